What follows belongs to an exercise in optimizing a design on an open flow for small area; a production flow would make more cautious choices.
Where RTL was checked, it was by simulation tests only, not by an equivalence proof against the original.
Runs are listed by start time; runs that overlapped did not see each other's results, and the first one shown may already differ from the original design.
The series may have gaps, and a smaller design here may also do less where the tests do not look.
For runs 2 and 3, only the layout was checked, not whether the RTL still works.
Power is estimated from default activity; no workload was simulated.

==> flow/design.v <==
`timescale 1ns / 1ps
module Decoder(
    input wire[3:0] number,
    output wire [6:0] seg
    );
    assign seg = (number == 4'b0000) ? 7'b1000000 :
                 (number == 4'b0001) ? 7'b1111001 :
                 (number == 4'b0010) ? 7'b0100100 :
                 (number == 4'b0011) ? 7'b0110000 :
                 (number == 4'b0100) ? 7'b0011001 :
                 (number == 4'b0101) ? 7'b0010010 :
                 (number == 4'b0110) ? 7'b0000010 :
                 (number == 4'b0111) ? 7'b1111000 :
                 (number == 4'b1000) ? 7'b0000000 :
                 (number == 4'b1001) ? 7'b0010000 :
                 (number == 4'b1010) ? 7'b0001000 :
                 (number == 4'b1011) ? 7'b0000011 :
                 (number == 4'b1100) ? 7'b0100111 :
                 (number == 4'b1101) ? 7'b0100001 :
                 (number == 4'b1110) ? 7'b0000110 :
                 (number == 4'b1111) ? 7'b0001110 :
                 7'b1111111;
endmodule
`timescale 1ns / 1ps
module VGA_Decoder(
    input wire [9:0] vert_Cnt,
    input wire [9:0] horiz_Cnt,
    input wire [6:0] digit1,
    input wire [6:0] digit2, 
    input wire [6:0] digit3, 
    input wire [6:0] digit4, 
    input wire [6:0] digit5,
    input wire [6:0] digit6,
    output drive_enable
    );
    wire Digit1SegA;
    wire Digit1SegB;
    wire Digit1SegF;
    wire Digit1SegG;
    wire Digit1SegC;
    wire Digit1SegE;
    wire Digit1SegD;
    wire Digit1;
    wire Digit2SegA;
    wire Digit2SegB;
    wire Digit2SegF;
    wire Digit2SegG;
    wire Digit2SegC;
    wire Digit2SegE;
    wire Digit2SegD;
    wire Digit2;
    wire Digit3SegA;
    wire Digit3SegB;
    wire Digit3SegF;
    wire Digit3SegG;
    wire Digit3SegC;
    wire Digit3SegE;
    wire Digit3SegD;
    wire Digit3;
    wire Digit4SegA;
    wire Digit4SegB;
    wire Digit4SegF;
    wire Digit4SegG;
    wire Digit4SegC;
    wire Digit4SegE;
    wire Digit4SegD;
    wire Digit4;
    wire Digit5SegA;
    wire Digit5SegB;
    wire Digit5SegF;
    wire Digit5SegG;
    wire Digit5SegC;
    wire Digit5SegE;
    wire Digit5SegD;
    wire Digit5;
    wire Digit6SegA;
    wire Digit6SegB;
    wire Digit6SegF;
    wire Digit6SegG;
    wire Digit6SegC;
    wire Digit6SegE;
    wire Digit6SegD;
    wire Digit6;
    wire colon1;
    wire colon2;
    parameter Hbias = 10'd144;
    assign Digit1 = Digit1SegA || Digit1SegB || Digit1SegF || Digit1SegG|| Digit1SegC || Digit1SegE || Digit1SegD;
    assign Digit2 = Digit2SegA || Digit2SegB || Digit2SegF || Digit2SegG|| Digit2SegC || Digit2SegE || Digit2SegD;
    assign Digit3 = Digit3SegA || Digit3SegB || Digit3SegF || Digit3SegG|| Digit3SegC || Digit3SegE || Digit3SegD;
    assign Digit4 = Digit4SegA || Digit4SegB || Digit4SegF || Digit4SegG|| Digit4SegC || Digit4SegE || Digit4SegD;
    assign Digit5 = Digit5SegA || Digit5SegB || Digit5SegF || Digit5SegG|| Digit5SegC || Digit5SegE || Digit5SegD;
    assign Digit6 = Digit6SegA || Digit6SegB || Digit6SegF || Digit6SegG|| Digit6SegC || Digit6SegE || Digit6SegD;
    assign drive_enable = Digit1 || Digit2 || colon1 || Digit3 || Digit4 || colon2 || Digit5 || Digit6;
    parameter segHsize = 10'd65;
    parameter segVsize = 10'd15;
    parameter segVsize2 = 10'd70;
    parameter segHsize2 = 10'd10;
    parameter DDHSpace = 10'd20;
    parameter DCHSpace = DDHSpace;
    parameter ColonHSize = 10'd14;
    parameter ColonVSize = 10'd17;
    parameter ColonVoffset = 10'd200;
    parameter CCVoffset = 10'd60;
    parameter SegD1AV1 = 10'd150;   
    parameter SegD1AV2 = SegD1AV1 + segVsize;
    parameter SegD1AH1 = 10'd50+Hbias;   
    parameter SegD1AH2 = SegD1AH1 + segHsize; 
    assign Digit1SegA = ((~digit1[0])&&(vert_Cnt >= SegD1AV1)&&(vert_Cnt <= SegD1AV2)&&(horiz_Cnt >= SegD1AH1)&&(horiz_Cnt <= SegD1AH2));
    parameter D2SAH1 = SegD1AH2 + DDHSpace;
    parameter D2SAH2 = D2SAH1 + segHsize;
    assign Digit2SegA = ((~digit2[0])&&(vert_Cnt >= SegD1AV1)&&(vert_Cnt <= SegD1AV2)&&(horiz_Cnt >= D2SAH1)&&(horiz_Cnt <= D2SAH2));
    parameter Colon1TopV2 = ColonVoffset + ColonVSize;
    parameter Colon1BotV1 = Colon1TopV2 + CCVoffset;
    parameter Colon1BotV2 = Colon1BotV1 + ColonVSize;
    parameter Colon1H1 = D2SAH2 + DCHSpace;
    parameter Colon1H2 = Colon1H1 + ColonHSize;
    assign colon1 = (((vert_Cnt >= ColonVoffset)&&(vert_Cnt <= Colon1TopV2)||(vert_Cnt >= Colon1BotV1)&&(vert_Cnt <= Colon1BotV2))&&(horiz_Cnt >= Colon1H1)&&(horiz_Cnt <= Colon1H2));
    parameter D3SAH1 = Colon1H2 + DCHSpace;
    parameter D3SAH2 = D3SAH1 + segHsize;
    assign Digit3SegA = ((~digit3[0])&&(vert_Cnt >= SegD1AV1)&&(vert_Cnt <= SegD1AV2)&&(horiz_Cnt >= D3SAH1)&&(horiz_Cnt <= D3SAH2));
    parameter D4SAH1 = D3SAH2 + DDHSpace;
    parameter D4SAH2 = D4SAH1 + segHsize;
    assign Digit4SegA = ((~digit4[0])&&(vert_Cnt >= SegD1AV1)&&(vert_Cnt <= SegD1AV2)&&(horiz_Cnt >= D4SAH1)&&(horiz_Cnt <= D4SAH2));
    parameter Colon2H1 = D4SAH2 + DCHSpace;
    parameter Colon2H2 = Colon2H1 + ColonHSize;
    assign colon2 = (((vert_Cnt >= ColonVoffset)&&(vert_Cnt <= Colon1TopV2)||(vert_Cnt >= Colon1BotV1)&&(vert_Cnt <= Colon1BotV2))&&(horiz_Cnt >= Colon2H1)&&(horiz_Cnt <= Colon2H2));
    parameter D5SAH1 = Colon2H2 + DCHSpace;
    parameter D5SAH2 = D5SAH1 + segHsize;
    assign Digit5SegA = ((~digit5[0])&&(vert_Cnt >= SegD1AV1)&&(vert_Cnt <= SegD1AV2)&&(horiz_Cnt >= D5SAH1)&&(horiz_Cnt <= D5SAH2));
    parameter D6SAH1 = D5SAH2 + DDHSpace;
    parameter D6SAH2 = D6SAH1 + segHsize;
    assign Digit6SegA = ((~digit6[0])&&(vert_Cnt >= SegD1AV1)&&(vert_Cnt <= SegD1AV2)&&(horiz_Cnt >= D6SAH1)&&(horiz_Cnt <= D6SAH2));
    parameter SegD1BV = SegD1AV2 + segVsize2;
    parameter SegD1BH = SegD1AH2 - segHsize2;
    assign Digit1SegB = ((~digit1[1])&&(vert_Cnt >= SegD1AV2)&&(vert_Cnt <= SegD1BV)&&(horiz_Cnt >= SegD1BH)&&(horiz_Cnt <= SegD1AH2));
    parameter D2SBH1 = SegD1BH + DDHSpace + segHsize;
    parameter D2SBH2 = D2SBH1 + segHsize2;
    assign Digit2SegB = ((~digit2[1])&&(vert_Cnt >= SegD1AV2)&&(vert_Cnt <= SegD1BV)&&(horiz_Cnt >= D2SBH1)&&(horiz_Cnt <= D2SBH2));
    parameter D3SBH1 = Colon1H2 + DCHSpace + segHsize - segHsize2;
    parameter D3SBH2 = D3SBH1 + segHsize2;
    assign Digit3SegB = ((~digit3[1])&&(vert_Cnt >= SegD1AV2)&&(vert_Cnt <= SegD1BV)&&(horiz_Cnt >= D3SBH1)&&(horiz_Cnt <= D3SBH2));
    parameter D4SBH1 = D3SBH1 + DDHSpace + segHsize;
    parameter D4SBH2 = D4SBH1 + segHsize2;
    assign Digit4SegB = ((~digit4[1])&&(vert_Cnt >= SegD1AV2)&&(vert_Cnt <= SegD1BV)&&(horiz_Cnt >= D4SBH1)&&(horiz_Cnt <= D4SBH2));
    parameter D5SBH1 = Colon2H2 + DCHSpace + segHsize - segHsize2;
    parameter D5SBH2 = D5SBH1 + segHsize2;
    assign Digit5SegB = ((~digit5[1])&&(vert_Cnt >= SegD1AV2)&&(vert_Cnt <= SegD1BV)&&(horiz_Cnt >= D5SBH1)&&(horiz_Cnt <= D5SBH2));
    parameter D6SBH1 = D5SBH1 + DDHSpace + segHsize;
    parameter D6SBH2 = D6SBH1 + segHsize2;
    assign Digit6SegB = ((~digit6[1])&&(vert_Cnt >= SegD1AV2)&&(vert_Cnt <= SegD1BV)&&(horiz_Cnt >= D6SBH1)&&(horiz_Cnt <= D6SBH2));
    parameter SegD1FH = SegD1AH1 + segHsize2;
    assign Digit1SegF = ((~digit1[5])&&(vert_Cnt >= SegD1AV2)&&(vert_Cnt <= SegD1BV)&&(horiz_Cnt >= SegD1AH1)&&(horiz_Cnt <= SegD1FH));
    parameter D2SFH1 = SegD1AH1 + DDHSpace + segHsize;
    parameter D2SFH2 = D2SFH1 + segHsize2;
    assign Digit2SegF = ((~digit2[5])&&(vert_Cnt >= SegD1AV2)&&(vert_Cnt <= SegD1BV)&&(horiz_Cnt >= D2SFH1)&&(horiz_Cnt <= D2SFH2));
    parameter D3SFH1 = Colon1H2 + DCHSpace;
    parameter D3SFH2 = D3SFH1 + segHsize2;
    assign Digit3SegF = ((~digit3[5])&&(vert_Cnt >= SegD1AV2)&&(vert_Cnt <= SegD1BV)&&(horiz_Cnt >= D3SFH1)&&(horiz_Cnt <= D3SFH2));
    parameter D4SFH1 = D3SFH1 + DDHSpace + segHsize;
    parameter D4SFH2 = D4SFH1 + segHsize2;
    assign Digit4SegF = ((~digit4[5])&&(vert_Cnt >= SegD1AV2)&&(vert_Cnt <= SegD1BV)&&(horiz_Cnt >= D4SFH1)&&(horiz_Cnt <= D4SFH2));
    parameter D5SFH1 = Colon2H2 + DCHSpace;
    parameter D5SFH2 = D5SFH1 + segHsize2;
    assign Digit5SegF = ((~digit5[5])&&(vert_Cnt >= SegD1AV2)&&(vert_Cnt <= SegD1BV)&&(horiz_Cnt >= D5SFH1)&&(horiz_Cnt <= D5SFH2));
    parameter D6SFH1 = D5SFH1 + DDHSpace + segHsize;
    parameter D6SFH2 = D6SFH1 + segHsize2;
    assign Digit6SegF = ((~digit6[5])&&(vert_Cnt >= SegD1AV2)&&(vert_Cnt <= SegD1BV)&&(horiz_Cnt >= D6SFH1)&&(horiz_Cnt <= D6SFH2));
    parameter SegD1GV = SegD1BV + segVsize;
    assign Digit1SegG = ((~digit1[6])&&(vert_Cnt >= SegD1BV)&&(vert_Cnt <= SegD1GV)&&(horiz_Cnt >= SegD1AH1)&&(horiz_Cnt <= SegD1AH2));
    parameter D2SGH1 = SegD1AH2 + DDHSpace;
    parameter D2SGH2 = D2SGH1 + segHsize;
    assign Digit2SegG = ((~digit2[6])&&(vert_Cnt >= SegD1BV)&&(vert_Cnt <= SegD1GV)&&(horiz_Cnt >= D2SGH1)&&(horiz_Cnt <= D2SGH2));
    assign Digit3SegG = ((~digit3[6])&&(vert_Cnt >= SegD1BV)&&(vert_Cnt <= SegD1GV)&&(horiz_Cnt >= D3SAH1)&&(horiz_Cnt <= D3SAH2));
    assign Digit4SegG = ((~digit4[6])&&(vert_Cnt >= SegD1BV)&&(vert_Cnt <= SegD1GV)&&(horiz_Cnt >= D4SAH1)&&(horiz_Cnt <= D4SAH2));
    assign Digit5SegG = ((~digit5[6])&&(vert_Cnt >= SegD1BV)&&(vert_Cnt <= SegD1GV)&&(horiz_Cnt >= D5SAH1)&&(horiz_Cnt <= D5SAH2));
    assign Digit6SegG = ((~digit6[6])&&(vert_Cnt >= SegD1BV)&&(vert_Cnt <= SegD1GV)&&(horiz_Cnt >= D6SAH1)&&(horiz_Cnt <= D6SAH2));
    parameter SegD1CV = SegD1GV + segVsize2;
    assign Digit1SegC = ((~digit1[2])&&(vert_Cnt >= SegD1GV)&&(vert_Cnt <= SegD1CV)&&(horiz_Cnt >= SegD1BH)&&(horiz_Cnt <= SegD1AH2));
    assign Digit2SegC = ((~digit2[2])&&(vert_Cnt >= SegD1GV)&&(vert_Cnt <= SegD1CV)&&(horiz_Cnt >= D2SBH1)&&(horiz_Cnt <= D2SBH2));
    assign Digit3SegC = ((~digit3[2])&&(vert_Cnt >= SegD1GV)&&(vert_Cnt <= SegD1CV)&&(horiz_Cnt >= D3SBH1)&&(horiz_Cnt <= D3SBH2));
    assign Digit4SegC = ((~digit4[2])&&(vert_Cnt >= SegD1GV)&&(vert_Cnt <= SegD1CV)&&(horiz_Cnt >= D4SBH1)&&(horiz_Cnt <= D4SBH2));
    assign Digit5SegC = ((~digit5[2])&&(vert_Cnt >= SegD1GV)&&(vert_Cnt <= SegD1CV)&&(horiz_Cnt >= D5SBH1)&&(horiz_Cnt <= D5SBH2));
    assign Digit6SegC = ((~digit6[2])&&(vert_Cnt >= SegD1GV)&&(vert_Cnt <= SegD1CV)&&(horiz_Cnt >= D6SBH1)&&(horiz_Cnt <= D6SBH2));
    assign Digit1SegE = ((~digit1[4])&&(vert_Cnt >= SegD1GV)&&(vert_Cnt <= SegD1CV)&&(horiz_Cnt >= SegD1AH1)&&(horiz_Cnt <= SegD1FH));
    assign Digit2SegE = ((~digit2[4])&&(vert_Cnt >= SegD1GV)&&(vert_Cnt <= SegD1CV)&&(horiz_Cnt >= D2SFH1)&&(horiz_Cnt <= D2SFH2));
    assign Digit3SegE = ((~digit3[4])&&(vert_Cnt >= SegD1GV)&&(vert_Cnt <= SegD1CV)&&(horiz_Cnt >= D3SFH1)&&(horiz_Cnt <= D3SFH2));
    assign Digit4SegE = ((~digit4[4])&&(vert_Cnt >= SegD1GV)&&(vert_Cnt <= SegD1CV)&&(horiz_Cnt >= D4SFH1)&&(horiz_Cnt <= D4SFH2));
    assign Digit5SegE = ((~digit5[4])&&(vert_Cnt >= SegD1GV)&&(vert_Cnt <= SegD1CV)&&(horiz_Cnt >= D5SFH1)&&(horiz_Cnt <= D5SFH2));
    assign Digit6SegE = ((~digit6[4])&&(vert_Cnt >= SegD1GV)&&(vert_Cnt <= SegD1CV)&&(horiz_Cnt >= D6SFH1)&&(horiz_Cnt <= D6SFH2));
    parameter SegD1DV = SegD1CV + segVsize;
    assign Digit1SegD = ((~digit1[3])&&(vert_Cnt >= SegD1CV)&&(vert_Cnt <= SegD1DV)&&(horiz_Cnt >= SegD1AH1)&&(horiz_Cnt <= SegD1AH2));
    parameter D2SDH1 = SegD1AH2 + DDHSpace;
    parameter D2SDH2 = D2SDH1 + segHsize;
    assign Digit2SegD = ((~digit2[3])&&(vert_Cnt >= SegD1CV)&&(vert_Cnt <= SegD1DV)&&(horiz_Cnt >= D2SDH1)&&(horiz_Cnt <= D2SDH2));
    assign Digit3SegD = ((~digit3[3])&&(vert_Cnt >= SegD1CV)&&(vert_Cnt <= SegD1DV)&&(horiz_Cnt >= D3SAH1)&&(horiz_Cnt <= D3SAH2));
    assign Digit4SegD = ((~digit4[3])&&(vert_Cnt >= SegD1CV)&&(vert_Cnt <= SegD1DV)&&(horiz_Cnt >= D4SAH1)&&(horiz_Cnt <= D4SAH2));
    assign Digit5SegD = ((~digit5[3])&&(vert_Cnt >= SegD1CV)&&(vert_Cnt <= SegD1DV)&&(horiz_Cnt >= D5SAH1)&&(horiz_Cnt <= D5SAH2));
    assign Digit6SegD = ((~digit6[3])&&(vert_Cnt >= SegD1CV)&&(vert_Cnt <= SegD1DV)&&(horiz_Cnt >= D6SAH1)&&(horiz_Cnt <= D6SAH2));
endmodule
`timescale 1ns / 1ps
module Clock_Divider #(
    parameter [26:0] DIV = 27'd5000
    )(
    input clk_100MHZ,
    input rst,
    output clk_1Hz,
    output tick_1Hz
    );
    reg [26:0] counter;
    reg clock;
    assign clk_1Hz = clock;
    assign tick_1Hz = (counter == DIV) && !clock;
    always @(posedge clk_100MHZ) begin
        if (rst) begin
            counter <= 0;
            clock <= 0;
        end else if (counter == DIV) begin
            counter <= 0;
            clock <= ~clock;
        end else begin
            counter <= counter + 1;
        end
    end
endmodule
`timescale 1ns / 1ps
module Clock_Divider_VGA(
    input clk_100MHZ,
    input rst,
    output clk_25MHz,
    output tick_25MHz
    );
    reg counter;
    reg clock;
    assign clk_25MHz = clock;
    assign tick_25MHz = (counter == 1) && !clock;
    always @(posedge clk_100MHZ) begin
        if (rst) begin
            counter <= 0;
            clock <= 0;
        end else if (counter == 1) begin
            counter <= 0;
            clock <= ~clock;
        end else begin
            counter <= counter + 1;
        end
    end
endmodule
`timescale 1ns / 1ps
module Horiz_Counter(
    input clk_100MHZ,
    input rst,
    input pix_en,
    output wire [9:0] hcount,
    output vert_clock,
    output vert_tick
    );
    reg [9:0] Hcounter;
    reg clock;
    assign hcount = Hcounter;
    assign vert_clock = clock;
    assign vert_tick = pix_en && (Hcounter == 799) && !clock;
    always @(posedge clk_100MHZ) begin
        if (rst) begin
            Hcounter <= 0;
            clock <= 0;
        end else if (pix_en) begin
            if(Hcounter == 799) begin
                clock <= ~clock;
                Hcounter <= 0;
            end else begin
                Hcounter <= Hcounter + 1;
            end
        end
    end
endmodule
`timescale 1ns / 1ps
module Vert_Counter(
    input clk_100MHZ,
    input rst,
    input vert_en,
    output wire [9:0] vcount
    );
    reg  [9:0] Vcounter;
    assign vcount = Vcounter;
    always @(posedge clk_100MHZ) begin
        if (rst) begin
            Vcounter <= 0;
        end else if (vert_en) begin
            if(Vcounter == 524) begin
                Vcounter <= 0;
            end else begin
                Vcounter <= Vcounter + 1;
            end
        end
    end
endmodule
`timescale 1ns / 1ps
module Seven_Seg_Mux #(
    parameter [26:0] DIV = 27'd5 - 1
    )(
    input clock,
    input rst,
    input decimal_place_1,
    input decimal_place_2,
    input decimal_place_3,
    input decimal_place_4,
    input wire [6:0] dig1,
    input wire [6:0] dig2,
    input wire [6:0] dig3,
    input wire [6:0] dig4,
    output wire[7:0] dig_out,
    output wire [3:0] anode
    );
    reg clk_1kHz;
    reg [26:0] counter;
    reg [1:0] sequencer;
    wire scan_en;
    reg [7:0] digit;
    reg [3:0] anode_reg;
    assign dig_out = digit;
    assign anode = anode_reg;
    assign scan_en = (counter == DIV) && !clk_1kHz;
    always @(posedge clock) begin
        if (rst) begin
            counter <= 0;
            clk_1kHz <= 0;
        end else if (counter == DIV) begin
            counter <= 0;
            clk_1kHz <= ~clk_1kHz;
        end else begin
            counter <= counter + 1;
        end
    end
    always @(posedge clock) begin
        if (rst) begin
            digit <= 8'b11111111;
            anode_reg <= 4'b1111;
            sequencer <= 2'b00;
        end else if (scan_en) begin
            case(sequencer)
                2'b00: begin
                digit <= {~decimal_place_1,dig1};
                anode_reg <= 4'b0111;
                sequencer <= sequencer + 1;
                end
                2'b01: begin
                digit <= {~decimal_place_2,dig2};
                anode_reg <= 4'b1011;
                sequencer <= sequencer + 1;
                end
                2'b10: begin
                digit <= {~decimal_place_3,dig3};
                anode_reg <= 4'b1101;
                sequencer <= sequencer + 1;
                end
                2'b11: begin
                digit <= {~decimal_place_4,dig4};
                anode_reg <= 4'b1110;
                sequencer <= sequencer + 1;
                end
            endcase
        end
    end
endmodule
`timescale 1ns / 1ps
module VGA_Driver(
    input clock_100mhz,
    input rst,
    input wire [3:0] red_color,
    input wire [3:0] green_color,
    input wire [3:0] blue_color,
    input drive_enable,
    output vsync,
    output hsync,
    output wire [3:0] drive_Red,
    output wire [3:0] drive_Blue,
    output wire [3:0] drive_Green,
    output wire [9:0] Hcnt,
    output wire [9:0] Vcnt
    );
    wire clock_25mhz;
    wire pix_en;
    wire [9:0] horizcnt;
    wire [9:0] vertcnt;
    wire vert_clk;
    wire vert_en;
    Clock_Divider_VGA inst0(.clk_100MHZ(clock_100mhz), .rst(rst), .clk_25MHz(clock_25mhz), .tick_25MHz(pix_en));
    Horiz_Counter inst1 (.clk_100MHZ(clock_100mhz), .rst(rst), .pix_en(pix_en), .hcount(horizcnt), .vert_clock(vert_clk), .vert_tick(vert_en));
    Vert_Counter inst2 (.clk_100MHZ(clock_100mhz), .rst(rst), .vert_en(vert_en), .vcount(vertcnt));
    parameter Hsync_on = 10'd0;  
    parameter Hsync_off = 10'd96;
    parameter Hdisplay_on = 10'd144;  
    parameter Hdisplay_off = 10'd784; 
    parameter Vsync_on = 10'd0;  
    parameter Vsync_off = 10'd2;
    assign Hcnt = horizcnt;
    assign Vcnt = vertcnt;
    assign hsync = ~((horizcnt >= Hsync_on)&&(horizcnt <= Hsync_off));
    assign vsync = ~((vertcnt >= Vsync_on)&&(vertcnt <= Vsync_off));
    assign drive_Red = (drive_enable && (horizcnt >= Hdisplay_on)&&(horizcnt <= Hdisplay_off)) ? red_color : 4'b0000;
    assign drive_Blue = (drive_enable && (horizcnt >= Hdisplay_on)&&(horizcnt <= Hdisplay_off)) ? blue_color : 4'b0000;
    assign drive_Green = (drive_enable && (horizcnt >= Hdisplay_on)&&(horizcnt <= Hdisplay_off)) ? green_color : 4'b0000;
endmodule
`timescale 1ns / 1ps
module Clock_Counter(
    input clk_100MHZ,
    input rst,
    input wire [4:0] pb,
    input wire [15:0] switch,
    output wire [7:0] seg,
    output wire [15:0] leds,
    output wire [3:0] anode,
    output hsync,
    output vsync,
    output wire [3:0] VGA_Red,
    output wire [3:0] VGA_Green,
    output wire [3:0] VGA_Blue
    );
    wire clk_1Hz;
    wire tick_1Hz;
    wire [6:0] seg1;
    wire [6:0] seg2;
    wire [6:0] seg3;
    wire [6:0] seg4;
    wire [6:0] seg5;
    wire [6:0] seg6;
    wire [9:0] vertcnt;
    wire [9:0] horizcnt;
    wire drive_enable;
    reg [3:0] sec_ones;
    reg [3:0] sec_tens;
    reg [3:0] mins_ones;
    reg [3:0] mins_tens;
    reg [3:0] hours_ones;
    reg [3:0] hours_tens;
    assign leds[3:0] = sec_ones;
    assign leds[7:4] = sec_tens;
    assign leds[15:8] = 8'b00000000;
    Clock_Divider inst0(.clk_100MHZ(clk_100MHZ), .rst(rst), .clk_1Hz(clk_1Hz), .tick_1Hz(tick_1Hz));
    Seven_Seg_Mux inst1 (.clock(clk_100MHZ),.rst(rst),.decimal_place_1(1'b0),.decimal_place_2(clk_1Hz),.decimal_place_3(1'b0),.decimal_place_4(1'b0),.dig1(seg1),.dig2(seg2),.dig3(seg3),.dig4(seg4),.dig_out(seg),.anode(anode));
    Decoder inst2 (.number(hours_tens),.seg(seg1));
    Decoder inst3 (.number(hours_ones),.seg(seg2));
    Decoder inst4 (.number(mins_tens),.seg(seg3));
    Decoder inst5 (.number(mins_ones),.seg(seg4));
    Decoder inst6 (.number(sec_tens),.seg(seg5));
    Decoder inst7 (.number(sec_ones),.seg(seg6));
    VGA_Driver inst8(.clock_100mhz(clk_100MHZ),.rst(rst),.red_color(switch[15:12]),.green_color(switch[11:8]),.blue_color(switch[7:4]),.drive_enable(drive_enable),.vsync(vsync),.hsync(hsync),.drive_Red(VGA_Red),.drive_Green(VGA_Green),.drive_Blue(VGA_Blue),.Hcnt(horizcnt),.Vcnt(vertcnt));
    VGA_Decoder inst9(.vert_Cnt(vertcnt),.digit1(seg1),.digit2(seg2),.digit3(seg3),.digit4(seg4),.digit5(seg5),.digit6(seg6),.horiz_Cnt(horizcnt),.drive_enable(drive_enable));
    always @(posedge clk_100MHZ) begin
        if (rst) begin
            sec_ones <= 0;
            sec_tens <= 0;
            mins_ones <= 0;
            mins_tens <= 0;
            hours_ones <= 0;
            hours_tens <= 0;
        end else if (tick_1Hz) begin
        if(pb[2]) begin
            hours_ones <= hours_ones + 1;
            if ((hours_tens == 2) && (hours_ones == 3)) begin
                hours_ones <= 0;
                hours_tens <= 0;
           end else if(hours_ones == 9) begin
                hours_ones <= 0;
                hours_tens <= hours_tens + 1;
           end
        end else if(pb[1]) begin
            mins_ones <= mins_ones + 1;
            if ((mins_tens == 5) && (mins_ones == 9)) begin
                mins_ones <= 0;
                mins_tens <= 0;
            end else if(mins_ones == 9) begin
                mins_ones <= 0;
                mins_tens <= mins_tens + 1;
            end
        end else begin
            if ((sec_tens == 5) && (sec_ones == 9)) begin
                sec_ones <= 0;
                sec_tens <= 0;
                mins_ones <= mins_ones + 1;
                if ((mins_tens == 5) && (mins_ones == 9)) begin
                    mins_ones <= 0;
                    mins_tens <= 0;
                    hours_ones <= hours_ones + 1;
                    if ((hours_tens == 2) && (hours_ones == 3)) begin
                        hours_ones <= 0;
                        hours_tens <= 0;
                    end else if(hours_ones == 9) begin
                        hours_ones <= 0;
                        hours_tens <= hours_tens + 1;
                    end
                end else if(mins_ones == 9) begin
                    mins_ones <= 0;
                    mins_tens <= mins_tens + 1;
                end
            end else if(sec_ones == 9) begin
                sec_ones <= 0;
                sec_tens <= sec_tens + 1;
            end else begin
                sec_ones <= sec_ones + 1;
            end
        end
        end
    end
endmodule
==> flow/run.sh <==
#!/bin/bash
# synth_recipe.tcl (not shown) runs the flow's synth.tcl, then flattens the netlist and writes it again
# the make line also repeats each setting of config.mk as NAME=value (left out here)
make -C /OpenROAD-flow-scripts/flow DESIGN_CONFIG=/design/flow/config.mk WORK_HOME=/design/flow/orfs CLKGATE_MAP_FILE= SYNTH_SCRIPT=/design/flow/synth_recipe.tcl finish
==> flow/config.mk <==
export PLATFORM = sky130hd
export DESIGN_NAME = Clock_Counter
export DESIGN_NICKNAME = Clock_Counter
export VERILOG_FILES = /design/flow/design.v
export SDC_FILE = /design/flow/constraint.sdc
export NUM_CORES = 4
export LEC_CHECK = 0
export CAP_MARGIN = 20
export CORE_MARGIN = 2
export CORE_UTILIZATION = 35
export PLACE_DENSITY = 0.6
export SLEW_MARGIN = 20
==> flow/constraint.sdc <==
create_clock -name core_clock -period 10.0 [get_ports {clk_100MHZ}]
set_input_delay 2.0000 -clock core_clock [delete_from_list [all_inputs] [get_ports {clk_100MHZ}]]
set_output_delay 2.0000 -clock core_clock [all_outputs]
set_load 0.01 [all_outputs]
==> run summary, run 1 <==
clk buf depth 2; n_diodes 0; hpwl dp approximately 15000 um; Clock Pin Slew Worst Setup and Hold Paths 0.06 ns; drt wl/cell approximately 15 um; Yosys top cell area share 27.9%; CTS tree yes; die area roughly 0.025 sq mm; root buf cell clkbuf_16; PostCTS Resize Cnt 0; proportion of layout cells with a drive suffix above 1 5.75%; DR vias/cell around 5.4; status timing/DRC/antenna clean; power per standard cell area about 120 mW/mm^2; Min-Delay Path Depth 1; most common cell in the netlist nor2_1; post-route ant nets 0; post-synthesis cell area 0.00840 sq mm; period utilization a little under two thirds; Post-CTS Setup Repair Bufs 0; sequential share of the synthesized area 27.9%; Arrival @ worst endpoint 4.34 ns; YS warnings 6; number of buffers created by CTS 17; Rel. slew slack a little under a third; Final Hold Viols 0; skew final between 0.015 and 0.02 ns; Die Wd between 150 and 200 um; Post-CTS Hold Buffers 0; routability cong. about 0.9; HP Start inst8.inst0.counter; initial antenna violation count 0; #FFs+latches synth about 120; drt first pass iters 5; DRT Wirelength around 22000 um; HP Class reg -> reg; r2r setup slk 6.84 ns; cells on worst reg2reg path 8; H-tree levels 4; Least-Margin Pin Slew 1.02 ns; RSZ-0062 raised after global routing false; Core ar. between 0.02 and 0.025 sq mm; area leader, netlist dfxtp_1; NumNets Final about 1200; Final min period 6.34 ns; largest net degree at the start of global routing 38; number of global-route vias before repair around 7200; Area growth, synth to finish 13.9%; # clock sinks 117; Final Setup Violations 0; critical path required time roughly 8 ns; Clk Latency, worst-skew pair 0.43 ns; reg-to-reg endpoint hours_tens[2]; top cells by instance count after synthesis nor2_1 (168), dfxtp_1 (117), nand2_1 (91); drt drc 0; peak supply drop between 0.0001 and 0.00015 V; Post-synth ARST share 0%; cell leakage power 3.40 nW; port bufs 49; Hold Path End inst8.inst0.counter; Worst Setup End Kind output pin; max-slew violations 0; routed via count just under 8000; CP max stage delay ~0.78 ns; top flop regs inst0.counter: 27 flops, inst1.counter: 27 flops; GRT Overall Usage ~17%; first-pass GRT wire length about 36000 um; worst r2r src sec_tens[0]; Post-Syn Instances around 1100; Max Cap Viol 0; Netlist cell types between 80 and 90; die span in y 159 um; Final Util around two fifths; site row count between 50 and 60; cells along the critical path inv_1, ha_1, nand2b_1, a2111oi_2, nor2_1, o311ai_0, o221ai_1, nor4_2, a31oi_1, clkdlybuf4s50_1; Avg Cell Area, Syn roughly 7.4 sq um; DR iter-0 viols approximately 560; Worst path slowest cell nor4_2; setup TNS 0 ns; grt total ovfl 0; # IOs 65; starting density of the core around 36%; Post-synth EDFFs 0; ys flop type dfxtp_1; crit-path max FO 12; Max Fclk 158 MHz; Worst Setup Path Type reg -> out; type of origin of the critical path register; largest cells by area after synthesis dfxtp_1 (28%), nor2_1 (7.5%), ha_1 (4.8%)
placed cells by master, fill, tap and decap left out, types with 9 or more instances in the layout:
master	Yosys	final
nand2b_1	18	18
nand3_1	47	47
nor2b_1	24	24
a31oi_1	17	17
xor2_1	40	40
a211oi_1	11	11
nor4_1	20	19
nand4_1	22	22
clkdlybuf4s50_1	0	49
o21ai_0	49	49
ha_1	32	32
a21oi_1	69	69
nor3b_1	9	9
inv_1	59	59
or2_2	14	14
clkbuf_16	0	17
dfxtp_1	117	117
nor3_1	26	26
or3_1	10	10
a22oi_1	11	11
xnor2_1	37	37
nand2_1	91	91
nor2_1	168	168
o22ai_1	10	10
mux2i_1	9	9
o211ai_1	12	12
cells by family (layout without fill, tap and decap cells):
logic type,count (synthesis),after routing,synth area share [%]
AND/OR/NAND/NOR,502,502,30.1
AO/OA/AOI/OAI,257,257,20.5
buffers and inverters,142,143,7.19
flip-flops,117,117,27.9
XOR/XNOR,77,77,8.03
adder cells (fa/ha/maj),32,32,4.77
multiplexers,12,12,1.47
other,1,8,0.0446
metal layers:
metal,up-vias,track usage (%),share of wire (%)
li1,4021,-,-
met2,182,27.5,46
met1,3677,23.1,48
met4,0,4.92,1.9
met5,-,0,0
met3,32,3.42,4.3
metrics by stage:
stage | area (sq um) | setup WS, ns | hold WS, ns | total power, W | cells
floorplan | 8430 | 5.24 | 0.422 | 0.000527 | 1147
global placement | 8970 | 4.11 | 0.435 | 0.000548 | 1436
detailed placement | 8970 | 4.11 | 0.448 | 0.000548 | 1436
CTS | 9570 | 3.63 | 0.459 | 0.00119 | 1467
global route | 9570 | 3.29 | 0.472 | 0.00122 | 1467
finish | 9570 | 3.66 | 0.456 | 0.00117 | 1467
worst max path at each step:
stage               slack (ns)  cells past startpoint      endpoint                    start
floorplan                 5.24                     11   VGA_Blue[0]  inst8.inst2.Vcounter[1]
global placement          4.11                     10   VGA_Blue[1]  inst8.inst2.Vcounter[1]
detailed placement        4.11                     10    VGA_Red[3]  inst8.inst2.Vcounter[1]
CTS                       3.63                     10    VGA_Red[3]  inst8.inst2.Vcounter[1]
global route              3.29                     10    VGA_Red[0]  inst8.inst2.Vcounter[1]
finish                    3.66                     10  VGA_Green[1]  inst8.inst2.Vcounter[1]
where the power goes:
part / internal [W] / total [W] / switching (W)
Sequential: 0.000473 / 0.000480 / 0.00000703
Clock: 0.000393 / 0.000636 / 0.000243
Combinational: 0.0000242 / 0.0000569 / 0.0000326
Total: 0.000890 / 0.00117 / 0.000283
layout make-up:
cell class                 count  area, sq um
tap                          319          399
clock inverter                14          176
multi-input combinational    888         5490
clock buffer                  17          425
sequential                   117         2340
inverter                      59          221
timing repair buffer          53          520
fill                        2481        14000
critical path: cells and delay by family (launching register included):
| family | cells | cell delay, ns |
|---|---|---|
| adders and majority gates | 1 | 0.23 |
| buffers and inverters | 2 | 0.67 |
| AOI/OAI and AO/OA | 4 | 1.24 |
| DFF | 1 | 0.53 |
| and+or+nand+nor | 3 | 1.23 |
==> run 2: changes to the inputs <==
==> flow/design.v (replaced) <==
`timescale 1ns / 1ps
module Clock_Counter(
    input clk_100MHZ,
    input rst,
    input wire [4:0] pb,
    input wire [15:0] switch,
    output wire [7:0] seg,
    output wire [15:0] leds,
    output wire [3:0] anode,
    output hsync,
    output vsync,
    output wire [3:0] VGA_Red,
    output wire [3:0] VGA_Green,
    output wire [3:0] VGA_Blue
    );
    localparam [12:0] TB_SEED = 13'd6948;
    localparam [12:0] TB_END  = 13'd3649;
    localparam [12:0] TB_MASK = 13'd3047;
    reg [12:0] tb_sr;
    reg        tb_half;
    wire       tb_end = ((tb_sr & TB_MASK) == (TB_END & TB_MASK));
    wire       tick = tb_end & ~tb_half;
    always @(posedge clk_100MHZ) begin
        if (rst) begin
            tb_sr <= TB_SEED;
            tb_half <= 0;
        end else if (tb_end) begin
            tb_sr <= TB_SEED;
            tb_half <= ~tb_half;
        end else
            tb_sr <= {tb_sr[11:0], tb_sr[12] ^ tb_sr[2]};
    end
    reg [3:0] s1, m1, h1;
    reg [2:0] s10, m10;
    reg [1:0] h10;
    wire s1_9  = (s1 == 9);
    wire s_59  = s1_9 & (s10 == 5);
    wire m1_9  = (m1 == 9);
    wire m_59  = m1_9 & (m10 == 5);
    wire h1_9  = (h1 == 9);
    wire h_23  = (h10 == 2) & (h1 == 3);
    wire inc_s = ~pb[2] & ~pb[1];
    wire inc_m = ~pb[2] & (pb[1] | s_59);
    wire inc_h = pb[2] | (~pb[1] & s_59 & m_59);
    always @(posedge clk_100MHZ) begin
        if (rst) begin
            s1 <= 0; s10 <= 0; m1 <= 0; m10 <= 0; h1 <= 0; h10 <= 0;
        end else if (tick) begin
            if (inc_s) begin
                s1 <= s1_9 ? 4'd0 : s1 + 1'b1;
                if (s1_9) s10 <= (s10 == 5) ? 3'd0 : s10 + 1'b1;
            end
            if (inc_m) begin
                m1 <= m1_9 ? 4'd0 : m1 + 1'b1;
                if (m1_9) m10 <= (m10 == 5) ? 3'd0 : m10 + 1'b1;
            end
            if (inc_h) begin
                h1 <= (h1_9 | h_23) ? 4'd0 : h1 + 1'b1;
                if (h_23) h10 <= 0;
                else if (h1_9) h10 <= h10 + 1'b1;
            end
        end
    end
    assign leds = {8'b0, 1'b0, s10, s1};
    function [6:0] seg_on;
        input [3:0] n;
        reg A, B, C, D;
        begin
            {A, B, C, D} = n;
            seg_on[0] = A | C | ~(B ^ D);
            seg_on[1] = ~B | ~(C ^ D);
            seg_on[2] = B | ~C | D;
            seg_on[3] = A | (~B & ~D) | (~B & C) | (C & ~D) | (B & ~C & D);
            seg_on[4] = ~D & (~B | C);
            seg_on[5] = A | (~C & ~D) | (B & ~C) | (B & ~D);
            seg_on[6] = A | (B ^ C) | (C & ~D);
        end
    endfunction
    reg [5:0] ph;
    always @(posedge clk_100MHZ) begin
        if (rst || ph == 6'd39) ph <= 0;
        else ph <= ph + 1'b1;
    end
    wire scan = (ph == 6'd4) | (ph == 6'd14) | (ph == 6'd24) | (ph == 6'd34);
    reg [3:0] disp;       
    reg       dp_n;
    always @(posedge clk_100MHZ) begin
        if (rst) begin
            disp <= 4'hC;
            dp_n <= 1'b1;
        end else if (scan) begin
            if (ph[5])      disp <= m1;
            else if (ph[4]) disp <= {1'b0, m10};
            else if (ph[3]) disp <= h1;
            else            disp <= {2'b00, h10};
            dp_n <= ~(ph[3] & ~ph[4] & tb_half);
        end
    end
    wire blank = disp[3] & disp[2];
    assign seg = {dp_n, ~(seg_on(disp) & {7{~blank}})};
    wire [1:0] cur = (ph >= 6'd5 && ph <= 6'd14) ? 2'd0 :
                     (ph >= 6'd15 && ph <= 6'd24) ? 2'd1 :
                     (ph >= 6'd25 && ph <= 6'd34) ? 2'd2 : 2'd3;
    assign anode = blank ? 4'hF : ~(4'b1000 >> cur);
    reg [9:0] h;
    reg [10:0] ln;        
    wire h_end = (h == 10'd799);
    always @(posedge clk_100MHZ) begin
        if (rst) begin
            h <= 0;
            ln <= 11'd1;
        end else if (ph[1:0] == 2'd1) begin
            h <= h_end ? 10'd0 : h + 1'b1;
            if (h_end) ln <= (ln == 11'd1049) ? 11'd0 : ln + 1'b1;
        end
    end
    wire [9:0] v = ln[10:1];
    assign hsync = (h > 10'd96);
    assign vsync = (v > 10'd2);
    wire rA  = (v >= 150) && (v <= 165);
    wire rBF = (v >= 165) && (v <= 235);
    wire rG  = (v >= 235) && (v <= 250);
    wire rCE = (v >= 250) && (v <= 320);
    wire rD  = (v >= 320) && (v <= 335);
    wire rCol = ((v >= 200) && (v <= 217)) || ((v >= 277) && (v <= 294));
    wire cW = ((h >= 194) && (h <= 259)) || ((h >= 279) && (h <= 344)) ||
              ((h >= 398) && (h <= 463)) || ((h >= 483) && (h <= 548)) ||
              ((h >= 602) && (h <= 667)) || ((h >= 687) && (h <= 752));
    wire cL = ((h >= 194) && (h <= 204)) || ((h >= 279) && (h <= 289)) ||
              ((h >= 398) && (h <= 408)) || ((h >= 483) && (h <= 493)) ||
              ((h >= 602) && (h <= 612)) || ((h >= 687) && (h <= 697));
    wire cR = ((h >= 249) && (h <= 259)) || ((h >= 334) && (h <= 344)) ||
              ((h >= 453) && (h <= 463)) || ((h >= 538) && (h <= 548)) ||
              ((h >= 657) && (h <= 667)) || ((h >= 742) && (h <= 752));
    wire cCol = ((h >= 364) && (h <= 378)) || ((h >= 568) && (h <= 582));
    reg [3:0] vd;         
    always @(*) begin
        if (h < 272)      vd = {2'b00, h10};
        else if (h < 384) vd = h1;
        else if (h < 480) vd = {1'b0, m10};
        else if (h < 576) vd = m1;
        else if (h < 672) vd = {1'b0, s10};
        else              vd = s1;
    end
    wire [6:0] vs = seg_on(vd);
    wire lit = (cW & ((rA & vs[0]) | (rG & vs[6]) | (rD & vs[3]))) |
               (cL & ((rBF & vs[5]) | (rCE & vs[4]))) |
               (cR & ((rBF & vs[1]) | (rCE & vs[2]))) |
               (cCol & rCol);
    assign VGA_Red   = lit ? switch[15:12] : 4'b0;
    assign VGA_Green = lit ? switch[11:8]  : 4'b0;
    assign VGA_Blue  = lit ? switch[7:4]   : 4'b0;
endmodule
==> run summary, run 2 <==
status timing/DRC/antenna clean; critical path required time 8.00 ns (about the same); n_diodes 0 (unchanged); skew final 0.0111 ns (-0.00813 ns); Netlist cell types 79 (-4.8%); Max Cap Viol 0 (unchanged); max-slew violations 0 (unchanged); Post-synth ARST share 0% (unchanged); Max Fclk 152 MHz (-3.8%); period utilization 66.0% (+2.5 points); worst r2r src ph[1]; port bufs 48 (-2.0%); DR vias/cell 5.44 (+0.87%); H-tree levels 3 (-1); setup TNS 0 ns (unchanged); cells on worst reg2reg path 9 (+1); GRT Overall Usage 16.9% (-0.15 points); area leader, netlist dfxtp_1; largest register by flop count tb_sr; Cell Count Post-Placement 858 (-40%); site row count 43 (-23%); most frequent cells in the layout nor2_1 (78), dfxtp_1 (66), nand2_1 (59); PostCTS Resize Cnt 0 (unchanged); type of origin of the critical path register; Least-Margin Pin Slew 0.825 ns (-0.193 ns); Pint 0.000489 W (-45%); initial antenna violation count 0 (unchanged); largest cells by area after synthesis dfxtp_1 (26%), ha_1 (5.9%), nor2_1 (5.8%); switch share 25.6% (+1.5 points); starting density of the core 36.2% (+0.53 points); Post-synth EDFFs 0 (unchanged); die span in y 124 um (-22%); Avg Cell Area, Syn 7.55 sq um (+2.5%); Area growth, synth to finish 15.5%; Net Sw Power 0.000168 W (-41%); top cells by instance count after synthesis nor2_1 (78), dfxtp_1 (66), nand2_1 (59); first-pass GRT wire length 21900 um (-40%); sequential share of the synthesized area 26.1% (-1.8 points); Min-Delay Path Depth 1 (unchanged); number of global-route vias before repair 4413 (-39%); drt first pass iters 6 (+1); Die Wd 124 um (-22%); most common cell after layout, fill and taps aside nor2_1; root buf cell clkbuf_16; Worst Setup Path Type reg -> out; # IOs 65 (unchanged); die area 0.0155 sq mm (-39%); proportion of layout cells with a drive suffix above 1 7.78% (+2.0 points); Core ar. 0.0140 sq mm (-41%); Final min period 6.60 ns (+0.254 ns); Rel. slew slack 45.0% (+13 points); Hold Path End tb_sr[5]; drt wl/cell 15.1 um (+2.7%); grt total ovfl 0 (unchanged); reg-to-reg endpoint ln[7]; clock power share 50.3% (-3.9 points); ys flop type dfxtp_1; hpwl dp 9250 um (-39%); routed via count 4755 (-40%); Post-Syn Instances 671 (-41%); DRT Wirelength 13200 um (-39%); HP Class reg -> reg; largest net degree at the start of global routing 36 (-5.3%); r2r setup slk 7.08 ns (+0.24 ns); crit-path max FO 22 (+10); Final Setup Violations 0 (unchanged); NumNets Final 736 (-38%); Post-CTS Hold Buffers 0 (unchanged); total power 0.000657 W (-44%); post-route ant nets 0 (unchanged); Post-CTS Setup Repair Bufs 0 (unchanged); Clk Latency, worst-skew pair 0.35 ns (-0.08 ns); RSZ-0062 raised after global routing false; post-synthesis cell area 0.00507 sq mm (-40%); Sequential Power Share 42.2% (+1.3 points); top flop regs tb_sr: 13 flops, ln: 11 flops, h: 10 flops; combinational power share 7.5% (+2.7 points); Largest register FFs 13; Arrival @ worst endpoint 4.60 ns (+0.26 ns); most common cell in the netlist nor2_1; routability cong. 0.910 (-0.38%); DR iter-0 viols 307 (-45%); peak supply drop 0.0000839 V (-17%); cell leakage power 2.16 nW (-36%); Worst Setup End Kind output pin; Final Hold Viols 0 (unchanged); Clock Pin Slew Worst Setup and Hold Paths 0.07 ns (about the same); non-filler cells, final 874 (-40%); power per standard cell area 112 mW/mm^2 (-8.4%); YS warnings 1 (-5); number of buffers created by CTS 9 (-8); clk buf depth 2 (unchanged); #FFs+latches synth 66 (-44%); CTS tree yes; drt drc 0 (unchanged); # clock sinks 66 (-44%); Yosys top cell area share 26.1% (-1.8 points); HP Start tb_sr[4]
run 2: worst max-delay path: stages (launching register included):
cell and delay, ns:
dfxtp_1 0.86, inv_1 0.47, nor2_1 0.27, a22oi_1 0.11
a21oi_1 0.26, a21o_1 0.12, nand2_1 0.09, ha_1 0.21
or3_1 0.35, a222oi_1 0.23, o311ai_1 0.16, o22ai_1 0.22
buf_4 0.26, a31oi_2 0.10, clkdlybuf4s50_1 0.53
run 2: worst max-delay path by stage:
stage / from / to / slack, ns
floorplan: h[4] / VGA_Blue[0] / 4.86
global placement: h[9] / VGA_Blue[1] / 3.79
detailed placement: h[9] / VGA_Blue[1] / 3.74
CTS: h[9] / VGA_Blue[1] / 3.37
global route: h[9] / VGA_Green[3] / 2.91
finish: h[9] / VGA_Blue[1] / 3.40
run 2: through the flow:
stage               utilization [%]  cell area [sq um]  setup WS [ns]  hold slack [ns]
detailed placement             39.6               5540           3.74            0.397
finish                         41.8               5850           3.40            0.410
global placement               39.6               5540           3.79            0.393
floorplan                         -               5100           4.86            0.386
CTS                            41.8               5850           3.37            0.411
global route                   41.8               5850           2.91            0.439
run 2: cells by family (layout without fill, tap and decap cells):
logic type,Yosys count,count (layout),share of synthesized area [%]
AO/OA/AOI/OAI,170,170,23.8
XOR/XNOR,29,29,5.01
adder cells (fa/ha/maj),24,24,5.93
buffers and inverters,89,104,8.45
flip-flops,66,66,26.1
multiplexers,8,8,1.58
other,1,9,0.0740
AND/OR/NAND/NOR,284,284,29.1
run 2: power groups by stage:
stage	clock network, W	registers [W]	logic, W
2_1_floorplan	0	0.000279	0.0000344
3_3_place_gp	0	0.000283	0.0000483
3_5_place_dp	0	0.000283	0.0000488
4_1_cts	0.000339	0.000277	0.0000493
5_1_grt	0.000350	0.000278	0.0000551
6_report	0.000331	0.000277	0.0000492
run 2: final cells by class:
cell class / instances / area [sq um]
clock buffer: 9 / 225
clock inverter: 7 / 85.1
fill: 1422 / 8140
inverter: 35 / 131
multi-input combinational: 524 / 3350
sequential: 66 / 1320
tap: 180 / 225
timing repair buffer: 53 / 518
run 2: layer usage:
layer  vias up  part of all wire (%)  global-route usage [%]
met3        27                   5.3                    4.25
li1       2406                     -                       -
met5         -                     0                       0
met2       139                    46                    26.4
met1      2183                    46                    21.9
met4         0                   2.8                    7.73
==> run 3: changes to the inputs <==
--- a/flow/config.mk
+++ b/flow/config.mk
@@ -8,5 +8,8 @@
 export CAP_MARGIN = 20
 export CORE_MARGIN = 2
 export CORE_UTILIZATION = 35
+export CTS_BUF_LIST = sky130_fd_sc_hd__clkbuf_8
+export CTS_CLUSTER_DIAMETER = 500
+export CTS_CLUSTER_SIZE = 100
 export PLACE_DENSITY = 0.6
 export SLEW_MARGIN = 20
==> run summary, run 3 <==
Avg Cell Area, Syn 7.55 sq um (unchanged); GRT Overall Usage 16.9% (about the same); grt total ovfl 0 (unchanged); largest cells by area after synthesis dfxtp_1 (26%), ha_1 (5.9%), nor2_1 (5.8%); Post-Syn Instances 671 (unchanged); Yosys top cell area share 26.1% (unchanged); n_diodes 0 (unchanged); status timing/DRC/antenna clean; # clock sinks 66 (unchanged); Clk Latency, worst-skew pair 0.38 ns (+0.03 ns); Final min period 6.67 ns (+0.0699 ns); die area 0.0155 sq mm (unchanged); reg-to-reg endpoint ln[7]; number of buffers created by CTS 9 (unchanged); sequential share of the synthesized area 26.1% (unchanged); Worst path slowest cell dfxtp_1; Arrival @ worst endpoint 4.67 ns (+0.07 ns); drt first pass iters 5 (-1); skew final 0.0172 ns (+0.00614 ns); drt wl/cell 15.1 um (+0.13%); proportion of layout cells with a drive suffix above 1 7.78% (unchanged); root buf cell clkbuf_8; hpwl dp 9250 um (unchanged); most common cell in the netlist nor2_1; post-synthesis cell area 0.00507 sq mm (unchanged); ys flop type dfxtp_1; r2r setup slk 7.06 ns (-0.02 ns); largest register by flop count tb_sr; setup TNS 0 ns (unchanged); DR iter-0 viols 383 (+25%); #FFs+latches synth 66 (unchanged); routability cong. 0.910 (unchanged); Post-CTS Hold Buffers 0 (unchanged); Least-Margin Pin Slew 0.852 ns (+0.0270 ns); Netlist cell types 79 (unchanged); RSZ-0062 raised after global routing false; clk buf depth 2 (unchanged); Die Wd 124 um (unchanged); worst r2r src ph[1]; Worst Setup End Kind output pin; Min-Delay Path Depth 1 (unchanged); final instance area 0.00575 sq mm (-1.7%); YS warnings 1 (unchanged); most common cell after layout, fill and taps aside nor2_1; Post-CTS Setup Repair Bufs 0 (unchanged); Hold Path End tb_sr[5]; Final Hold Viols 0 (unchanged); cells along the critical path inv_1, nor2_1, a22oi_1, a21oi_1, a21o_1, nand2_1, ha_1, or3_1, a222oi_1, o311ai_1, o22ai_1, buf_4, a31oi_2, clkdlybuf4s50_1; DR vias/cell 5.49 (+0.82%); Clock Pin Slew Worst Setup and Hold Paths 0.09 ns (+0.02 ns); Final Util 41.1% (-0.72 points); starting density of the core 36.2% (unchanged); routed via count 4794 (+0.82%); drt drc 0 (unchanged); Area growth, synth to finish 13.5%; Final Setup Violations 0 (unchanged); DRT Wirelength 13200 um (+0.13%); type of origin of the critical path register; Largest register FFs 13 (unchanged); critical path required time 8.00 ns (about the same); initial antenna violation count 0 (unchanged); cell leakage power 2.12 nW (-2.1%); power per standard cell area 99.1 mW/mm^2 (-12%); Max Cap Viol 0 (unchanged); first-pass GRT wire length 21900 um (about the same); most frequent cells in the layout nor2_1 (78), dfxtp_1 (66), nand2_1 (59); top cells by instance count after synthesis nor2_1 (78), dfxtp_1 (66), nand2_1 (59); largest net degree at the start of global routing 36 (unchanged); Post-synth ARST share 0% (unchanged); # IOs 65 (unchanged); cells on worst reg2reg path 9 (unchanged); area leader, netlist dfxtp_1; CTS tree yes; H-tree levels 3 (unchanged); post-route ant nets 0 (unchanged); Rel. slew slack 43.2% (-1.8 points); top flop regs tb_sr: 13 flops, ln: 11 flops, h: 10 flops; die span in y 124 um (unchanged); peak supply drop 0.0000862 V (+2.9%); HP Class reg -> reg; max-slew violations 0 (unchanged); DP Area 0.00554 sq mm (unchanged); Post-synth EDFFs 0 (unchanged); Worst Setup Path Type reg -> out; HP Start tb_sr[4]; period utilization 66.7% (+0.70 points); number of global-route vias before repair 4407 (-0.14%); Core ar. 0.0140 sq mm (unchanged); site row count 43 (unchanged); crit-path max FO 22 (unchanged); NumNets Final 736 (unchanged); Max Fclk 150 MHz (-1.0%); PostCTS Resize Cnt 0 (unchanged); port bufs 48 (unchanged); CP max stage delay 0.89 ns (+0.03 ns)
## run 3: cell counts after synthesis
No cell type changed its count.
## run 3: metal layers
| metal | global-route usage (%) | vias up | part of all wire (%) |
|---|---|---|---|
| li1 | - | 2399 | - |
| met1 | 21.8 | 2194 | 45 |
| met2 | 26.5 | 172 | 46 |
| met3 | 3.82 | 29 | 5.9 |
| met4 | 8.26 | 0 | 2.7 |
| met5 | 0 | - | 0 |
## run 3: where the power goes
part / total (W) / leakage (nW) / internal (W) / switching, W
combinational: 0.0000493 / 1.47 / 0.0000225 / 0.0000268
sequential: 0.000277 / 0.536 / 0.000269 / 0.00000812
clock: 0.000244 / 0.106 / 0.000120 / 0.000124
total: 0.000570 / 2.12 / 0.000411 / 0.000159
## run 3: worst max path at each step
stage	startpoint	to	slack [ns]	cells after the start
final	h[9]	VGA_Blue[1]	3.33	14
after global routing	h[9]	VGA_Green[3]	2.86	14
after CTS	h[9]	VGA_Blue[1]	3.31	14
after detailed placement	h[9]	VGA_Blue[1]	3.74	14
after global placement	h[9]	VGA_Blue[1]	3.79	14
after floorplan	h[4]	VGA_Blue[0]	4.86	12
## run 3: metrics by stage
step	instances	worst slack [ns]	hold slack [ns]	total power [W]
floorplan	679	4.86	0.386	0.000314
global placement	858	3.79	0.393	0.000331
detailed placement	858	3.74	0.397	0.000332
CTS	874	3.31	0.416	0.000578
global route	874	2.86	0.445	0.000595
finish	874	3.33	0.415	0.000570
## run 3: kinds of logic (layout without fill, tap and decap cells)
family,count (synthesis),in the layout,synth area share [%]
mux,8,8,1.58
compound gates,170,170,23.8
simple gates,284,284,29.1
xor+xnor,29,29,5.01
other cells,1,9,0.0740
fa+ha+maj,24,24,5.93
buf+inv,89,104,8.45
flops,66,66,26.1
## run 3: area by class of cell
class                   count  area (sq um)
clock buffers               9           124
clock inverters             7          85.1
fillers                  1431          8240
inverters                  35           131
multi-input cells         524          3350
flip-flops and latches     66          1320
well taps                 180           225
repair buffers             53           518
## run 3: critical path, delay by kind of cell, from the launching register on
| family | cells | cell delay [ns] |
|---|---|---|
| AO/OA/AOI/OAI | 7 | 1.20 |
| adder cells (fa/ha/maj) | 1 | 0.21 |
| buffers and inverters | 3 | 1.26 |
| flip-flops | 1 | 0.89 |
| AND/OR/NAND/NOR | 3 | 0.70 |
==> run 4: changes to the inputs <==
==> flow/design.v (replaced) <==
`timescale 1ns / 1ps
module Clock_Counter(
    input clk_100MHZ,
    input rst,
    input wire [4:0] pb,
    input wire [15:0] switch,
    output wire [7:0] seg,
    output wire [15:0] leds,
    output wire [3:0] anode,
    output hsync,
    output vsync,
    output wire [3:0] VGA_Red,
    output wire [3:0] VGA_Green,
    output wire [3:0] VGA_Blue
    );
    function ge10; input [9:0] x; input [9:0] k; integer i; reg r;
        begin
            r = 1'b1;
            for (i = 0; i < 10; i = i + 1)
                r = k[i] ? (x[i] & r) : (x[i] | r);
            ge10 = r;
        end
    endfunction
    function le10; input [9:0] x; input [9:0] k; integer i; reg r;
        begin
            r = 1'b1;
            for (i = 0; i < 10; i = i + 1)
                r = k[i] ? (~x[i] | r) : (~x[i] & r);
            le10 = r;
        end
    endfunction
    localparam [12:0] TB_SEED = 13'd6948;
    localparam [12:0] TB_END  = 13'd3649;
    localparam [12:0] TB_MASK = 13'd3047;
    reg [12:0] tb_sr;
    reg        tb_half;
    wire       tb_end = ((tb_sr & TB_MASK) == (TB_END & TB_MASK));
    wire       tick = tb_end & ~tb_half;
    always @(posedge clk_100MHZ) begin
        if (rst) begin
            tb_sr <= TB_SEED;
            tb_half <= 0;
        end else if (tb_end) begin
            tb_sr <= TB_SEED;
            tb_half <= ~tb_half;
        end else
            tb_sr <= {tb_sr[11:0], tb_sr[12] ^ tb_sr[2]};
    end
    reg [3:0] s1, m1, h1;
    reg [2:0] s10, m10;
    reg [1:0] h10;
    function [3:0] inc10; input [3:0] d;    
        inc10 = {(d[3] & ~d[0]) | (d[2] & d[1] & d[0]),
                 d[2] ^ (d[1] & d[0]),
                 ~d[3] & (d[1] ^ d[0]),
                 ~d[0]};
    endfunction
    function [2:0] inc6; input [2:0] d;     
        inc6 = {(d[2] & ~d[0]) | (d[1] & d[0]),
                ~d[2] & (d[1] ^ d[0]),
                ~d[0]};
    endfunction
    wire s1_9 = s1[3] & s1[0];
    wire s_59 = s1_9 & s10[2] & s10[0];
    wire m1_9 = m1[3] & m1[0];
    wire m_59 = m1_9 & m10[2] & m10[0];
    wire h1_9 = h1[3] & h1[0];
    wire h_23 = h10[1] & h1[1] & h1[0];
    wire en_s1  = tick & ~pb[2] & ~pb[1];
    wire en_s10 = en_s1 & s1_9;
    wire en_m1  = tick & ~pb[2] & (pb[1] | s_59);
    wire en_m10 = en_m1 & m1_9;
    wire en_h1  = tick & (pb[2] | (~pb[1] & s_59 & m_59));
    wire en_h10 = en_h1 & (h1_9 | h_23);
    always @(posedge clk_100MHZ) begin
        if (rst | en_s1)  s1  <= rst ? 4'd0 : inc10(s1);
        if (rst | en_s10) s10 <= rst ? 3'd0 : inc6(s10);
        if (rst | en_m1)  m1  <= rst ? 4'd0 : inc10(m1);
        if (rst | en_m10) m10 <= rst ? 3'd0 : inc6(m10);
        if (rst | en_h1)  h1  <= (rst | h_23) ? 4'd0 : inc10(h1);
        if (rst | en_h10) h10 <= (rst | h_23) ? 2'd0 : {h10[0], ~h10[0]};
    end
    assign leds = {8'b0, 1'b0, s10, s1};
    function [6:0] seg_on;
        input [3:0] n;
        reg A, B, C, D;
        begin
            {A, B, C, D} = n;
            seg_on[0] = A | C | ~(B ^ D);
            seg_on[1] = ~B | ~(C ^ D);
            seg_on[2] = B | ~C | D;
            seg_on[3] = A | (~B & ~D) | (~B & C) | (C & ~D) | (B & ~C & D);
            seg_on[4] = ~D & (~B | C);
            seg_on[5] = A | (~C & ~D) | (B & ~C) | (B & ~D);
            seg_on[6] = A | (B ^ C) | (C & ~D);
        end
    endfunction
    reg [5:0] ph;
    always @(posedge clk_100MHZ) begin
        if (rst || ph == 6'd39) ph <= 0;
        else ph <= ph + 1'b1;
    end
    wire scan = (ph == 6'd4) | (ph == 6'd14) | (ph == 6'd24) | (ph == 6'd34);
    wire pix = (ph[1:0] == 2'd1);
    reg [3:0] disp;       
    reg       dp_n;
    always @(posedge clk_100MHZ) begin
        if (rst) begin
            disp <= 4'hC;
            dp_n <= 1'b1;
        end else if (scan) begin
            if (ph[5])      disp <= m1;
            else if (ph[4]) disp <= {1'b0, m10};
            else if (ph[3]) disp <= h1;
            else            disp <= {2'b00, h10};
            dp_n <= ~(ph[3] & ~ph[4] & tb_half);
        end
    end
    wire blank = disp[3] & disp[2];
    assign seg = {dp_n, ~(seg_on(disp) & {7{~blank}})};
    wire [1:0] cur = (ge10({4'd0, ph}, 10'd5) && le10({4'd0, ph}, 10'd14)) ? 2'd0 :
                     (ge10({4'd0, ph}, 10'd15) && le10({4'd0, ph}, 10'd24)) ? 2'd1 :
                     (ge10({4'd0, ph}, 10'd25) && le10({4'd0, ph}, 10'd34)) ? 2'd2 : 2'd3;
    assign anode = blank ? 4'hF : ~(4'b1000 >> cur);
    reg [3:0] slot;
    reg [7:0] hp;
    wire s_col = (slot == 4'd2) | (slot == 4'd5);
    wire s_x   = slot[3];
    wire s_dig = ~s_col & ~s_x;
    wire slot_end = (s_dig & (hp == 8'd84)) | (s_col & (hp == 8'd33)) |
                    (s_x & (hp == 8'd221));
    wire h_wrap = s_x & (hp == 8'd27);      
    reg [10:0] ln;        
    wire adv = pix & slot_end;
    wire lnw = pix & h_wrap;
    always @(posedge clk_100MHZ) begin
        if (rst) begin
            slot <= 4'd8;
            hp <= 8'd28;
        end else begin
            slot <= (adv & s_x) ? 4'd0 : slot + adv;
            hp <= adv ? 8'd0 : hp + pix;
        end
    end
    always @(posedge clk_100MHZ) begin
        if (rst) ln <= 11'd1;
        else if (lnw & (ln == 11'd1049)) ln <= 11'd0;
        else ln <= ln + lnw;
    end
    wire [9:0] v = ln[10:1];
    assign hsync = ~(s_x & (ge10({2'd0, hp}, 10'd28)) & (le10({2'd0, hp}, 10'd124)));
    assign vsync = ge10(v, 10'd3);
    wire rA  = (ge10(v, 10'd150)) && (le10(v, 10'd165));
    wire rBF = (ge10(v, 10'd165)) && (le10(v, 10'd235));
    wire rG  = (ge10(v, 10'd235)) && (le10(v, 10'd250));
    wire rCE = (ge10(v, 10'd250)) && (le10(v, 10'd320));
    wire rD  = (ge10(v, 10'd320)) && (le10(v, 10'd335));
    wire rCol = ((ge10(v, 10'd200)) && (le10(v, 10'd217))) || ((ge10(v, 10'd277)) && (le10(v, 10'd294)));
    wire cW = s_dig & (le10({2'd0, hp}, 10'd65));
    wire cL = s_dig & (le10({2'd0, hp}, 10'd10));
    wire cR = s_dig & (ge10({2'd0, hp}, 10'd55)) & (le10({2'd0, hp}, 10'd65));
    wire cCol = s_col & (le10({2'd0, hp}, 10'd14));
    reg [3:0] vd;         
    always @(*) begin
        case (slot[2:0])
            3'd0: vd = {2'b00, h10};
            3'd1: vd = h1;
            3'd3: vd = {1'b0, m10};
            3'd4: vd = m1;
            3'd6: vd = {1'b0, s10};
            default: vd = s1;
        endcase
    end
    wire [6:0] vs = seg_on(vd);
    wire lit = (cW & ((rA & vs[0]) | (rG & vs[6]) | (rD & vs[3]))) |
               (cL & ((rBF & vs[5]) | (rCE & vs[4]))) |
               (cR & ((rBF & vs[1]) | (rCE & vs[2]))) |
               (cCol & rCol);
    assign VGA_Red   = lit ? switch[15:12] : 4'b0;
    assign VGA_Green = lit ? switch[11:8]  : 4'b0;
    assign VGA_Blue  = lit ? switch[7:4]   : 4'b0;
endmodule
==> flow/flow/run.sh (new file) <==
#!/bin/bash
# Standard ORFS layout with two changes: port buffers use the smallest
# buffer cell, and clock tree synthesis uses small clock buffers without
# dummy loads. Make's output goes to flow.log; each ORFS step writes its
# own log under orfs/logs/.
set -euo pipefail
bash standard.sh \
  "BUFFER_PORTS_ARGS=-buffer_cell sky130_fd_sc_hd__buf_1" \
  "CTS_ARGS=-sink_clustering_enable -repair_clock_nets -dont_use_dummy_load -buf_list sky130_fd_sc_hd__clkbuf_8" \
  finish > flow.log 2>&1
==> flow/standard.sh (new file) <==
#!/bin/bash
# synth_recipe.tcl (not shown) runs the flow's synth.tcl, then flattens the netlist and writes it again
# the make line also repeats each setting of config.mk as NAME=value (left out here)
make -C /OpenROAD-flow-scripts/flow DESIGN_CONFIG=/design/flow/config.mk WORK_HOME=/design/flow/orfs CLKGATE_MAP_FILE= SYNTH_SCRIPT=/design/flow/synth_recipe.tcl "${@:-finish}"
--- a/flow/config.mk
+++ b/flow/config.mk
@@ -8,8 +8,5 @@
 export CAP_MARGIN = 20
 export CORE_MARGIN = 2
 export CORE_UTILIZATION = 35
-export CTS_BUF_LIST = sky130_fd_sc_hd__clkbuf_8
-export CTS_CLUSTER_DIAMETER = 500
-export CTS_CLUSTER_SIZE = 100
 export PLACE_DENSITY = 0.6
 export SLEW_MARGIN = 20
removed: flow/run.sh
==> run summary, run 4 <==
die area 0.0135 sq mm (-13%); number of global-route vias before repair 3251 (-26%); starting density of the core 36.2% (about the same); Final Setup Violations 0 (unchanged); final instance area 0.00470 sq mm (-18%); cell leakage power 1.75 nW (-17%); power per standard cell area 113 mW/mm^2 (+14%); period utilization 56.1% (-11 points); setup TNS 0 ns (unchanged); Post-CTS Hold Buffers 0 (unchanged); Area growth, synth to finish 7.07%; YS warnings 1 (unchanged); # IOs 65 (unchanged); Final min period 5.61 ns (-1.06 ns); grt total ovfl 0 (unchanged); HP Class reg -> reg; Netlist cell types 71 (-10%); Worst Setup End Kind output pin; status timing/DRC/antenna clean; Min-Delay Path Depth 1 (unchanged); largest register by flop count tb_sr; Largest register FFs 13 (unchanged); initial antenna violation count 0 (unchanged); DRT Wirelength 8850 um (-33%); Core ar. 0.0121 sq mm (-13%); port bufs 48 (unchanged); critical path required time 8.00 ns (about the same); DR iter-0 viols 241 (-37%); Post-synth EDFFs 20 (+20); DP Area 0.00458 sq mm (-17%); Post-CTS Setup Repair Bufs 0 (unchanged); Sequential Power Share 58.6% (+10 points); worst slack at placement 4.72 ns (+0.980 ns); drt wl/cell 12.7 um (-16%); area leader, netlist dfxtp_1; # clock sinks 68 (+3.0%); Fillers 1275 (-11%); sequential share of the synthesized area 35.6% (+9.5 points); Clk Latency, worst-skew pair 0.35 ns (-0.03 ns); Final Hold Viols 0 (unchanged); post-route ant nets 0 (unchanged); root buf cell clkbuf_8; Post-synth ARST share 0% (unchanged); Worst setup startpoint slot[0]; ys flop type dfxtp_1; Pint 0.000399 W (-2.8%); largest cells by area after synthesis dfxtp_1 (22%), edfxtp_1 (14%), ha_1 (7.7%); RSZ-0062 raised after global routing false; Die Wd 116 um (-6.7%); cells on worst reg2reg path 10 (+1); Worst Setup Path Type reg -> out; combinational power share 9.6% (+1.0 points); Least-Margin Pin Slew 0.872 ns (+0.0209 ns); routed via count 3539 (-26%); crit-path max FO 17 (-23%); site row count 40 (-7.0%); H-tree levels 3 (unchanged); GRT Overall Usage 14.0% (-2.9 points); Post-Syn Instances 504 (-25%); type of origin of the critical path register; hpwl dp 6430 um (-31%); Final Worst Setup Slack 4.39 ns (+1.06 ns); skew final 0.0152 ns (-0.00200 ns); DR vias/cell 5.08 (-7.3%); peak supply drop 0.0000528 V (-39%); Cell Count Post-Placement 687 (-20%); most common cell in the netlist nor2_1; Rel. slew slack 41.8% (-1.3 points); post-synthesis cell area 0.00439 sq mm (-13%); die span in y 116 um (-6.7%); worst r2r src slot[0]; Yosys top cell area share 21.9% (-4.2 points); switch share 24.8% (-3.1 points); routability cong. 0.825 (-9.3%); NumNets Final 580 (-21%); Avg Cell Area, Syn 8.71 sq um (+15%); Clock Pin Slew Worst Setup and Hold Paths 0.07 ns (-0.02 ns); HP Start tb_sr[4]; non-filler cells, final 696 (-20%); top cells by instance count after synthesis nor2_1 (66), dfxtp_1 (48), ha_1 (27), nand2_1 (27), inv_1 (23); clk buf depth 2 (unchanged); Arrival @ worst endpoint 3.61 ns (-1.06 ns); top flop regs tb_sr: 13 flops, ln: 11 flops, hp: 8 flops; most common cell after layout, fill and taps aside nor2_1; max-slew violations 0 (unchanged); Net Sw Power 0.000132 W (-17%); #FFs+latches synth 68 (+3.0%); drt drc 0 (unchanged); n_diodes 0 (unchanged); most frequent cells in the layout nor2_1 (66), dfxtp_1 (48), buf_1 (47); drt first pass iters 4 (-1); proportion of layout cells with a drive suffix above 1 7.39% (-0.39 points); CTS tree yes; PostCTS Resize Cnt 0 (unchanged); Max Cap Viol 0 (unchanged); clock power share 31.8% (-11 points); first-pass GRT wire length 15100 um (-31%); largest net degree at the start of global routing 44 (+22%); number of buffers created by CTS 9 (unchanged); Max Fclk 178 MHz (+19%)
[run 4: worst paths after layout]
kind                       end  slack, ns
hold reg to reg       tb_sr[5]       0.41
hold / removal        tb_sr[5]       0.41
setup reg to reg       slot[3]       7.28
setup / recovery  VGA_Green[0]       4.39
[run 4: through the flow]
| step | power [W] | hold slack (ns) | util [%] |
|---|---|---|---|
| floorplan | 0.000354 | 0.386 | - |
| global placement | 0.000366 | 0.392 | 37.8 |
| detailed placement | 0.000368 | 0.410 | 37.8 |
| CTS | 0.000539 | 0.421 | 38.8 |
| global route | 0.000560 | 0.450 | 38.8 |
| finish | 0.000531 | 0.414 | 38.8 |
[run 4: cell type report]
| cell class | instances | area (sq um) | area share (%) |
|---|---|---|---|
| timing repair buffer | 48 | 181 | 3.86 |
| tap | 168 | 210 | 4.47 |
| inverter | 23 | 86.3 | 1.84 |
| sequential | 68 | 1560 | 33.2 |
| clock buffer | 9 | 124 | 2.64 |
| multi-input combinational | 380 | 2540 | 54.0 |
[run 4: logic make-up (layout without fill, tap and decap cells)]
group,Yosys count,count (layout),synth area share [%]
multiplexers,7,7,1.60
buffers and inverters,64,80,7.33
other,1,9,0.0854
flip-flops,68,68,35.6
adder cells (fa/ha/maj),27,27,7.70
AND/OR/NAND/NOR,221,221,27.3
AO/OA/AOI/OAI,89,89,15.0
XOR/XNOR,27,27,5.39
[run 4: critical path: stages (launching register included)]
cell       delay [ns]
dfxtp_1          0.67
nand2b_1         0.11
a32o_1           0.31
o32ai_4          0.34
inv_1            0.11
ha_1             0.30
nor2b_1          0.14
a2111oi_2        0.35
a211oi_1         0.10
o221ai_2         0.46
and2_4           0.23
buf_1            0.14
[run 4: power groups by stage]
stage                     Sequential [W]  Clock [W]  Combinational (W)
after floorplan                 0.000312          0          0.0000417
after global placement          0.000317          0          0.0000496
after detailed placement        0.000317          0          0.0000514
after CTS                       0.000311   0.000176          0.0000517
after global routing            0.000313   0.000189          0.0000583
final                           0.000311   0.000169          0.0000509
[run 4: routing by layer]
metal | track usage, % | wire, um | vias up
li1 | - | - | 1790
met1 | 18.0 | 4220 | 1659
met2 | 22.7 | 4070 | 83
met3 | 4.18 | 475 | 7
met4 | 4.21 | 91 | 0
met5 | 0 | 0 | -
==> run 5: changes to the inputs <==
--- a/flow/flow/run.sh
+++ b/flow/flow/run.sh
@@ -6,5 +6,5 @@
 set -euo pipefail
 bash standard.sh \
   "BUFFER_PORTS_ARGS=-buffer_cell sky130_fd_sc_hd__buf_1" \
-  "CTS_ARGS=-sink_clustering_enable -repair_clock_nets -dont_use_dummy_load -buf_list sky130_fd_sc_hd__clkbuf_8" \
+  "CTS_ARGS=-sink_clustering_enable -repair_clock_nets -dont_use_dummy_load -buf_list sky130_fd_sc_hd__clkbuf_4" \
   finish > flow.log 2>&1
==> run summary, run 5 <==
most frequent cells in the layout nor2_1 (66), dfxtp_1 (48), buf_1 (47); initial antenna violation count 0 (unchanged); Worst Setup Path Type reg -> out; r2r setup slk 7.29 ns (about the same); largest net degree at the start of global routing 44 (unchanged); status timing/DRC/antenna clean; peak supply drop 0.0000484 V (-8.4%); number of global-route vias before repair 3248 (-0.092%); sequential share of the synthesized area 35.6% (unchanged); clk buf depth 2 (unchanged); NumNets Final 580 (unchanged); H-tree levels 3 (unchanged); Final Setup Violations 0 (unchanged); Avg Cell Area, Syn 8.71 sq um (unchanged); crit-path max FO 17 (unchanged); area leader, netlist dfxtp_1; YS warnings 1 (unchanged); Sequential Area 0.00156 sq mm (unchanged); #FFs+latches synth 68 (unchanged); period utilization 56.8% (+0.76 points); type of origin of the critical path register; top cells by instance count after synthesis nor2_1 (66), dfxtp_1 (48), ha_1 (27), nand2_1 (27), inv_1 (23); DRT Wirelength 8850 um (about the same); Worst Setup End Kind output pin; CP endpoint VGA_Green[0]; routability cong. 0.825 (unchanged); grt total ovfl 0 (unchanged); top flop regs tb_sr: 13 flops, ln: 11 flops, hp: 8 flops; Post-CTS Setup Repair Bufs 0 (unchanged); Rel. slew slack 40.7% (-1.2 points); port bufs 48 (unchanged); largest register by flop count tb_sr; RSZ-0062 raised after global routing false; Max Fclk 176 MHz (-1.3%); # clock sinks 68 (unchanged); power per standard cell area 105 mW/mm^2 (-7.0%); Post-Syn Instances 504 (unchanged); drt wl/cell 12.7 um (about the same); HP Class reg -> reg; drt first pass iters 4 (unchanged); max-slew violations 0 (unchanged); Post-synth EDFFs 20 (unchanged); total power 0.000488 W (-8.1%); site row count 40 (unchanged); DR iter-0 viols 261 (+8.3%); Netlist cell types 71 (unchanged); Final Hold Viols 0 (unchanged); Worst setup startpoint slot[0]; Core ar. 0.0121 sq mm (unchanged); critical path required time 8.00 ns (about the same); most common cell after layout, fill and taps aside nor2_1; CTS tree yes; proportion of layout cells with a drive suffix above 1 7.39% (unchanged); starting density of the core 36.2% (unchanged); cells on worst reg2reg path 10 (unchanged); Largest register FFs 13 (unchanged); DP Area 0.00458 sq mm (unchanged); Final min period 5.68 ns (+0.0763 ns); Area growth, synth to finish 5.79%; setup TNS 0 ns (unchanged); skew final 0.0250 ns (+0.00978 ns); drt drc 0 (unchanged); Post-CTS Hold Buffers 0 (unchanged); reg-to-reg endpoint slot[3]; area of the multi-input gates 0.00254 sq mm (unchanged); Clock Pin Slew Worst Setup and Hold Paths 0.11 ns (+0.04 ns); worst r2r src slot[0]; ys flop type dfxtp_1; Clk Latency, worst-skew pair 0.43 ns (+0.08 ns); largest cells by area after synthesis dfxtp_1 (22%), edfxtp_1 (14%), ha_1 (7.7%); routed via count 3540 (+0.028%); post-synthesis cell area 0.00439 sq mm (unchanged); # IOs 65 (unchanged); first-pass GRT wire length 15100 um (about the same); PostCTS Resize Cnt 0 (unchanged); Hold Slack 0.423 ns (+0.00899 ns); hpwl dp 6430 um (unchanged); Arrival @ worst endpoint 3.68 ns (+0.07 ns); die span in y 116 um (unchanged); final instance area 0.00464 sq mm (-1.2%); n_diodes 0 (unchanged); Fillers 1280 (+0.39%); GRT Overall Usage 14.0% (+0.044 points); post-route ant nets 0 (unchanged); Final Util 38.3% (-0.46 points); number of buffers created by CTS 9 (unchanged); die area 0.0135 sq mm (unchanged); Yosys top cell area share 21.9% (unchanged); root buf cell clkbuf_4; cell leakage power 1.72 nW (-1.3%); DR vias/cell 5.09 (about the same); Post-synth ARST share 0% (unchanged); most common cell in the netlist nor2_1; Least-Margin Pin Slew 0.890 ns (+0.0178 ns); Max Cap Viol 0 (unchanged); Die Wd 116 um (unchanged)
-- run 5: kinds of logic after synthesis --
kind of cell | share of synthesized area [%]
buf+inv | 7.33
mux | 1.60
fa+ha+maj | 7.70
compound gates | 15.0
other cells | 0.0854
xor+xnor | 5.39
simple gates | 27.3
flops | 35.6
-- run 5: area by class of cell --
cell class | count | area share (%)
clock buffers | 9 | 1.46
inverters | 23 | 1.86
multi-input cells | 380 | 54.6
flip-flops and latches | 68 | 33.6
well taps | 168 | 4.53
repair buffers | 48 | 3.91
-- run 5: metal layers --
metal  vias to the layer above  global-route usage, %  wire length (um)
li1                       1787                      -                 -
met5                         -                      0                 0
met1                      1658                   17.9              4190
met2                        85                   22.8              4060
met3                        10                   4.18               496
met4                         0                   4.44               105
-- run 5: worst max-delay path, stage by stage, from the launching register on --
cell and delay, ns:
dfxtp_1 0.68, nand2b_1 0.11, a32o_1 0.31, o32ai_4 0.34
inv_1 0.10, ha_1 0.30, nor2b_1 0.14, a2111oi_2 0.35
a211oi_1 0.10, o221ai_2 0.46, and2_4 0.23, buf_1 0.14
-- run 5: worst min-delay path by stage --
stage	from	end	slack (ns)	depth (start not counted)
finish	tb_sr[4]	tb_sr[5]	0.42	1
global route	tb_sr[4]	tb_sr[5]	0.46	1
CTS	tb_sr[4]	tb_sr[5]	0.43	1
detailed placement	tb_sr[4]	tb_sr[5]	0.41	1
global placement	tb_sr[10]	tb_sr[11]	0.39	1
floorplan	tb_sr[10]	tb_sr[11]	0.39	1
-- run 5: power by group --
group / total, W / switching, W / internal, W / leakage (nW)
combinational: 0.0000510 / 0.0000286 / 0.0000223 / 1.09
sequential: 0.000311 / 0.0000141 / 0.000296 / 0.595
clock: 0.000126 / 0.0000846 / 0.0000417 / 0.0414
total: 0.000488 / 0.000127 / 0.000360 / 1.72
-- run 5: through the flow --
stage | worst slack (ns) | instances
6_report | 4.32 | 696
5_1_grt | 3.92 | 696
4_1_cts | 4.21 | 696
3_5_place_dp | 4.72 | 687
3_3_place_gp | 4.77 | 687
2_1_floorplan | 5.39 | 512
==> run 6: changes to the inputs <==
==> flow/design.v (replaced) <==
`timescale 1ns / 1ps
module Clock_Counter(
    input clk_100MHZ,
    input rst,
    input wire [4:0] pb,
    input wire [15:0] switch,
    output wire [7:0] seg,
    output wire [15:0] leds,
    output wire [3:0] anode,
    output hsync,
    output vsync,
    output wire [3:0] VGA_Red,
    output wire [3:0] VGA_Green,
    output wire [3:0] VGA_Blue
    );
    function ge10; input [9:0] x; input [9:0] k; integer i; reg r;
        begin
            r = 1'b1;
            for (i = 0; i < 10; i = i + 1)
                r = k[i] ? (x[i] & r) : (x[i] | r);
            ge10 = r;
        end
    endfunction
    function le10; input [9:0] x; input [9:0] k; integer i; reg r;
        begin
            r = 1'b1;
            for (i = 0; i < 10; i = i + 1)
                r = k[i] ? (~x[i] | r) : (~x[i] & r);
            le10 = r;
        end
    endfunction
    localparam [12:0] TB_SEED = 13'd6948;
    localparam [12:0] TB_END  = 13'd3649;
    localparam [12:0] TB_MASK = 13'd3047;
    reg [12:0] tb_sr;
    reg        tb_half;
    wire       tb_end = ((tb_sr & TB_MASK) == (TB_END & TB_MASK));
    wire       tick = tb_end & ~tb_half;
    always @(posedge clk_100MHZ) begin
        if (rst) begin
            tb_sr <= TB_SEED;
            tb_half <= 0;
        end else if (tb_end) begin
            tb_sr <= TB_SEED;
            tb_half <= ~tb_half;
        end else
            tb_sr <= {tb_sr[11:0], tb_sr[12] ^ tb_sr[2]};
    end
    reg [3:0] s1, m1, h1;
    reg [2:0] s10, m10;
    reg [1:0] h10;
    function [3:0] t10; input [3:0] d;
        t10 = {d[0] & (d[3] | (d[2] & d[1])), d[1] & d[0], d[0] & ~d[3], 1'b1};
    endfunction
    function [2:0] t6; input [2:0] d;
        t6 = {d[0] & (d[2] | d[1]), d[0] & ~d[2], 1'b1};
    endfunction
    wire s1_9 = s1[3] & s1[0];
    wire s_59 = s1_9 & s10[2] & s10[0];
    wire m1_9 = m1[3] & m1[0];
    wire m_59 = m1_9 & m10[2] & m10[0];
    wire h1_9 = h1[3] & h1[0];
    wire h_23 = h10[1] & h1[1] & h1[0];
    wire en_s1  = tick & ~pb[2] & ~pb[1];
    wire en_s10 = en_s1 & s1_9;
    wire en_m1  = tick & ~pb[2] & (pb[1] | s_59);
    wire en_m10 = en_m1 & m1_9;
    wire en_h1  = tick & (pb[2] | (~pb[1] & s_59 & m_59));
    wire en_h10 = en_h1 & (h1_9 | h_23);
    always @(posedge clk_100MHZ) begin
        s1  <= {4{~rst}} & (s1  ^ ({4{en_s1}}  & t10(s1)));
        s10 <= {3{~rst}} & (s10 ^ ({3{en_s10}} & t6(s10)));
        m1  <= {4{~rst}} & (m1  ^ ({4{en_m1}}  & t10(m1)));
        m10 <= {3{~rst}} & (m10 ^ ({3{en_m10}} & t6(m10)));
        h1  <= {4{~rst}} & (h1  ^ ({4{en_h1}}  & (h_23 ? h1 : t10(h1))));
        h10 <= {2{~rst}} & (h10 ^ ({2{en_h10}} & (h_23 ? h10 : {h10[0], 1'b1})));
    end
    assign leds = {8'b0, 1'b0, s10, s1};
    function [6:0] seg_on;
        input [3:0] n;
        reg A, B, C, D;
        begin
            {A, B, C, D} = n;
            seg_on[0] = A | C | ~(B ^ D);
            seg_on[1] = ~B | ~(C ^ D);
            seg_on[2] = B | ~C | D;
            seg_on[3] = A | (~B & ~D) | (~B & C) | (C & ~D) | (B & ~C & D);
            seg_on[4] = ~D & (~B | C);
            seg_on[5] = A | (~C & ~D) | (B & ~C) | (B & ~D);
            seg_on[6] = A | (B ^ C) | (C & ~D);
        end
    endfunction
    reg [1:0] px;
    always @(posedge clk_100MHZ) px <= {2{~rst}} & {px[0], ~px[1]};
    wire pix = ~px[1] & px[0];
    reg [4:0] sc;
    always @(posedge clk_100MHZ) sc <= {5{~rst}} & {sc[3:0], ~sc[4]};
    wire scan = ~sc[4] & sc[3];
    reg [1:0] cur;
    reg [3:0] disp;       
    reg       dp_n;
    always @(posedge clk_100MHZ) begin
        if (rst) begin
            cur <= 2'b10;
            disp <= 4'hC;
            dp_n <= 1'b1;
        end else if (scan) begin
            cur <= {cur[0], ~cur[1]};
            case (cur)
                2'b10: disp <= {2'b00, h10};
                2'b00: disp <= h1;
                2'b01: disp <= {1'b0, m10};
                default: disp <= m1;
            endcase
            dp_n <= ~((cur == 2'b00) & tb_half);
        end
    end
    wire blank = disp[3] & disp[2];
    assign seg = {dp_n, ~(seg_on(disp) & {7{~blank}})};
    assign anode = {4{blank}} | ~{cur == 2'b00, cur == 2'b01, cur == 2'b11, cur == 2'b10};
    reg [3:0] slot;
    reg [6:0] hp;
    wire s_col = (slot == 4'd2) | (slot == 4'd5);
    wire s_x   = slot[3];
    wire s_xa  = s_x & ~slot[0];
    wire s_dig = ~s_col & ~s_x;
    wire slot_end = &hp;
    wire [6:0] hp_start = (slot == 4'd7) ? 7'd3 :           
                          (slot == 4'd8) ? 7'd31 :          
                          (slot == 4'd1 || slot == 4'd4) ? 7'd94 :   
                          7'd43;                            
    wire h_wrap = s_xa & (hp == 7'd30);     
    reg [10:0] ln;        
    wire adv = pix & slot_end;
    wire lnw = pix & h_wrap;
    always @(posedge clk_100MHZ) begin
        if (rst) begin
            slot <= 4'd8;
            hp <= 7'd31;
        end else begin
            slot <= (adv & slot[3] & slot[0]) ? 4'd0 : slot + adv;
            hp <= adv ? hp_start : hp + pix;
        end
    end
    localparam [9:0] VOFS = 10'd245;
    always @(posedge clk_100MHZ) begin
        if (rst) ln <= {VOFS, 1'b1};
        else if (lnw & (ln == {VOFS + 10'd524, 1'b1})) ln <= {VOFS, 1'b0};
        else ln <= ln + lnw;
    end
    wire [9:0] v = ln[10:1];
    assign hsync = ~(s_xa & ge10({3'd0, hp}, 10'd31));
    assign vsync = ge10(v, VOFS + 10'd3);
    wire rA  = ge10(v, VOFS + 10'd150) & le10(v, VOFS + 10'd165);
    wire rBF = ge10(v, VOFS + 10'd165) & le10(v, VOFS + 10'd235);
    wire rG  = ge10(v, VOFS + 10'd235) & le10(v, VOFS + 10'd250);
    wire rCE = ge10(v, VOFS + 10'd250) & le10(v, VOFS + 10'd320);
    wire rD  = ge10(v, VOFS + 10'd320) & le10(v, VOFS + 10'd335);
    wire rCol = (ge10(v, VOFS + 10'd200) & le10(v, VOFS + 10'd217)) |
                (ge10(v, VOFS + 10'd277) & le10(v, VOFS + 10'd294));
    wire cWC = ~s_x & le10({3'd0, hp}, 10'd108);    
    wire cW = cWC & ~s_col;
    wire cL = s_dig & le10({3'd0, hp}, 10'd53);
    wire cR = cW & ge10({3'd0, hp}, 10'd98);
    wire cCol = cWC & s_col;
    reg [3:0] vd;         
    always @(*) begin
        case (slot[2:0])
            3'd0: vd = {2'b00, h10};
            3'd1: vd = h1;
            3'd3: vd = {1'b0, m10};
            3'd4: vd = m1;
            3'd6: vd = {1'b0, s10};
            default: vd = s1;
        endcase
    end
    wire [6:0] vs = seg_on(vd);
    wire lit = (cW & ((rA & vs[0]) | (rG & vs[6]) | (rD & vs[3]))) |
               (cL & ((rBF & vs[5]) | (rCE & vs[4]))) |
               (cR & ((rBF & vs[1]) | (rCE & vs[2]))) |
               (cCol & rCol);
    assign VGA_Red   = lit ? switch[15:12] : 4'b0;
    assign VGA_Green = lit ? switch[11:8]  : 4'b0;
    assign VGA_Blue  = lit ? switch[7:4]   : 4'b0;
endmodule
==> run summary, run 6 <==
cells on worst reg2reg path 10 (unchanged); Worst Setup Path Type reg -> out; number of global-route vias before repair 3094 (-4.7%); Post-synth ARST share 0% (unchanged); first-pass GRT wire length 14500 um (-4.0%); Min-Delay Path Depth 1 (unchanged); period utilization 60.9% (+4.0 points); top cells by instance count after synthesis dfxtp_1 (70), nand2_1 (59), nor2_1 (58); DR vias/cell 5.18 (+1.8%); Least-Margin Pin Slew 0.910 ns (+0.0201 ns); non-filler cells, final 673 (-3.3%); worst r2r src slot[0]; initial antenna violation count 0 (unchanged); grt total ovfl 0 (unchanged); most common cell after layout, fill and taps aside dfxtp_1; largest register by flop count tb_sr; power per standard cell area 110 mW/mm^2 (+5.1%); Fillers 1165 (-9.0%); Post-CTS Hold Buffers 0 (unchanged); Hold Path End px[0]; Arrival @ worst endpoint 4.09 ns (+0.41 ns); Clock Pin Slew Worst Setup and Hold Paths 0.10 ns (about the same); Final Util 38.0% (-0.36 points); proportion of layout cells with a drive suffix above 1 6.23% (-1.2 points); DR iter-0 viols 226 (-13%); most frequent cells in the layout dfxtp_1 (70), nand2_1 (59), nor2_1 (58); #FFs+latches synth 70 (+2.9%); Post-CTS Setup Repair Bufs 0 (unchanged); Post-Syn Instances 502 (-0.40%); site row count 39 (-2.5%); Sequential Area 0.00140 sq mm (-10%); Yosys top cell area share 34.9% (+13 points); cell leakage power 1.53 nW (-11%); Most common cell on crit path a21oi_1; root buf cell clkbuf_4; Post-synth EDFFs 0 (-100%); DRT Wirelength 8520 um (-3.6%); post-route ant nets 0 (unchanged); drt wl/cell 12.7 um (-0.35%); reg-to-reg endpoint ln[8]; Final min period 6.09 ns (+0.403 ns); Worst Setup End Kind output pin; largest net degree at the start of global routing 48 (+9.1%); YS warnings 1 (unchanged); max-slew violations 0 (unchanged); PostCTS Resize Cnt 0 (unchanged); post-synthesis cell area 0.00402 sq mm (-8.5%); drt drc 0 (unchanged); Max Fclk 164 MHz (-6.6%); Avg Cell Area, Syn 8.00 sq um (-8.2%); sequential share of the synthesized area 34.9% (-0.67 points); Max Cap Viol 0 (unchanged); Hold Slack 0.420 ns (-0.00325 ns); Cell Count Post-Placement 664 (-3.3%); peak supply drop 0.0000583 V (+20%); skew final 0.0329 ns (+0.00795 ns); clk buf depth 2 (unchanged); n_diodes 0 (unchanged); ys flop type dfxtp_1; status timing/DRC/antenna clean; port bufs 48 (unchanged); routed via count 3486 (-1.5%); area leader, netlist dfxtp_1; Rel. slew slack 38.5% (-2.1 points); HP Start px[1]; routability cong. 0.816 (-1.1%); CTS tree yes; Area growth, synth to finish 7.07%; RSZ-0062 raised after global routing false; die span in y 111 um (-4.2%); drt first pass iters 4 (unchanged); crit-path leading delay family compound AO/OA/AOI/OAI gates; # clock sinks 70 (+2.9%); GRT Overall Usage 14.1% (+0.063 points); r2r setup slk 7.38 ns (+0.09 ns); area of the multi-input gates 0.00239 sq mm (-5.6%); starting density of the core 35.5% (-0.77 points); Clk Latency, worst-skew pair 0.44 ns (about the same); Final Hold Viols 0 (unchanged); setup TNS 0 ns (unchanged); worst path buffer plus inverter count 2 (unchanged); Largest register FFs 13 (unchanged); cells along the critical path nor3b_1, a21oi_1, nor2_1, a21oi_1, inv_1, ha_1, a2111oi_0, nor3_1, a211oi_1, o311ai_2, and2_1, buf_1; HP Class reg -> reg; crit-path max FO 25 (+8); Netlist cell types 67 (-5.6%); number of buffers created by CTS 9 (unchanged); die area 0.0123 sq mm (-8.2%); Final Setup Violations 0 (unchanged); # IOs 65 (unchanged); NumNets Final 573 (-1.2%); Worst path slowest cell dfxtp_1; type of origin of the critical path register; Core ar. 0.0113 sq mm (-6.5%); most common cell in the netlist dfxtp_1; hpwl dp 6130 um (-4.6%); top flop regs tb_sr: 13 flops, ln: 11 flops, hp: 7 flops; CP max stage delay 0.84 ns (+0.16 ns); Die Wd 111 um (-4.2%); critical path required time 8.00 ns (about the same); largest cells by area after synthesis dfxtp_1 (35%), ha_1 (5.6%), nand2_1 (5.5%); H-tree levels 3 (unchanged)
[run 6: cell count changes in the layout (fill, tap and decap cells not counted), moves of 5 or more]
| cell | previous run | this run |
|---|---|---|
| and2_4 | 10 | 0 |
| mux2i_1 | 7 | 2 |
| nand2b_1 | 17 | 3 |
| a21oi_1 | 21 | 28 |
| nor2_1 | 66 | 58 |
| o21ai_0 | 14 | 21 |
| and2_1 | 9 | 19 |
| or3_1 | 3 | 11 |
| edfxtp_1 | 20 | 0 |
| ha_1 | 27 | 18 |
| nand2_1 | 27 | 59 |
| inv_1 | 23 | 17 |
| dfxtp_1 | 48 | 70 |
[run 6: area by class of cell]
cell class | instances | area share, %
clock buffer | 9 | 1.57
multi-input combinational | 384 | 55.7
inverter | 18 | 1.57
timing repair buffer | 49 | 4.39
sequential | 70 | 32.6
tap | 143 | 4.16
[run 6: per-layer routing]
layer | global-route usage (%) | part of all wire, % | vias up
li1 | - | - | 1774
met1 | 18.9 | 48 | 1615
met2 | 21.5 | 45 | 82
met3 | 2.57 | 4.7 | 15
met4 | 7.65 | 2.1 | 0
met5 | 0 | 0 | -
[run 6: worst register-to-register path, stage by stage (launching register included)]
cell	delay (ns)
dfxtp_1	0.57
nor2b_1	0.34
nand4_1	0.13
nor3b_1	0.26
ha_1	0.24
ha_1	0.20
nand3_1	0.11
or2_2	0.34
nor2_1	0.13
xnor2_1	0.12
nand2_1	0.06
[run 6: where the power goes]
group          internal, W  switching (W)  total (W)
combinational    0.0000191      0.0000250  0.0000441
clock            0.0000418      0.0000888   0.000131
sequential        0.000288      0.0000115   0.000300
total             0.000349       0.000125   0.000475
[run 6: worst max path at each step]
stage	from	to	slack, ns	depth (start not counted)
CTS	slot[0]	VGA_Red[1]	3.76	11
global route	slot[0]	VGA_Blue[1]	3.57	11
finish	slot[0]	VGA_Red[1]	3.91	12
floorplan	slot[1]	VGA_Blue[0]	5.35	12
global placement	slot[0]	VGA_Red[1]	4.40	11
detailed placement	slot[0]	VGA_Red[1]	4.25	11
[run 6: per-stage QoR]
stage | cell area [sq um] | setup slack, ns | total power [W]
CTS | 4290 | 3.76 | 0.000482
global route | 4300 | 3.57 | 0.000502
detailed placement | 4220 | 4.25 | 0.000351
global placement | 4220 | 4.40 | 0.000350
finish | 4300 | 3.91 | 0.000475
floorplan | 4050 | 5.35 | 0.000341
[run 6: cell families (layout without fill, tap and decap cells)]
logic type	Yosys count	in the layout	synth area share [%]
AO/OA/AOI/OAI	92	92	15.4
XOR/XNOR	29	29	6.33
adder cells (fa/ha/maj)	18	18	5.61
buffers and inverters	56	76	6.39
flip-flops	70	70	34.9
multiplexers	6	6	2.18
other	1	9	0.0934
AND/OR/NAND/NOR	230	230	29.1
==> run 7: changes to the inputs <==
==> flow/flow/run.sh (replaced) <==
#!/bin/bash
# Standard ORFS layout with these changes: port buffers use the smallest
# buffer cell, logic cells are swapped to their smallest drive strength
# before repair_design (flow/downsize.tcl), and clock tree synthesis uses
# small clock buffers without dummy loads. Make's output goes to flow.log;
# each ORFS step writes its own log under orfs/logs/.
set -euo pipefail
HERE=$(pwd)
CTS_EXTRA=${CTS_EXTRA:-}
bash standard.sh \
  "BUFFER_PORTS_ARGS=-buffer_cell sky130_fd_sc_hd__buf_1" \
  "PRE_RESIZE_TCL=$HERE/flow/downsize.tcl" \
  "CTS_ARGS=-sink_clustering_enable -repair_clock_nets -dont_use_dummy_load -buf_list sky130_fd_sc_hd__clkbuf_4 -sink_clustering_size 12" \
  finish > flow.log 2>&1
==> flow/flow/downsize.tcl (new file) <==
# Swap each logic cell for the smallest-area drive strength of the same
# cell (same function and pins, not on the don't-use list). repair_design,
# which runs next, upsizes again wherever slew, capacitance or fanout need it.
set dont_use $::env(DONT_USE_CELLS)
set swapped 0
set saved 0.0
foreach inst [get_cells *] {
  set lc [get_lib_cells -of_objects $inst]
  if { $lc == "" || $lc == "NULL" } { continue }
  set name [get_name $lc]
  if { ![regexp {^(sky130_fd_sc_hd__[a-z0-9]+)_[0-9]+$} $name -> base] } { continue }
  if { [regexp {tap|fill|conb|df|dl|clk|lpflow} $base] } { continue }
  set best $lc
  set best_area [get_property $lc area]
  foreach e [get_lib_cells */${base}_*] {
    if { $e == "NULL" } { continue }
    set en [get_name $e]
    if { ![regexp "^${base}_\[0-9\]+\$" $en] } { continue }
    if { [lsearch -exact $dont_use $en] >= 0 } { continue }
    if { ![sta::equiv_cells $lc $e] } { continue }
    set a [get_property $e area]
    if { $a < $best_area - 1e-6 } {
      set best $e
      set best_area $a
    }
  }
  if { $best != $lc } {
    set saved [expr { $saved + [get_property $lc area] - $best_area }]
    replace_cell $inst $best
    incr swapped
  }
}
puts "downsize: swapped $swapped cells, saved [format %.1f $saved] um^2"
==> run summary, run 7 <==
status timing/DRC/antenna clean; PostCTS Resize Cnt 0 (unchanged); most common cell after layout, fill and taps aside dfxtp_1; setup TNS 0 ns (unchanged); Avg Cell Area, Syn 8.00 sq um (unchanged); initial antenna violation count 0 (unchanged); Post-synth EDFFs 0 (unchanged); drt drc 0 (unchanged); power per standard cell area 111 mW/mm^2 (+0.14%); Post-synth ARST share 0% (unchanged); Final Setup Violations 0 (unchanged); Clk Latency, worst-skew pair 0.43 ns (about the same); post-synthesis cell area 0.00402 sq mm (unchanged); proportion of layout cells with a drive suffix above 1 4.71% (-1.5 points); Max Cap Viol 0 (unchanged); final instance area 0.00428 sq mm (-0.35%); DRT Wirelength 8510 um (-0.20%); hpwl dp 6150 um (+0.29%); Fillers 1180 (+1.3%); area leader, netlist dfxtp_1; crit-path max FO 25 (unchanged); ys flop type dfxtp_1; Rel. slew slack 41.6% (+3.1 points); starting density of the core 35.5% (unchanged); DP Area 0.00421 sq mm (-0.36%); number of global-route vias before repair 3078 (-0.52%); site row count 39 (unchanged); most frequent cells in the layout dfxtp_1 (70), nand2_1 (60), nor2_1 (58); largest register by flop count tb_sr; Post-CTS Hold Buffers 0 (unchanged); Most common cell on crit path a21oi_1; Largest register FFs 13 (unchanged); Yosys top cell area share 34.9% (unchanged); cell leakage power 1.53 nW (+0.31%); Max Fclk 164 MHz (-0.23%); NumNets Final 574 (+0.17%); Die Wd 111 um (unchanged); GRT Overall Usage 13.9% (-0.16 points); worst slack at placement 4.26 ns (+0.00522 ns); sequential share of the synthesized area 34.9% (unchanged); Final Util 37.8% (-0.13 points); top flop regs tb_sr: 13 flops, ln: 11 flops, hp: 7 flops; routability cong. 0.816 (unchanged); root buf cell clkbuf_4; Least-Margin Pin Slew 0.854 ns (-0.0566 ns); clk buf depth 2 (unchanged); # clock sinks 70 (unchanged); n_diodes 0 (unchanged); cells along the critical path nor3b_1, a21oi_1, nor2_1, a21oi_1, inv_1, ha_1, a2111oi_0, nor3_1, a211oi_1, o311ai_2, and2_1, buf_1; Final min period 6.10 ns (+0.0142 ns); Arrival @ worst endpoint 4.10 ns (about the same); crit-path leading delay family compound AO/OA/AOI/OAI gates; type of origin of the critical path register; H-tree levels 3 (unchanged); top cells by instance count after synthesis dfxtp_1 (70), nand2_1 (59), nor2_1 (58); first-pass GRT wire length 14300 um (-0.95%); drt first pass iters 5 (+1); Post-Syn Instances 502 (unchanged); Post-CTS Setup Repair Bufs 0 (unchanged); DR iter-0 viols 176 (-22%); Core ar. 0.0113 sq mm (unchanged); routed via count 3515 (+0.83%); Area growth, synth to finish 6.70%; Netlist cell types 67 (unchanged); #FFs+latches synth 70 (unchanged); grt total ovfl 0 (unchanged); Final Worst Setup Slack 3.90 ns (-0.0142 ns); die span in y 111 um (unchanged); drt wl/cell 12.6 um (-0.35%); max-slew violations 0 (unchanged); worst path buffer plus inverter count 2 (unchanged); Hold Slack 0.424 ns (+0.00354 ns); largest net degree at the start of global routing 42 (-13%); skew final 0.0372 ns (+0.00423 ns); Worst path slowest cell dfxtp_1; YS warnings 1 (unchanged); critical path required time 8.00 ns (about the same); HP Class reg -> reg; number of buffers created by CTS 9 (unchanged); die area 0.0123 sq mm (unchanged); peak supply drop 0.0000561 V (-3.8%); Worst Setup End Kind output pin; RSZ-0062 raised after global routing false; # IOs 65 (unchanged); period utilization 61.0% (+0.14 points); CTS tree yes; Clock Pin Slew Worst Setup and Hold Paths 0.12 ns (+0.02 ns); Final Hold Viols 0 (unchanged); port bufs 48 (unchanged); largest cells by area after synthesis dfxtp_1 (35%), ha_1 (5.6%), nand2_1 (5.5%); CP max stage delay 0.87 ns (+0.03 ns); post-route ant nets 0 (unchanged); DR vias/cell 5.22 (+0.68%); most common cell in the netlist dfxtp_1; Worst Setup Path Type reg -> out
run 7: worst register-to-register path, cell delays in order, from the launching register on:
cell and delay [ns]:
dfxtp_1 0.32, or3b_1 0.42, or4_1 0.53, a2111oi_0 0.81, nand2_1 0.29, or4_1 0.45
a21oi_1 0.13
run 7: report_power, final:
group          internal, W  total [W]  leakage [nW]  switching, W
Clock            0.0000418   0.000129        0.0414     0.0000874
Combinational    0.0000195  0.0000446         0.918     0.0000251
Sequential        0.000288   0.000300         0.571     0.0000114
Total             0.000350   0.000474          1.53      0.000124
run 7: cells by family after synthesis:
kind of cell / synth area share, %
compound gates: 15.4
xor+xnor: 6.33
fa+ha+maj: 5.61
buf+inv: 6.39
flops: 34.9
mux: 2.18
other cells: 0.0934
simple gates: 29.1
run 7: worst paths after layout:
check	end	start	slack [ns]	cells past startpoint
worst max register to register	m10[2]	tb_sr[1]	6.99	6
worst max-delay path	VGA_Red[1]	slot[0]	3.90	12
worst min register to register	tb_sr[11]	tb_sr[10]	0.42	1
worst min-delay path	tb_sr[11]	tb_sr[10]	0.42	1
run 7: metrics by stage:
| stage | instances | total power, W |
|---|---|---|
| 2_1_floorplan | 510 | 0.000341 |
| 3_3_place_gp | 664 | 0.000350 |
| 3_5_place_dp | 665 | 0.000351 |
| 4_1_cts | 674 | 0.000481 |
| 5_1_grt | 674 | 0.000500 |
| 6_report | 674 | 0.000474 |
run 7: area by class of cell:
cell class	instances	area (sq um)	area share, %
multi-input cells	384	2360	55.1
flip-flops and latches	70	1400	32.7
repair buffers	50	206	4.82
well taps	143	179	4.18
clock buffers	9	67.6	1.58
inverters	18	67.6	1.58
run 7: metal layers:
metal	vias to the layer above	GRT usage, %	wire length [um]
met3	9	3.72	376
met2	87	22.1	3870
met5	-	0	0
met1	1645	18.3	4130
met4	0	4.94	131
li1	1774	-	-
==> run 8: changes to the inputs <==
==> flow/flow/run.sh (replaced) <==
#!/bin/bash
# Standard ORFS layout with these changes: port buffers use the smallest
# buffer cell, logic cells are swapped to their smallest drive strength
# before repair_design (flow/downsize.tcl), constant outputs share one tie
# cell, and clock tree synthesis uses small clock buffers without dummy
# loads. Make's output goes to flow.log; each ORFS step writes its own log
# under orfs/logs/.
set -euo pipefail
HERE=$(pwd)
bash standard.sh \
  "BUFFER_PORTS_ARGS=-buffer_cell sky130_fd_sc_hd__buf_1" \
  "PRE_RESIZE_TCL=$HERE/flow/downsize.tcl" \
  "SKIP_REPAIR_TIE_FANOUT=1" \
  "CTS_ARGS=-sink_clustering_enable -repair_clock_nets -dont_use_dummy_load -buf_list sky130_fd_sc_hd__clkbuf_4 -sink_clustering_size 12" \
  finish > flow.log 2>&1
==> run summary, run 8 <==
largest net degree at the start of global routing 42 (unchanged); Worst Setup Path Type reg -> out; Final min period 6.10 ns (-0.00645 ns); H-tree levels 3 (unchanged); proportion of layout cells with a drive suffix above 1 4.78% (+0.072 points); Clk Latency, worst-skew pair 0.44 ns (about the same); Largest register FFs 13 (unchanged); starting density of the core 35.5% (unchanged); Fillers 1170 (-0.85%); max-slew violations 0 (unchanged); area leader, netlist dfxtp_1; top flop regs tb_sr: 13 flops, ln: 11 flops, hp: 7 flops; number of buffers created by CTS 9 (unchanged); largest register by flop count tb_sr; Post-CTS Hold Buffers 0 (unchanged); Avg Cell Area, Syn 8.00 sq um (unchanged); most frequent cells in the layout dfxtp_1 (70), nand2_1 (60), nor2_1 (58); status timing/DRC/antenna clean; final instance area 0.00425 sq mm (-0.70%); Netlist cell types 67 (unchanged); routed via count 3435 (-2.3%); top cells by instance count after synthesis dfxtp_1 (70), nand2_1 (59), nor2_1 (58); drt drc 0 (unchanged); Post-CTS Setup Repair Bufs 0 (unchanged); # clock sinks 70 (unchanged); first-pass GRT wire length 14500 um (+1.3%); drt wl/cell 12.7 um (+0.83%); number of global-route vias before repair 3183 (+3.4%); DR iter-0 viols 225 (+28%); cell leakage power 1.50 nW (-1.7%); Die Wd 111 um (unchanged); site row count 39 (unchanged); DR vias/cell 5.16 (-1.1%); Clock Pin Slew Worst Setup and Hold Paths 0.12 ns (about the same); Rel. slew slack 39.1% (-2.5 points); drt first pass iters 4 (-1); critical path required time 8.00 ns (about the same); PostCTS Resize Cnt 0 (unchanged); Max Fclk 164 MHz (+0.11%); clk buf depth 2 (unchanged); #FFs+latches synth 70 (unchanged); CTS tree yes; Worst Setup End Kind output pin; met1 Use GR 18.5% (+0.25 points); port bufs 48 (unchanged); met2 GRT Util 22.3% (+0.16 points); initial antenna violation count 0 (unchanged); Yosys top cell area share 34.9% (unchanged); post-synthesis cell area 0.00402 sq mm (unchanged); Post-synth ARST share 0% (unchanged); grt total ovfl 0 (unchanged); busiest layer in global routing met2; post-route ant nets 0 (unchanged); sequential share of the synthesized area 34.9% (unchanged); # IOs 65 (unchanged); power per standard cell area 112 mW/mm^2 (+0.96%); Post-synth EDFFs 0 (unchanged); Core ar. 0.0113 sq mm (unchanged); routability cong. 0.824 (+0.97%); HP Class reg -> reg; Post-Syn Instances 502 (unchanged); Area growth, synth to finish 5.95%; Arrival @ worst endpoint 4.10 ns (about the same); Final Setup Violations 0 (unchanged); type of origin of the critical path register; setup TNS 0 ns (unchanged); root buf cell clkbuf_4; area of the multi-input gates 0.00233 sq mm (-1.3%); ys flop type dfxtp_1; most common cell in the netlist dfxtp_1; n_diodes 0 (unchanged); die span in y 111 um (unchanged); Final Hold Viols 0 (unchanged); NumNets Final 566 (-1.4%); crit-path max FO 25 (unchanged); hpwl dp 6190 um (+0.68%); Least-Margin Pin Slew 0.890 ns (+0.0361 ns); RSZ-0062 raised after global routing false; YS warnings 1 (unchanged); die area 0.0123 sq mm (unchanged); largest cells by area after synthesis dfxtp_1 (35%), ha_1 (5.6%), nand2_1 (5.5%); M3 GR Usage 2.35% (-1.4 points); period utilization 61.0% (-0.064 points); Max Cap Viol 0 (unchanged); Sequential Area 0.00140 sq mm (unchanged); DRT Wirelength 8480 um (-0.36%); DP Area 0.00418 sq mm (-0.71%); most common cell after layout, fill and taps aside dfxtp_1; peak supply drop 0.0000431 V (-23%); skew final 0.0305 ns (-0.00666 ns); GRT Overall Usage 14.1% (+0.21 points)
## run 8: cell counts after synthesis
Identical to the previous run, type by type.
## run 8: final timing paths
check | slack (ns) | cells after the start | end | startpoint
worst max-delay path | 3.90 | 11 | VGA_Green[0] | slot[0]
worst min-delay path | 0.42 | 1 | px[0] | px[1]
worst max register to register | 6.96 | 6 | m10[2] | tb_sr[0]
worst min register to register | 0.42 | 1 | px[0] | px[1]
## run 8: area by class of cell
type | count | share of cell area, %
sequential | 70 | 32.9
clock buffer | 9 | 1.59
tap | 143 | 4.21
multi-input combinational | 376 | 54.8
timing repair buffer | 50 | 4.85
inverter | 18 | 1.59
## run 8: through the flow
stage | setup slack [ns] | instances | hold slack (ns) | util [%] | power, W
finish | 3.90 | 666 | 0.415 | 37.6 | 0.000475
global route | 3.43 | 666 | 0.438 | 37.6 | 0.000499
CTS | 3.77 | 666 | 0.424 | 37.5 | 0.000480
detailed placement | 4.27 | 657 | 0.398 | 36.9 | 0.000351
global placement | 4.43 | 656 | 0.394 | 37.0 | 0.000350
floorplan | 5.35 | 502 | 0.390 | - | 0.000341
## run 8: per-layer routing
metal	routed length, um	vias to the layer above
li1	-	1765
met1	4180	1589
met2	3780	67
met3	319	14
met4	199	0
met5	0	-
## run 8: critical path, cell delays in order (launching register included)
cell	delay, ns
dfxtp_1	0.88
nor3b_1	0.21
a21oi_1	0.38
nor2_1	0.10
or2_2	0.35
ha_1	0.19
a2111oi_0	0.39
o31ai_1	0.16
a221oi_1	0.40
o311ai_2	0.23
and2_1	0.24
buf_1	0.12
## run 8: kinds of logic (layout without fill, tap and decap cells)
| logic type | after synthesis | in the layout | synth area share (%) |
|---|---|---|---|
| xor gates and xnor gates | 29 | 29 | 6.33 |
| DFF | 70 | 70 | 34.9 |
| AOI/OAI and AO/OA | 92 | 92 | 15.4 |
| other | 1 | 1 | 0.0934 |
| and+or+nand+nor | 230 | 230 | 29.1 |
| muxes | 6 | 6 | 2.18 |
| buffers and inverters | 56 | 77 | 6.39 |
| adders and majority gates | 18 | 18 | 5.61 |
## run 8: power by group
group	switching, W	internal [W]
combinational	0.0000248	0.0000196
sequential	0.0000117	0.000288
clock	0.0000887	0.0000417
==> run 9: changes to the inputs <==
--- a/flow/config.mk
+++ b/flow/config.mk
@@ -5,8 +5,8 @@
 export SDC_FILE = /design/flow/constraint.sdc
 export NUM_CORES = 4
 export LEC_CHECK = 0
-export CAP_MARGIN = 20
+export CAP_MARGIN = 0
 export CORE_MARGIN = 2
 export CORE_UTILIZATION = 35
 export PLACE_DENSITY = 0.6
-export SLEW_MARGIN = 20
+export SLEW_MARGIN = 0
==> run summary, run 9 <==
largest family of logic cells by synthesized area simple AND/OR/NAND/NOR gates; Die Wd 111 um (unchanged); # clock sinks 70 (unchanged); max-slew violations 0 (unchanged); Most common cell on crit path a21oi_1; WL met1 4070 um (-2.6%); Worst Setup Path Type reg -> out; GRT Overall Usage 14.1% (-0.028 points); Post-Syn Instances 502 (unchanged); post-synthesis cell area 0.00402 sq mm (unchanged); initial antenna violation count 0 (unchanged); NumNets Final 565 (-0.18%); WL met2 3810 um (+0.74%); area leader, netlist dfxtp_1; hpwl dp 6160 um (-0.59%); starting density of the core 35.5% (unchanged); reg-to-reg endpoint m10[2]; Clk Latency, worst-skew pair 0.43 ns (about the same); Area growth, synth to finish 5.27%; routed via count 3454 (+0.55%); skew final 0.0299 ns (-0.000581 ns); drt wl/cell 12.7 um (-0.31%); xor and xnor fraction of the mapped netlist area 6.33% (unchanged); CTS tree yes; r2r setup slk 6.99 ns (+0.03 ns); uppermost layer routed met4; site row count 39 (unchanged); type of origin of the critical path register; largest cells by area after synthesis dfxtp_1 (35%), ha_1 (5.6%), nand2_1 (5.5%); PostCTS Resize Cnt 0 (unchanged); grt total ovfl 0 (unchanged); CP endpoint VGA_Green[1]; DR iter-0 viols 203 (-9.8%); post-route ant nets 0 (unchanged); critical path required time 8.00 ns (about the same); most common cell in the netlist dfxtp_1; status timing/DRC/antenna clean; sequential share of the synthesized area 34.9% (unchanged); most common cell after layout, fill and taps aside dfxtp_1; Worst path slowest cell dfxtp_1; drt first pass iters 4 (unchanged); setup TNS 0 ns (unchanged); cells along the critical path nor3b_1, a21oi_1, nor2_1, or2_2, ha_1, a21oi_1, o32ai_1, a221oi_1, o311ai_1, and2_1, buf_1; number of buffers created by CTS 9 (unchanged); Netlist cell types 67 (unchanged); DRT Wirelength 8440 um (-0.46%); post-synthesis adder-cell area fraction 5.61% (unchanged); Final Util 37.3% (-0.24 points); Max Cap Viol 0 (unchanged); Post-synth ARST share 0% (unchanged); die span in y 111 um (unchanged); Worst setup startpoint slot[0]; #FFs+latches synth 70 (unchanged); top cells by instance count after synthesis dfxtp_1 (70), nand2_1 (59), nor2_1 (58); Final min period 6.26 ns (+0.163 ns); Arrival @ worst endpoint 4.26 ns (+0.16 ns); n_diodes 0 (unchanged); clk buf depth 2 (unchanged); Worst Setup End Kind output pin; ys flop type dfxtp_1; cell leakage power 1.49 nW (-0.75%); most frequent cells in the layout dfxtp_1 (70), nand2_1 (60), nor2_1 (58); YS warnings 1 (unchanged); DR vias/cell 5.19 (+0.70%); port bufs 48 (unchanged); power per standard cell area 111 mW/mm^2 (-0.24%); peak supply drop 0.0000436 V (+1.3%); Simple-Gate Fraction of Synth Area 29.1% (unchanged); Clock Pin Slew Worst Setup and Hold Paths 0.11 ns (about the same); Post-CTS Hold Buffers 0 (unchanged); die area 0.0123 sq mm (unchanged); crit-path max FO 25 (unchanged); Post-synth EDFFs 0 (unchanged); compound-cell area share of the yosys netlist 15.4% (unchanged); period utilization 62.6% (+1.6 points); routability cong. 0.824 (unchanged); Max Fclk 160 MHz (-2.6%); HP Class reg -> reg; # IOs 65 (unchanged); DP Area 0.00415 sq mm (-0.63%); RSZ-0062 raised after global routing false; largest net degree at the start of global routing 48 (+14%); Rel. slew slack 30.8% (-8.4 points); cells on worst reg2reg path 6 (unchanged); mux contribution to synthesized area 2.18% (unchanged); met3 wire len 405 um (+27%); Post-CTS Setup Repair Bufs 0 (unchanged); Yosys top cell area share 34.9% (unchanged); H-tree levels 3 (unchanged); Final Hold Viols 0 (unchanged); proportion of layout cells with a drive suffix above 1 4.41% (-0.37 points); first-pass GRT wire length 14600 um (+0.52%); Least-Margin Pin Slew 1.02 ns (+0.132 ns); Core ar. 0.0113 sq mm (unchanged); number of global-route vias before repair 3193 (+0.31%); top flop regs tb_sr: 13 flops, ln: 11 flops, hp: 7 flops; CP max stage delay 0.87 ns (about the same); largest register by flop count tb_sr; root buf cell clkbuf_4; drt drc 0 (unchanged); final instance area 0.00423 sq mm (-0.65%); Largest register FFs 13 (unchanged); Avg Cell Area, Syn 8.00 sq um (unchanged); Final Setup Violations 0 (unchanged); worst r2r src tb_sr[0]
-- run 9: cell counts after synthesis --
Identical to the previous run, type by type.
-- run 9: logic make-up after synthesis --
family,count (synthesis)
buf+inv,56
flops,70
fa+ha+maj,18
xor+xnor,29
mux,6
simple gates,230
compound gates,92
other cells,1
-- run 9: worst min path at each step --
stage	start	to	slack [ns]	cells after the start
global route	tb_sr[4]	tb_sr[5]	0.44	1
finish	px[1]	px[0]	0.42	1
CTS	px[1]	px[0]	0.43	1
detailed placement	tb_sr[4]	tb_sr[5]	0.40	1
global placement	tb_sr[4]	tb_sr[5]	0.39	1
floorplan	tb_sr[10]	tb_sr[11]	0.39	1
-- run 9: layout make-up --
| class | instances | area (sq um) |
|---|---|---|
| Tap cell | 143 | 179 |
| Timing Repair Buffer | 49 | 186 |
| Clock buffer | 9 | 67.6 |
| Sequential cell | 70 | 1400 |
| Inverter | 18 | 67.6 |
| Multi-Input combinational cell | 376 | 2320 |
| Fill cell | 1164 | 7090 |
-- run 9: worst max-delay path: cells and delay by family, from the launching register on --
family | cells | cell delay (ns)
DFF | 1 | 0.87
buffers and inverters | 1 | 0.15
adders and majority gates | 1 | 0.29
and+or+nand+nor | 4 | 0.92
AOI/OAI and AO/OA | 5 | 1.60
-- run 9: stage by stage --
stage          power, W  setup WS (ns)  cells  hold WS [ns]
6_report       0.000471           3.74    665         0.419
5_1_grt        0.000495           3.28    665         0.437
4_1_cts        0.000479           3.69    665         0.427
3_5_place_dp   0.000350           4.19    656         0.398
3_3_place_gp   0.000350           4.43    656         0.394
2_1_floorplan  0.000341           5.35    502         0.390
-- run 9: power by group --
| group | leakage (nW) | total [W] | internal (W) | switching [W] |
|---|---|---|---|---|
| clock network | 0.0414 | 0.000127 | 0.0000417 | 0.0000855 |
| logic | 0.881 | 0.0000437 | 0.0000187 | 0.0000249 |
| registers | 0.571 | 0.000300 | 0.000288 | 0.0000113 |
-- run 9: metal layers --
metal | up-vias | global-route usage [%]
met4 | 0 | 5.84
met1 | 1581 | 18.7
met3 | 15 | 3.23
met5 | - | 0
li1 | 1770 | -
met2 | 88 | 22.2
==> run 10: changes to the inputs <==
--- a/flow/config.mk
+++ b/flow/config.mk
@@ -8,5 +8,6 @@
 export CAP_MARGIN = 0
 export CORE_MARGIN = 2
 export CORE_UTILIZATION = 35
+export GPL_TIMING_DRIVEN = 0
 export PLACE_DENSITY = 0.6
 export SLEW_MARGIN = 0
==> run summary, run 10 <==
first-pass GRT wire length 15700 um (+7.7%); skew final 0.0413 ns (+0.0113 ns); period utilization 60.0% (-2.6 points); Least-Margin Pin Slew 0.988 ns (-0.0343 ns); die span in y 111 um (unchanged); Largest register FFs 13 (unchanged); DR iter-0 viols 180 (-11%); Max Cap Viol 0 (unchanged); critical path required time 8.00 ns (about the same); number of buffers created by CTS 9 (unchanged); grt total ovfl 0 (unchanged); xor and xnor fraction of the mapped netlist area 6.33% (unchanged); RSZ-0062 raised after global routing false; root buf cell clkbuf_4; NumNets Final 601 (+6.4%); starting density of the core 35.5% (unchanged); crit-path max FO 10 (-60%); Area growth, synth to finish 8.66%; ys flop type dfxtp_1; largest cells by area after synthesis dfxtp_1 (35%), ha_1 (5.6%), nand2_1 (5.5%); Clock Pin Slew Worst Setup and Hold Paths 0.12 ns (about the same); reg-to-reg endpoint m10[2]; site row count 39 (unchanged); largest family of logic cells by synthesized area simple AND/OR/NAND/NOR gates; most common cell in the netlist dfxtp_1; GRT Overall Usage 15.4% (+1.3 points); met1 Use GR 21.0% (+2.3 points); routability cong. 0.859 (+4.2%); worst slack at placement 4.47 ns (+0.274 ns); port bufs 47 (-2.1%); CTS tree yes; Worst setup startpoint slot[0]; power per standard cell area 110 mW/mm^2 (-1.1%); peak supply drop 0.0000417 V (-4.3%); r2r setup slk 6.91 ns (-0.08 ns); Worst Setup End Kind output pin; number of global-route vias before repair 3357 (+5.1%); HP Class reg -> reg; busiest layer in global routing met2; Worst path slowest cell dfxtp_1; mux contribution to synthesized area 2.18% (unchanged); Netlist cell types 67 (unchanged); met2 GRT Util 24.0% (+1.8 points); initial antenna violation count 0 (unchanged); Post-CTS Setup Repair Bufs 0 (unchanged); most common cell after layout, fill and taps aside dfxtp_1; Avg Cell Area, Syn 8.00 sq um (unchanged); compound-cell area share of the yosys netlist 15.4% (unchanged); top flop regs tb_sr: 13 flops, ln: 11 flops, hp: 7 flops; sequential share of the synthesized area 34.9% (unchanged); CP endpoint VGA_Green[0]; Max Fclk 167 MHz (+4.4%); Post-Syn Instances 502 (unchanged); Final Worst Setup Slack 4.00 ns (+0.262 ns); worst r2r src tb_sr[1]; top cells by instance count after synthesis dfxtp_1 (70), nand2_1 (59), nor2_1 (58); largest register by flop count tb_sr; Post-synth ARST share 0% (unchanged); largest net degree at the start of global routing 13 (-73%); H-tree levels 3 (unchanged); Core ar. 0.0113 sq mm (unchanged); cells on worst reg2reg path 6 (unchanged); post-route ant nets 0 (unchanged); YS warnings 1 (unchanged); Post-CTS Hold Buffers 0 (unchanged); Arrival @ worst endpoint 4.00 ns (-0.26 ns); drt first pass iters 4 (unchanged); Post-synth EDFFs 0 (unchanged); Crit path depth 13 (+2); Final Setup Violations 0 (unchanged); # IOs 65 (unchanged); Simple-Gate Fraction of Synth Area 29.1% (unchanged); status timing/DRC/antenna clean; routed via count 3660 (+6.0%); # clock sinks 70 (unchanged); worst path buffer plus inverter count 5 (+4); die area 0.0123 sq mm (unchanged); setup TNS 0 ns (unchanged); cells along the critical path buf_1, buf_1, o22ai_1, a21oi_1, inv_1, ha_1, a2111oi_0, nor3_1, a211oi_1, o311ai_1, buf_1, and2_1, buf_1; crit-path leading delay family compound AO/OA/AOI/OAI gates; Rel. slew slack 33.6% (+2.8 points); Most common cell on crit path buf_1; Die Wd 111 um (unchanged); Final min period 6.00 ns (-0.262 ns); Hold Slack 0.421 ns (+0.00212 ns); clk buf depth 2 (unchanged); most frequent cells in the layout dfxtp_1 (70), buf_1 (65), nand2_1 (60); max-slew violations 0 (unchanged); post-synthesis adder-cell area fraction 5.61% (unchanged); DRT Wirelength 9340 um (+11%); PostCTS Resize Cnt 0 (unchanged); type of origin of the critical path register; cell leakage power 1.53 nW (+2.7%); M3 GR Usage 3.06% (-0.16 points); drt drc 0 (unchanged); #FFs+latches synth 70 (unchanged); Clk Latency, worst-skew pair 0.44 ns (about the same); hpwl dp 6960 um (+13%); proportion of layout cells with a drive suffix above 1 3.94% (-0.46 points); Final Hold Viols 0 (unchanged); post-synthesis cell area 0.00402 sq mm (unchanged); area leader, netlist dfxtp_1; CP max stage delay 0.50 ns (-0.37 ns); DR vias/cell 5.21 (+0.38%); drt wl/cell 13.3 um (+4.9%); Yosys top cell area share 34.9% (unchanged); Worst Setup Path Type reg -> out
## run 10: cell counts after synthesis
Identical to the previous run, type by type.
## run 10: final cells by class
| type | instances | area (sq um) |
|---|---|---|
| multi-input combinational | 376 | 2320 |
| antenna | 1 | 2.50 |
| timing repair buffer | 47 | 176 |
| sequential | 70 | 1400 |
| tap | 143 | 179 |
| buffer | 38 | 144 |
| fill | 1197 | 6960 |
| inverter | 18 | 67.6 |
| clock buffer | 9 | 67.6 |
## run 10: stage by stage
| stage | util, % | cell area, sq um | cells | total power, W |
|---|---|---|---|---|
| 3_3_place_gp | 38.6 | 4370 | 692 | 0.000355 |
| 2_1_floorplan | - | 4020 | 502 | 0.000341 |
| 6_report | 38.5 | 4360 | 702 | 0.000480 |
| 3_5_place_dp | 37.9 | 4290 | 692 | 0.000354 |
| 4_1_cts | 38.5 | 4360 | 701 | 0.000487 |
| 5_1_grt | 38.5 | 4360 | 701 | 0.000506 |
## run 10: per-layer routing
metal,wire length [um],up-vias
li1,-,1842
met1,4510,1710
met2,4260,90
met3,421,18
met4,150,0
met5,0,-
## run 10: kinds of logic after synthesis
logic type,after synthesis
adder cells (fa/ha/maj),18
other,1
XOR/XNOR,29
AND/OR/NAND/NOR,230
AO/OA/AOI/OAI,92
multiplexers,6
buffers and inverters,56
flip-flops,70
## run 10: worst min-delay path by stage
stage | startpoint | end | slack (ns) | cells after the start
after global routing | tb_sr[4] | tb_sr[5] | 0.45 | 1
after floorplan | tb_sr[10] | tb_sr[11] | 0.39 | 1
after CTS | px[1] | px[0] | 0.43 | 1
final | px[1] | px[0] | 0.42 | 1
after global placement | tb_sr[10] | tb_sr[11] | 0.40 | 1
after detailed placement | sc[4] | sc[0] | 0.41 | 1
## run 10: report_power, final
group          leakage [nW]  internal (W)  total [W]  switching [W]
Sequential            0.571      0.000288   0.000295     0.00000691
Clock                0.0414     0.0000418   0.000132      0.0000905
Combinational         0.921     0.0000207  0.0000526      0.0000319

-- separate check: timing with driven ports --
The results above use ideal ports. As a check the final layouts listed here were re-extracted and re-timed, cells and wires unchanged.
Step 1, drivers: a clkbuf_16 drives clk_100MHZ and a buf_2 each remaining input, both assumed.
Step 2 times the ports against the registers' clock, not the clock port: input delays grow and output delays shrink by t, the midpoint of the rising clock arrivals with the driver on.
Three values: ideal ports, drivers, drivers and shift; two values: the first two.
| run | t, ns | slack for setup (ns) | worst hold slack (ns) | worst setup path after step 2 | slew at the worst register clock pin (ns) |
|---|---|---|---|---|---|
| run 1 | 0.463 | 3.656 / 3.612 / 4.074 | 0.456 / 0.456 / 0.456 | register to output | 0.07 / 0.07 |
| run 2 | 0.388 | 3.402 / 3.361 / 3.749 | 0.410 / 0.410 / 0.410 | register to output | 0.07 / 0.07 |
| run 3 | 0.408 | 3.332 / 3.297 / 3.706 | 0.415 / 0.415 / 0.415 | register to output | 0.09 / 0.09 |
| run 4 | 0.377 | 4.392 / 4.359 / 4.736 | 0.414 / 0.414 / 0.414 | register to output | 0.07 / 0.07 |
| run 5 | 0.446 | 4.315 / 4.286 / 4.731 | 0.423 / 0.423 / 0.423 | register to output | 0.11 / 0.11 |
| run 6 | 0.455 | 3.913 / 3.882 / 4.337 | 0.420 / 0.420 / 0.420 | register to output | 0.13 / 0.13 |
| run 7 | 0.442 | 3.898 / 3.870 / 4.312 | 0.424 / 0.424 / 0.424 | register to output | 0.12 / 0.12 |
| run 8 | 0.456 | 3.905 / 3.876 / 4.331 | 0.415 / 0.415 / 0.415 | register to output | 0.12 / 0.12 |
| run 9 | 0.440 | 3.742 / 3.717 / 4.157 | 0.419 / 0.419 / 0.419 | register to output | 0.11 / 0.11 |
| run 10 | 0.450 | 4.005 / 3.974 / 4.424 | 0.421 / 0.421 / 0.421 | register to output | 0.12 / 0.12 |
After both steps every run listed still meets setup and hold.
